What follows belongs to an exercise in optimizing a design on an open flow for small area; a production flow would make more cautious choices. The RTL was checked by simulation tests, not by an equivalence proof against the original design. The runs stand in the order in which they began. Some may have run side by side, so a run need not build on the results above it, and the first need not be the original design. Some runs may be left out. An edit can pass the tests and still lose a function that they never use. In run 12 the design's own scripts or RTL, not TritonCTS, make the clock network. The clock input has no modelled driver; a real chip could not lean on it and would need a root buffer or a full tree.

<file path="design/flow/config.mk">
export PLATFORM = sky130hd
export DESIGN_NAME = EF_PSRAM_CTRL_AHBL
export DESIGN_NICKNAME = EF_PSRAM_CTRL_AHBL
export VERILOG_FILES = /design/flow/design.v
export SDC_FILE = /design/flow/constraint.sdc
export NUM_CORES = 4
export LEC_CHECK = 0
export CAP_MARGIN = 20
export CORE_MARGIN = 2
export CORE_UTILIZATION = 40
export SLEW_MARGIN = 20
</file>
<file path="design/flow/constraint.sdc">
create_clock -name core_clock -period 10.0 [get_ports {HCLK}]
set_input_delay 2.0000 -clock core_clock [delete_from_list [all_inputs] [get_ports {HCLK}]]
set_output_delay 2.0000 -clock core_clock [all_outputs]
set_load 0.01 [all_outputs]
</file>
<file path="design/flow/design.v">
`timescale              1ns/1ps
`default_nettype        none
module EF_PSRAM_CTRL (
    input   wire            clk,
    input   wire            rst_n,
    input   wire [23:0]     addr,
    input   wire [31: 0]    data_i,
    output  wire [31: 0]    data_o,
    input   wire [2:0]      size,
    input   wire            start,
    output  wire            done,
    input   wire  [3:0]     wait_states,
    input   wire  [7:0]     cmd,
    input   wire            rd_wr,
    input   wire            qspi,
    input   wire            qpi,
    input   wire            short_cmd,
    output  reg             sck,
    output  reg             ce_n,
    input   wire [3:0]      din,
    output  wire [3:0]      dout,
    output  wire [3:0]      douten
);
    localparam  IDLE = 1'b0, 
                BUSY = 1'b1;
    reg         state, nstate;
    reg [7:0]   counter;
    reg [23:0]  saddr;
    reg [7:0]   data [3:0]; 
    always @*
        case (state)
            IDLE: if(start) nstate = BUSY; else nstate = IDLE;
            BUSY: if(done) nstate = IDLE; else nstate = BUSY;
        endcase 
    always @ (posedge clk or negedge rst_n)
        if(!rst_n) state <= IDLE;
        else state <= nstate;
    always @ (posedge clk or negedge rst_n)
        if(!rst_n) 
            sck <= 1'b0;
        else if(done) 
            sck <= 1'b0;
        else if(~ce_n) 
            sck <= ~ sck;
    always @ (posedge clk or negedge rst_n)
        if(!rst_n) 
            ce_n <= 1'b1;
        else if(done)
            ce_n <= 1'b1;
        else if (state == BUSY) 
            ce_n <= 1'b0;
        else 
            ce_n <= 1'b1;
    wire [7:0]  wait_start  = (~qpi ? 8 : 2)                     
                            + ((qpi | qspi) ? 6 : 24);           
    wire [7:0]  data_start  = wait_start + (rd_wr ? wait_states : 0);
    wire [7:0]  data_count  = ((qpi | qspi) ? 2 : 8) * size;    
    wire [7:0]  final_count = short_cmd ? 8 : data_start + data_count;
    assign done     = (counter == final_count);
    always @ (posedge clk or negedge rst_n)
        if(!rst_n) 
            counter <= 8'b0;
        else if(sck & ~done) 
            counter <= counter + 1'b1;
        else if(state == IDLE) 
            counter <= 8'b0;
    wire [3:0]      dout_spi;
    wire [3:0]      dout_qspi;
    wire [3:0]      dout_qpi;
    wire [7:0]      spi_bit_index = (counter < 40)  ?   39 - (counter)  :
                                    (counter < 48)  ?   55 - (counter)  :
                                    (counter < 56)  ?   71 - (counter)  :
                                    (counter < 64)  ?   87 - (counter)  :
                                    0;
    assign dout_spi =   (counter < 8)   ?   cmd[7 - counter]            :
                        (counter < 32)  ?   addr[31 - counter]          : 
                        data_i[spi_bit_index];
    assign dout_qspi=   (counter < 8)   ?   cmd[7 - counter]            :
                        (counter == 8)  ?   addr[23:20]                 : 
                        (counter == 9)  ?   addr[19:16]                 :
                        (counter == 10) ?   addr[15:12]                 :
                        (counter == 11) ?   addr[11:8]                  :
                        (counter == 12) ?   addr[7:4]                   :
                        (counter == 13) ?   addr[3:0]                   :
                        (counter == 14) ?   data_i[7:4]                 :
                        (counter == 15) ?   data_i[3:0]                 :
                        (counter == 16) ?   data_i[15:12]               :
                        (counter == 17) ?   data_i[11:8]                :
                        (counter == 18) ?   data_i[23:20]               :
                        (counter == 19) ?   data_i[19:16]               :
                        (counter == 20) ?   data_i[31:28]               :                   
                        (counter == 21) ?   data_i[27:24]                 :
                        4'b0000;
    assign dout_qpi =   (counter == 0)  ?   cmd[7:4]                    :
                        (counter == 1)  ?   cmd[3:0]                    :
                        (counter == 2)  ?   addr[23:20]                 : 
                        (counter == 3)  ?   addr[19:16]                 :
                        (counter == 4)  ?   addr[15:12]                 :
                        (counter == 5)  ?   addr[11:8]                  :
                        (counter == 6)  ?   addr[7:4]                   :
                        (counter == 7)  ?   addr[3:0]                   :
                        (counter == 8)  ?   data_i[7:4]                 :
                        (counter == 9)  ?   data_i[3:0]                 :
                        (counter == 10) ?   data_i[15:12]               :
                        (counter == 11) ?   data_i[11:8]                :
                        (counter == 12) ?   data_i[23:20]               :
                        (counter == 13) ?   data_i[19:16]               :
                        (counter == 14) ?   data_i[31:28]               :                   
                        (counter == 15) ?   data_i[27:24]                 :
                        4'b0000;
    assign  dout    =   qpi     ?   dout_qpi    :
                        qspi    ?   dout_qspi   :
                        dout_spi;
    wire [7:0]  byte_index = (counter - data_start) >> ((qpi | qspi) ? 1 : 3);
    always @ (posedge clk)
        if(counter >= data_start && counter <= final_count)
            if(sck) 
                if(qpi | qspi) 
                    data[byte_index] <= {data[byte_index][3:0], din}; 
                else
                    data[byte_index] <= {data[byte_index][6:0], din[1]};  
    assign data_o = {data[3], data[2], data[1], data[0]};
    wire [3:0]  douten_qpi;
    wire [3:0]  douten_qspi;
    wire [3:0]  douten_spi;
    wire        has_wait_states = (wait_states != 0) & rd_wr;
    assign douten_spi   =   4'b0001;
    assign douten_qspi  =   (counter < 8)                               ?   4'b0001 :
                            (counter < 14)                              ?   4'b1111 :
                            ((counter < data_start) & has_wait_states)  ?   4'b0000 :
                            (rd_wr)                                     ?   4'b0000 :
                            4'b1111;
    assign douten_qpi   =   (counter < 2)                               ?   4'b1111 :
                            (counter < 8)                               ?   4'b1111 :
                            ((counter < data_start) & has_wait_states)  ?   4'b0000 :
                            (rd_wr)                                     ?   4'b0000 :
                            4'b1111;
    assign  douten      =   qpi     ?   douten_qpi    :
                            qspi    ?   douten_qspi   :
                            douten_spi;
endmodule
`timescale              1ns/1ps
`default_nettype        none
module EF_PSRAM_CTRL_AHBL #(parameter REGISTER_HWDATA = 1) 
(
    input   wire            HCLK,
    input   wire            HRESETn,
    input   wire            HSEL,
    input   wire [31:0]     HADDR,
    input   wire [31:0]     HWDATA,
    input   wire [1:0]      HTRANS,
    input   wire [2:0]      HSIZE,
    input   wire            HWRITE,
    input   wire            HREADY,
    output  reg             HREADYOUT,
    output  reg [31:0]      HRDATA,
    output  wire            sck,
    output  wire            ce_n,
    input   wire [3:0]      din,
    output  wire [3:0]      dout,
    output  wire [3:0]      douten     
);
    localparam  ST_IDLE = 1'b0,
                ST_WAIT = 1'b1;
    reg         state, nstate;
    reg         last_HSEL;
    reg [31:0]  last_HADDR;
    reg         last_HWRITE;
    reg [1:0]   last_HTRANS;
    reg [2:0]   last_HSIZE;
    wire [2:0]  size =  (last_HSIZE == 0) ? 1 :
                        (last_HSIZE == 1) ? 2 :
                        (last_HSIZE == 2) ? 4 : 4;
    reg data_cfg;
    wire        last_data_cfg   =   ~last_HADDR[23];
    wire        control         =   HADDR[22];
    wire        ahb_addr_phase  =   HTRANS[1] & HSEL & HREADY;
    wire        rd_wr;
    reg         rd_wr_reg;
    wire [3:0]  wait_states;
    wire [7:0]  cmd;
    wire        qspi;
    wire        qpi;
    wire        start;
    wire        done;
    reg [31:0]  data_i;
    reg [31:0]  data_i_sized;
    wire [31:0]  data_o;
    wire is_byte     = (last_HSIZE == 3'b000);
    wire is_half     = (last_HSIZE == 3'b001);
    wire is_word     = (last_HSIZE == 3'b010);
    wire byte_0      = is_byte & (last_HADDR[1:0] == 2'b00);
    wire byte_1      = is_byte & (last_HADDR[1:0] == 2'b01);
    wire byte_2      = is_byte & (last_HADDR[1:0] == 2'b10);
    wire byte_3      = is_byte & (last_HADDR[1:0] == 2'b11);
    wire half_0      = is_half & ~last_HADDR[1];
    wire half_2      = is_half & last_HADDR[1];
    always @(*) begin
        if (is_word) begin
            data_i_sized = data_i;   
        end
        else if (is_half) begin
            if (half_0) begin
                data_i_sized = data_i[15:0];   
            end
            else begin
                data_i_sized = data_i[31:16];   
            end
        end
        else begin
            if (byte_0) begin
                data_i_sized = data_i[7:0];   
            end
            else if (byte_1) begin
                data_i_sized = data_i[15:8];   
            end
            else if (byte_2) begin
                data_i_sized = data_i[23:16];   
            end
            else begin
                data_i_sized = data_i[31:24];   
            end
        end
    end
    always @(*) begin
        if (is_word) begin
            HRDATA = data_o;   
        end
        else if (is_half) begin
            if (half_0) begin
                HRDATA = data_o[15:0];   
            end
            else begin
                HRDATA = {data_o[15:0], 16'b0};   
            end
        end else begin
            if (byte_0) begin
                HRDATA = data_o[7:0];   
            end
            else if (byte_1) begin
                HRDATA = {data_o[7:0], 8'b0};   
            end
            else if (byte_2) begin
                HRDATA = {data_o[7:0], 16'b0};   
            end
            else begin
                HRDATA = {data_o[7:0], 24'b0};   
            end
        end
    end
    always@ (posedge HCLK or negedge HRESETn) begin
        if (!HRESETn) begin
            last_HSEL       <= 0;
            last_HADDR      <= 0;
            last_HWRITE     <= 0;
            last_HTRANS     <= 0;
        end
        else if(HREADY) begin
            last_HSEL       <= HSEL;
            last_HADDR      <= HADDR;
            last_HWRITE     <= HWRITE;
            last_HTRANS     <= HTRANS;
        end
    end
    always@(posedge HCLK or negedge HRESETn) begin 
        if(!HRESETn) 
            last_HSIZE <= 0;
        else if (HTRANS[1] & HREADYOUT)
                last_HSIZE<=HSIZE;
    end
    reg [7:0]   RD_CMD_REG;
    reg [7:0]   WR_CMD_REG;
    reg [7:0]   EQPI_CMD_REG;
    reg [7:0]   XQPI_CMD_REG;
    reg [3:0]   WAIT_STATES_REG;
    reg [1:0]   MODE_REG;
    reg         ENTER_QPI_REG;
    reg         EXIT_QPI_REG;
    always@(posedge HCLK or negedge HRESETn)
        if(!HRESETn) begin
            RD_CMD_REG      <= 8'h03;
            WR_CMD_REG      <= 8'h02;
            EQPI_CMD_REG    <= 8'h35;
            XQPI_CMD_REG    <= 8'hF5;
            WAIT_STATES_REG <= 8'd0;
            MODE_REG        <= 2'd0;
            ENTER_QPI_REG   <= 1'b0;
            EXIT_QPI_REG    <= 1'b0;
        end
        else if(~last_data_cfg & last_HWRITE & last_HSEL & last_HTRANS[1]) begin
            if(last_HADDR[8])   RD_CMD_REG      <= HWDATA;
            if(last_HADDR[9])   WR_CMD_REG      <= HWDATA;
            if(last_HADDR[10])  EQPI_CMD_REG    <= HWDATA;
            if(last_HADDR[11])  XQPI_CMD_REG    <= HWDATA;
            if(last_HADDR[12])  WAIT_STATES_REG <= HWDATA;
            if(last_HADDR[13])  MODE_REG        <= HWDATA;
            if(last_HADDR[14])  ENTER_QPI_REG   <= HWDATA;
            if(last_HADDR[15])  EXIT_QPI_REG    <= HWDATA;
        end
    assign  wait_states = WAIT_STATES_REG;
    assign  qspi        = MODE_REG[0];
    assign  qpi         = MODE_REG[1];
    always @ (posedge HCLK or negedge HRESETn)
        if(HRESETn == 0) 
            state <= ST_IDLE;
        else 
            state <= nstate;
    always @* begin
        case(state)
            ST_IDLE :   
                if(start) 
                    nstate = ST_WAIT;
                else
                    nstate = ST_IDLE;
            ST_WAIT :   
                if((done & last_data_cfg))
                    nstate = ST_IDLE;
                else
                    nstate = ST_WAIT; 
        endcase
    end
    reg         last_ahb_addr_phase;
    always @(posedge HCLK or negedge HRESETn)
        if(!HRESETn) 
            HREADYOUT <= 1'b1;
        else
            case (state)
                ST_IDLE :   
                    if((last_ahb_addr_phase|ahb_addr_phase)) 
                        HREADYOUT <= 1'b0;
                    else 
                        HREADYOUT <= 1'b1;
                ST_WAIT :   
                    if((done & last_data_cfg))  
                        HREADYOUT <= 1'b1;
                    else 
                        HREADYOUT <= 1'b0;
            endcase
    assign  rd_wr   =   ~last_HWRITE;
    always @(posedge HCLK or negedge HRESETn)
        if(!HRESETn)
            rd_wr_reg <= 1'b0;
        else if (last_HTRANS[1])
            rd_wr_reg <= rd_wr;
    assign  cmd     =   ENTER_QPI_REG   ?   EQPI_CMD_REG    :
                        EXIT_QPI_REG    ?   XQPI_CMD_REG    :
                        rd_wr_reg           ?   RD_CMD_REG      :
                        WR_CMD_REG; 
    wire    short_cmd   =   (ENTER_QPI_REG|EXIT_QPI_REG);
    wire [23:0] mctrl_addr = {1'b0,last_HADDR[22:0]};
            always @(posedge HCLK or negedge HRESETn) begin
                if(!HRESETn)
                    last_ahb_addr_phase <= 0;
                else
                    last_ahb_addr_phase <= ahb_addr_phase;
            end
            always @(posedge HCLK)
                if(last_ahb_addr_phase)
                    data_i <= HWDATA;
            assign  start   =   ( last_ahb_addr_phase & (state == ST_IDLE ) & data_cfg );
        always@(posedge HCLK or negedge HRESETn)
        if(!HRESETn)
            data_cfg <= 0;
        else if (ahb_addr_phase)
            data_cfg <= ~HADDR[23];
    EF_PSRAM_CTRL MCTRL(
        .clk(HCLK), 
        .rst_n(HRESETn), 
	    .addr(mctrl_addr), 
        .data_i(data_i_sized),
        .data_o(data_o),
        .size(size),
        .start(start),
        .done(done), 
        .wait_states(wait_states),
        .cmd(cmd),
        .rd_wr(rd_wr_reg),
        .qspi(qspi),
        .qpi(qpi),
        .sck(sck), 
        .ce_n(ce_n), 
        .din(din), 
        .dout(dout), 
        .douten(douten),
        .short_cmd(short_cmd)
    );
endmodule
</file>
<file path="design/flow/run.sh">
#!/bin/bash
# synth_recipe.tcl (not shown) runs the flow's synth.tcl, then flattens the netlist and writes it again
# the make line also repeats each setting of config.mk as NAME=value (left out here)
make -C /OpenROAD-flow-scripts/flow DESIGN_CONFIG=/design/flow/config.mk WORK_HOME=/design/flow/orfs CLKGATE_MAP_FILE= SYNTH_SCRIPT=/design/flow/synth_recipe.tcl finish
</file>
==> out/qor.txt, run 1 <==
status - no timing/DRC/antenna violations
final setup violation count - 0
Post-CTS Hold Buffers - 0
peak fanout along the critical path - 29
clock tree buffer depth - 2
wire length per cell - 23.53 um
die height - 164.9 um
Worst-path clk slew - 70 ps
Buffers on Ports - 111
Setup TNS Final - 0 ps
Ports - 121
initial antenna violation count - 0
CP max stage delay - 760 ps
RePlAce Congestion - 1.011
fin crit period - 6625 ps
Layout Nets - 1247
hold crit path type - reg -> reg
Initial Util - 0.4088
Distinct cells, synth - 92
Slew headroom - 0.3045
syn avg cell area - 9.841 um2
synth warn - 2
DRC Markers - 0
Worst Setup End Kind - primary output
layout cell share with drive strength beyond 1 - 0.1600
Post-Syn Area - 10350 um2
sequential-to-total area share from yosys stat - 0.3953
CP bufs+invs - 5
Routed Antenna Nets - 0
Final Hold Vio Count - 0
largest net degree at the start of global routing - 56
area delta synth->final - 18.69%
ANT cells - 0
critical path's most frequent cell - buf_4
WS Path Type - reg -> out
initial drt markers - 1334
die span in x - 164.9 um
vias in the first global route - 8711
# Post-CTS Setup Buffers - 0
remaining global-route overflow - 0
Max-cap violations - 0
family with the most delay on the worst path - buffers and inverters
row count - 58
Post-synth EDFFs - 64
Resize count post-CTS - 0
worst-margin pin slew - 1036 ps
Worst Path Required - 8000 ps
clock sink count - 150
Worst-Skew Late Latency - 440 ps
syn nets - 1168
gr usage total - 0.2596
Detailed Route WL - 34690 um
crit path DAT - 4620 ps
fraction of registers with async set/reset - 0.5733
vias - 9199
core area - 25330 um2
Slowest-stage cell, CP - nor2_1
Worst Skew - 13.44 ps
Die ar. - 27180 um2
max-slew violations - 0
vias per inst - 6.241
CTS tree - yes
Detailed Routing Iterations Pass 1 - 6
Main synth FF type - dfrtp_1
fin crit share - 0.6625
post-synthesis cell count - 1052
first-pass GRT wire length - 52750 um
Num CTS Buffers - 17
CP Cell Sequence - buf_4 -> inv_1 -> ha_1 -> buf_4 -> clkinv_1 -> nor2_1 -> a221oi_1 -> a22o_1 -> a31oi_1 -> o211ai_2 -> o221ai_2 -> clkdlybuf4s50_1
Root Buffer - clkbuf_16
type of origin of the critical path - register
H-tree depth - 4
RSZ-0062 raised after global routing - no
Top Registers - MCTRL.data x32, data_i x32, last_HADDR x24
Yosys reg bits - 150
Max Clock Freq - 151.0 MHz
HPWL Detailed - 25020 um
## final cells by class
class | count | area [um2]
Timing Repair Buffer | 131 | 1259
Tap cell | 330 | 412.9
Inverter | 36 | 135.1
Clock buffer | 18 | 429.2
Sequential cell | 150 | 4093
Clock inverter | 14 | 137.6
Fill cell | 2386 | 13040
Multi-Input combinational cell | 795 | 5821
## worst reg2reg max path, cell delays in order, from the launching register on
cell and delay (ps):
dfrtp_1 620, nor2_1 730, inv_1 310, fa_1 550, inv_1 50, fa_1 430
xnor2_1 150, xnor2_1 380, xnor2_1 140, ha_1 350, a21o_1 170, a21oi_1 160
xnor2_1 130, nand2_1 70, ha_1 310, nand4_1 120, nor2_1 270, nor2_1 90
o31ai_1 120, nand4_1 490, mux2_2 490
## Yosys cell counts (all sizes together), types with 6 or more instances
library cell,instances,area share
nand4,10,0.0060
a221oi,16,0.014
a22o,20,0.017
nand3,33,0.016
o2111ai,6,0.0051
mux2,81,0.088
nor3,22,0.012
o211ai,19,0.014
a31oi,16,0.0097
nand2,91,0.033
xnor2,11,0.0093
dfstp,15,0.038
ha,33,0.040
buf,32,0.016
and3,9,0.0054
mux4,12,0.026
o31ai,10,0.0073
a22oi,7,0.0051
edfxtp,64,0.19
o21ai,62,0.030
inv,35,0.013
nand2b,6,0.0036
and2,21,0.013
nor3b,6,0.0053
o221ai,10,0.0091
dfrtp,71,0.17
clkbuf,39,0.014
mux2i,18,0.017
o21a,6,0.0044
a21o,7,0.0051
nor2b,17,0.010
a211oi,17,0.014
a21oi,58,0.028
nor2,80,0.030
## layout by cell type, fill, tap and decap left out, types with 7 or more instances in the layout
master and n:
o31ai_1 10, inv_1 33, a22oi_1 7, a22o_1 20, mux2i_1 18, o221ai_1 9, nor2_1 78, xnor2_1 11
clkbuf_16 17, edfxtp_1 64, nand3_1 33, a221oi_1 16, mux4_2 12, buf_4 21, mux2_2 81, a31oi_1 16
nor3_1 20, ha_1 33, a21o_1 7, nand2_1 90, a211oi_1 16, a21oi_1 58, o21ai_0 56, and3_1 9
and2_1 21, o211ai_1 18, dfstp_2 15, clkdlybuf4s50_1 110, nand4_1 10, nor2b_1 17, dfrtp_1 71
## worst paths after layout
kind | start | endpoint | slack, ps | cells past startpoint
hold reg to reg | last_HWRITE | rd_wr_reg | 460 | 1
setup reg to reg | MODE_REG[1] | MCTRL.data[3][2] | 3590 | 20
max in group asynchronous | HRESETn | MCTRL.counter[1] | 7440 | 2
hold / removal | last_HWRITE | rd_wr_reg | 460 | 1
min in group asynchronous | HRESETn | WR_CMD_REG[5] | 1500 | 1
setup / recovery | MCTRL.counter[1] | dout[0] | 3380 | 12
## kinds of logic after synthesis
kind of cell,synth area share
AO/OA/AOI/OAI,0.2105
adder cells (fa/ha/maj),0.05052
XOR/XNOR,0.01015
flip-flops,0.3953
AND/OR/NAND/NOR,0.1584
other,0.0003622
buffers and inverters,0.04303
multiplexers,0.1316
## layer usage
layer / up-vias / GRT usage / share of wire
met4: 0 / 0.08538 / 0.031
met3: 70 / 0.03918 / 0.077
met5: - / 0 / 0
met1: 4494 / 0.3675 / 0.44
li1: 4166 / - / -
met2: 469 / 0.4083 / 0.45
## metrics by stage
stage                     instances  hold WS (ps)  area [um2]  utilization  setup WS, ps
after floorplan                1052         427.4       10350            -          4605
after global placement         1442         453.9       11720       0.4628          3669
after detailed placement       1442         463.9       11720       0.4628          3612
after CTS                      1474         470.4       12290       0.4851          3483
after global routing           1474         486.1       12290       0.4851          3058
final                          1474         465.0       12290       0.4851          3375
Power of run 1 is not shown: the default activity estimate is doubtful for this run.
==> run 2, diff against run 1 <==
==> design/flow/flow/run.sh (new file) <==
#!/bin/bash
# Standard ORFS layout, with small port buffers and a CTS without dummy loads.
set -euo pipefail
export BUFFER_PORTS_ARGS="-buffer_cell sky130_fd_sc_hd__buf_1"
export CTS_ARGS="-sink_clustering_enable -repair_clock_nets -dont_use_dummy_load -buf_list sky130_fd_sc_hd__clkbuf_8"
bash standard.sh > standard_flow.log 2>&1
==> design/flow/standard.sh (new file) <==
#!/bin/bash
# synth_recipe.tcl (not shown) runs the flow's synth.tcl, then flattens the netlist and writes it again
# the make line also repeats each setting of config.mk as NAME=value (left out here)
make -C /OpenROAD-flow-scripts/flow DESIGN_CONFIG=/design/flow/config.mk WORK_HOME=/design/flow/orfs CLKGATE_MAP_FILE= SYNTH_SCRIPT=/design/flow/synth_recipe.tcl "${@:-finish}"
removed: design/flow/run.sh
==> out/qor.txt, run 2 <==
die height - 164.9 um (unchanged)
# Post-CTS Setup Buffers - 0 (unchanged)
Distinct cells, synth - 92 (unchanged)
die span in x - 164.9 um (unchanged)
Synth area leader - edfxtp_1
RSZ-0062 raised after global routing - no
most frequent cells in the layout - buf_1, nand2_1, mux2_2
max-slew violations - 0 (unchanged)
Buffers on Ports - 111 (unchanged)
Resize count post-CTS - 0 (unchanged)
synth warn - 2 (unchanged)
post-synthesis cell count - 1052 (unchanged)
Filler cells - 2468 (+3.4%)
CTS tree - yes
syn avg cell area - 9.841 um2 (unchanged)
remaining global-route overflow - 0 (unchanged)
worst-margin pin slew - 1014 ps (-22.20 ps)
CP Cell Sequence - nor2_1 -> inv_1 -> fa_1 -> inv_1 -> fa_1 -> xnor2_1 -> xnor2_1 -> xnor2_1 -> ha_1 -> a21o_1 -> a21oi_1 -> xnor2_1 -> nand2_1 -> ha_1 -> nand4_1 -> nor2_1 -> nor2_1 -> o31ai_1 -> nand3_1 -> nor3b_1 -> buf_4
reg-to-reg critical path endpoint - MCTRL.data[2][4]
R2R cell count - 21 (+5.0%)
Worst-path clk slew - 90 ps (+20 ps)
Detailed Routing Iterations Pass 1 - 7 (+1)
Post-CTS Hold Buffers - 0 (unchanged)
critical path's most frequent cell - xnor2_1
HPWL Detailed - 24550 um (-1.9%)
fraction of registers with async set/reset - 0.5733 (unchanged)
Initial Util - 0.4088 (unchanged)
Max-cap violations - 0 (unchanged)
hold crit path type - reg -> reg
first-pass GRT wire length - 51920 um (-1.6%)
status - no timing/DRC/antenna violations
wire length per cell - 23.50 um (-0.15%)
Detailed Route WL - 34170 um (-1.5%)
ANT cells - 0 (unchanged)
Top Registers - MCTRL.data x32, data_i x32, last_HADDR x24
sequential-to-total area share from yosys stat - 0.3953 (unchanged)
Worst Path Required - 10140 ps (+2140 ps)
fin crit share - 0.6575 (-0.005011)
most common cell in the netlist - nand2_1
top cell type's share of synthesized area - 0.1856 (unchanged)
Worst Setup End Kind - register
crit path DAT - 6720 ps (+2100 ps)
layout cell share with drive strength beyond 1 - 0.1486 (-0.01139)
Hold Path Stages - 1 (unchanged)
Final WS setup - 3425 ps (+50.11 ps)
Worst-Skew Late Latency - 460 ps (+20 ps)
Slew headroom - 0.3194 (+0.01490)
vias - 9211 (+0.13%)
area of the multi-input gates - 5824 um2 (about the same)
gr usage total - 0.2538 (-0.005841)
initial antenna violation count - 0 (unchanged)
H-tree depth - 4 (unchanged)
Yosys reg bits - 150 (unchanged)
core area - 25330 um2 (unchanged)
peak fanout along the critical path - 14 (-52%)
FF+latch area - 4093 um2 (unchanged)
CP endpoint - MCTRL.data[2][4]
Layout Nets - 1242 (-0.40%)
row count - 58 (unchanged)
WS Path Type - reg -> reg
Crit Reg-Reg Startpoint - MODE_REG[1]
top cells by area in the synthesized netlist - edfxtp_1, dfrtp_1, mux2_2
clock tree buffer depth - 2 (unchanged)
critical path startpoint - MODE_REG[1]
worst slack at placement - 3427 ps (-185.6 ps)
Routed Antenna Nets - 0 (unchanged)
DRC Markers - 0 (unchanged)
Main synth FF type - dfrtp_1
initial drt markers - 1357 (+1.7%)
final setup violation count - 0 (unchanged)
Die ar. - 27180 um2 (unchanged)
vias per inst - 6.335 (+1.5%)
Num CTS Buffers - 17 (unchanged)
fin crit period - 6575 ps (-50.11 ps)
Final Hold Vio Count - 0 (unchanged)
Worst Skew - 37.32 ps (+23.88 ps)
vias in the first global route - 8544 (-1.9%)
Post-Syn Area - 10350 um2 (unchanged)
most common cell after layout, fill and taps aside - buf_1
CP max stage delay - 760 ps (about the same)
syn nets - 1168 (unchanged)
Post-synth EDFFs - 64 (unchanged)
r2r setup slk - 3430 ps (-160 ps)
Slowest-stage cell, CP - nor2_1
Root Buffer - clkbuf_8
area delta synth->final - 8.509%
type of origin of the critical path - register
largest net degree at the start of global routing - 58 (+3.6%)
Ports - 121 (unchanged)
Max Clock Freq - 152.1 MHz (+0.76%)
clock sink count - 150 (unchanged)
Synth top cells by count - nand2_1, mux2_2, nor2_1, dfrtp_1, edfxtp_1
Setup TNS Final - 0 ps (unchanged)
RePlAce Congestion - 0.9900 (-2.1%)
-- run 2: cell count changes in the layout (fill, tap and decap cells not counted), moves of 6 or more --
cell,before,now
buf_1,0,109
buf_4,21,15
clkbuf_16,17,0
clkbuf_8,0,17
clkdlybuf4s50_1,110,0
inv_6,6,0
-- run 2: worst min-delay path by stage --
stage | startpoint | to | slack, ps
floorplan | last_HWRITE | rd_wr_reg | 430
global placement | last_HWRITE | rd_wr_reg | 450
detailed placement | last_HWRITE | rd_wr_reg | 470
CTS | last_HWRITE | rd_wr_reg | 470
global route | last_HWRITE | rd_wr_reg | 500
finish | last_HWRITE | rd_wr_reg | 470
-- run 2: layer usage --
metal | global-route usage | share of wire | up-vias
met5 | 0 | 0 | -
li1 | - | - | 4133
met2 | 0.3918 | 0.45 | 519
met3 | 0.03867 | 0.085 | 76
met4 | 0.1016 | 0.037 | 0
met1 | 0.3575 | 0.43 | 4483
-- run 2: through the flow --
step | cells | hold slack (ps) | cell area (um2) | util
finish | 1454 | 472.5 | 11230 | 0.4435
global route | 1454 | 503.4 | 11230 | 0.4435
CTS | 1454 | 474.3 | 11230 | 0.4434
detailed placement | 1437 | 469.7 | 11000 | 0.4341
global placement | 1437 | 454.5 | 11000 | 0.4341
floorplan | 1052 | 427.4 | 10350 | -
-- run 2: worst max-delay path, delay by kind of cell, from the launching register on --
kind,cells,cell delay [ps]
buf+inv,3,650
xor+xnor,4,800
compound gates,3,470
simple gates,7,2060
fa+ha+maj,4,1670
flops,1,620
-- run 2: final cells by class --
class,count,area share
Sequential cell,150,0.3643
Inverter,36,0.01203
Timing Repair Buffer,126,0.04756
Tap cell,330,0.03676
Multi-Input combinational cell,795,0.5185
Clock buffer,17,0.02083
-- run 2: kinds of logic (layout without fill, tap and decap cells) --
group / Yosys count / after routing / share of synthesized area
AOI/OAI and AO/OA: 308 / 308 / 0.2105
xor gates and xnor gates: 12 / 12 / 0.01015
adders and majority gates: 39 / 39 / 0.05052
buffers and inverters: 107 / 179 / 0.04303
DFF: 150 / 150 / 0.3953
muxes: 111 / 111 / 0.1316
other: 1 / 1 / 0.0003622
and+or+nand+nor: 324 / 324 / 0.1584
Power of run 2 is not shown: the default activity estimate is doubtful for this run.
==> run 3, diff against run 2 <==
==> design/flow/design.v (replaced) <==
`timescale              1ns/1ps
`default_nettype        none
module EF_PSRAM_CTRL (
    input   wire            clk,
    input   wire            rst_n,
    input   wire            load,        
    input   wire            busy,        
    input   wire [31:0]     wdata,
    input   wire [22:0]     addr,
    input   wire [1:0]      size,        
    input   wire            rd_wr,
    input   wire            qspi,
    input   wire            qpi,
    input   wire            short_cmd,
    input   wire [3:0]      wait_states,
    input   wire [7:0]      cmd,
    output  wire            done,
    output  reg  [31:0]     sr,
    output  reg             sck,
    output  reg             ce_n,
    input   wire [3:0]      din,
    output  wire [3:0]      dout,
    output  wire [3:0]      douten
);
    reg  [6:0]  c;
    reg         d0;              
    wire        spi     = ~(qpi | qspi);
    wire        word    = size[1];
    wire        half    = size[0];
    wire [6:0]  dlen    = spi ? (word ? 7'd32 : half ? 7'd16 : 7'd8)
                              : (word ? 7'd8  : half ? 7'd4  : 7'd2);
    wire [6:0]  dend    = (spi ? 7'd56 : 7'd38) + dlen;
    wire [6:0]  nfinal  = short_cmd ? (qpi ? 7'd38 : 7'd32)
                                    : dend + (rd_wr ? {3'd0, wait_states} : 7'd0);
    assign done = (c == nfinal);
    wire        in_data = spi ? (c >= 7'd56) : (c >= 7'd38);
    wire        past    = (c >= dend);
    wire        bitmode = spi | (qspi & ~qpi & ~c[5]);
    always @(posedge clk)
        if (ce_n | done)
            c <= {2'b00, 2'b11, qpi, qpi, 1'b0};
        else
            c <= c + {6'd0, sck};
    always @(posedge clk or negedge rst_n)
        if (!rst_n)
            sck <= 1'b0;
        else
            sck <= ~(ce_n | done | sck);
    always @(posedge clk or negedge rst_n)
        if (!rst_n)
            ce_n <= 1'b1;
        else
            ce_n <= ~busy | done;
    wire [7:0]  lane_byte = (addr[1:0] == 2'd0) ? wdata[7:0]   :
                            (addr[1:0] == 2'd1) ? wdata[15:8]  :
                            (addr[1:0] == 2'd2) ? wdata[23:16] :
                                                  wdata[31:24];
    always @(posedge clk)
        if (load) begin
            sr  <= {lane_byte, (addr[1] ? wdata[31:24] : wdata[15:8]), wdata[23:16], wdata[31:24]};
            d0  <= spi & word & wdata[0];
        end
        else if (sck & in_data)
            sr  <= spi ? {sr[30:0], din[1]} : {sr[27:0], din};
    wire [2:0]  q = bitmode ? c[4:2] : c[2:0];
    reg  [3:0]  nib;
    always @*
        case (q)
            3'd6:   nib = cmd[7:4];
            3'd7:   nib = cmd[3:0];
            3'd0:   nib = {1'b0, addr[22:20]};
            3'd1:   nib = addr[19:16];
            3'd2:   nib = addr[15:12];
            3'd3:   nib = addr[11:8];
            3'd4:   nib = addr[7:4];
            default:nib = addr[3:0];
        endcase
    wire        head_bit = nib[~c[1:0]];
    assign dout[3:1] = in_data ? (past ? 3'b000 : sr[31:29]) : nib[3:1];
    assign dout[0]   = in_data ? (past ? d0 : (spi ? sr[31] : sr[28]))
                               : (bitmode ? head_bit : nib[0]);
    wire        oe_off  = in_data & rd_wr;
    assign douten[0]    = bitmode | ~oe_off;
    assign douten[3:1]  = {3{~bitmode & ~oe_off}};
endmodule
`timescale              1ns/1ps
`default_nettype        none
module EF_PSRAM_CTRL_AHBL #(parameter REGISTER_HWDATA = 1)
(
    input   wire            HCLK,
    input   wire            HRESETn,
    input   wire            HSEL,
    input   wire [31:0]     HADDR,
    input   wire [31:0]     HWDATA,
    input   wire [1:0]      HTRANS,
    input   wire [2:0]      HSIZE,
    input   wire            HWRITE,
    input   wire            HREADY,
    output  reg             HREADYOUT,
    output  reg [31:0]      HRDATA,
    output  wire            sck,
    output  wire            ce_n,
    input   wire [3:0]      din,
    output  wire [3:0]      dout,
    output  wire [3:0]      douten
);
    reg [22:0]  last_HADDR;
    reg         last_cfg;            
    reg         last_HWRITE;
    reg [1:0]   last_HSIZE;          
    reg         last_ahb_addr_phase;
    wire        ahb_addr_phase  = HTRANS[1] & HSEL & HREADY;
    always @(posedge HCLK)
        if (HREADY) begin
            last_HADDR  <= HADDR[22:0];
            last_cfg    <= HADDR[23];
            last_HWRITE <= HWRITE;
            last_HSIZE  <= HSIZE[1:0];
        end
    always @(posedge HCLK or negedge HRESETn)
        if (!HRESETn)
            last_ahb_addr_phase <= 1'b0;
        else
            last_ahb_addr_phase <= ahb_addr_phase;
    reg [7:0]   RD_CMD_REG;
    reg [7:0]   WR_CMD_REG;
    reg [7:0]   EQPI_CMD_REG;
    reg [7:0]   XQPI_CMD_REG;
    reg [3:0]   WAIT_STATES_REG;
    reg [1:0]   MODE_REG;
    reg         ENTER_QPI_REG;
    reg         EXIT_QPI_REG;
    wire        cfg_we = last_ahb_addr_phase & last_cfg & last_HWRITE;
    always @(posedge HCLK)
        if (!HRESETn) begin
            RD_CMD_REG      <= 8'h03;
            WR_CMD_REG      <= 8'h02;
            EQPI_CMD_REG    <= 8'h35;
            XQPI_CMD_REG    <= 8'hF5;
            WAIT_STATES_REG <= 4'd0;
            MODE_REG        <= 2'd0;
            ENTER_QPI_REG   <= 1'b0;
            EXIT_QPI_REG    <= 1'b0;
        end
        else if (cfg_we) begin
            if (last_HADDR[8])  RD_CMD_REG      <= HWDATA[7:0];
            if (last_HADDR[9])  WR_CMD_REG      <= HWDATA[7:0];
            if (last_HADDR[10]) EQPI_CMD_REG    <= HWDATA[7:0];
            if (last_HADDR[11]) XQPI_CMD_REG    <= HWDATA[7:0];
            if (last_HADDR[12]) WAIT_STATES_REG <= HWDATA[3:0];
            if (last_HADDR[13]) MODE_REG        <= HWDATA[1:0];
            if (last_HADDR[14]) ENTER_QPI_REG   <= HWDATA[0];
            if (last_HADDR[15]) EXIT_QPI_REG    <= HWDATA[0];
        end
    wire        done;
    wire        busy = ~HREADYOUT & ~last_ahb_addr_phase & ~last_cfg;
    always @(posedge HCLK or negedge HRESETn)
        if (!HRESETn)
            HREADYOUT <= 1'b1;
        else
            HREADYOUT <= ~ahb_addr_phase & ~last_ahb_addr_phase & (HREADYOUT | last_cfg | done);
    wire        rd_wr   = ~last_HWRITE;
    wire        short_cmd = ENTER_QPI_REG | EXIT_QPI_REG;
    wire [7:0]  cmd     = ENTER_QPI_REG ? EQPI_CMD_REG :
                          EXIT_QPI_REG  ? XQPI_CMD_REG :
                          rd_wr         ? RD_CMD_REG   :
                                          WR_CMD_REG;
    wire [31:0] sr;
    EF_PSRAM_CTRL MCTRL (
        .clk(HCLK),
        .rst_n(HRESETn),
        .load(last_ahb_addr_phase),
        .busy(busy),
        .wdata(HWDATA),
        .addr(last_HADDR),
        .size(last_HSIZE),
        .rd_wr(rd_wr),
        .qspi(MODE_REG[0]),
        .qpi(MODE_REG[1]),
        .short_cmd(short_cmd),
        .wait_states(WAIT_STATES_REG),
        .cmd(cmd),
        .done(done),
        .sr(sr),
        .sck(sck),
        .ce_n(ce_n),
        .din(din),
        .dout(dout),
        .douten(douten)
    );
    wire        is_word = last_HSIZE[1];
    wire        is_half = last_HSIZE[0];
    wire        is_byte = ~is_word & ~is_half;
    wire [1:0]  lane    = last_HADDR[1:0];
    always @* begin
        HRDATA[7:0]   = is_word ? sr[31:24] :
                        (is_half & ~lane[1]) ? sr[15:8] :
                        (is_byte & (lane == 2'd0)) ? sr[7:0] : 8'd0;
        HRDATA[15:8]  = is_word ? sr[23:16] :
                        (is_half & ~lane[1]) ? sr[7:0] :
                        (is_byte & (lane == 2'd1)) ? sr[7:0] : 8'd0;
        HRDATA[23:16] = is_word ? sr[15:8] :
                        (is_half & lane[1]) ? sr[15:8] :
                        (is_byte & (lane == 2'd2)) ? sr[7:0] : 8'd0;
        HRDATA[31:24] = (is_word | (is_half & lane[1]) | (is_byte & (lane == 2'd3))) ? sr[7:0] : 8'd0;
    end
endmodule
--- a/design/flow/config.mk
+++ b/design/flow/config.mk
@@ -5,6 +5,7 @@
 export SDC_FILE = /design/flow/constraint.sdc
 export NUM_CORES = 4
 export LEC_CHECK = 0
+export ABC_AREA = 1
 export CAP_MARGIN = 20
 export CORE_MARGIN = 2
 export CORE_UTILIZATION = 40
==> out/qor.txt, run 3 <==
hold path start - WR_CMD_REG[6]
area delta synth->final - 10.35%
Worst-Skew Late Latency - 390 ps (-70 ps)
Worst Path Required - 8000 ps (-2140 ps)
H-tree depth - 3 (-1)
Initial Util - 0.4056 (-0.003196)
gr usage total - 0.2377 (-0.01606)
clock sink count - 111 (-26%)
Post-Syn Area - 6372 um2 (-38%)
CP Cell Sequence - inv_2 -> nand2_4 -> inv_4 -> a21oi_1 -> ha_1 -> nor2_1 -> nor3_1 -> inv_1 -> ha_1 -> nand2_1 -> inv_1 -> o211ai_1 -> nand3_1 -> inv_1 -> o21ai_0 -> o211ai_1 -> nand2_1 -> buf_1
top cell type's share of synthesized area - 0.2827 (+0.09710)
hold crit path type - reg -> reg
vias per inst - 5.328 (-16%)
Layout Nets - 1022 (-18%)
sequential-to-total area share from yosys stat - 0.4465 (+0.05116)
most common cell in the netlist - nand2_1
first-pass GRT wire length - 30260 um (-42%)
CP bufs+invs - 6 (+3)
crit path DAT - 3730 ps (-2990 ps)
critical path startpoint - MODE_REG[1]
Detailed Route WL - 19970 um (-42%)
die height - 130.2 um (-21%)
Main synth FF type - edfxtp_1
largest net degree at the start of global routing - 52 (-10%)
Num CTS Buffers - 9 (-8)
synth warn - 2 (unchanged)
ANT cells - 0 (unchanged)
WS Path Type - reg -> out
Synth area leader - edfxtp_1
Worst Setup End Kind - primary output
Ports - 121 (unchanged)
layout cell share with drive strength beyond 1 - 0.04844 (-0.1001)
syn nets - 936 (-20%)
Buffers on Ports - 110 (-0.90%)
Root Buffer - clkbuf_8
Post-synth EDFFs - 60 (-6.3%)
initial antenna violation count - 0 (unchanged)
remaining global-route overflow - 0 (unchanged)
r2r setup slk - 6140 ps (+2710 ps)
family with the most delay on the worst path - simple AND/OR/NAND/NOR gates
vias in the first global route - 5503 (-36%)
core area - 15710 um2 (-38%)
status - no timing/DRC/antenna violations
Post-CTS Hold Buffers - 0 (unchanged)
row count - 46 (-21%)
R2R cell count - 19 (-9.5%)
Filler cells - 1646 (-33%)
vias - 6101 (-34%)
Worst-path clk slew - 90 ps (about the same)
Top Registers - MCTRL.sr x32, last_HADDR x23
Setup TNS Final - 0 ps (unchanged)
CTS tree - yes
Max Clock Freq - 174.4 MHz (+15%)
Resize count post-CTS - 0 (unchanged)
Crit Reg-Reg Startpoint - MODE_REG[1]
type of origin of the critical path - register
Routed Antenna Nets - 0 (unchanged)
syn avg cell area - 7.541 um2 (-23%)
CP max stage delay - 430 ps (-330 ps)
largest reg by FF count - MCTRL.sr
critical path's most frequent cell - inv_1
wire length per cell - 17.44 um (-26%)
initial drt markers - 709 (-48%)
Final Hold Vio Count - 0 (unchanged)
Hold Path End - WR_CMD_REG[6]
# Post-CTS Setup Buffers - 0 (unchanged)
peak fanout along the critical path - 51 (+37)
Slew headroom - 0.2984 (-0.02098)
max FFs per register - 32
post-synthesis cell count - 845 (-20%)
DRC Markers - 0 (unchanged)
fin crit period - 5734 ps (-840.2 ps)
HPWL Detailed - 14190 um (-42%)
clock tree buffer depth - 2 (unchanged)
top cells by area in the synthesized netlist - edfxtp_1, dfxtp_1, nand2_1
RSZ-0062 raised after global routing - no
final setup violation count - 0 (unchanged)
reg-to-reg critical path endpoint - MCTRL.c[2]
fraction of registers with async set/reset - 0.03604 (-0.5373)
die span in x - 130.2 um (-21%)
max-slew violations - 0 (unchanged)
Distinct cells, synth - 51 (-45%)
Worst Skew - 20.40 ps (-16.93 ps)
Die ar. - 16960 um2 (-38%)
Slowest-stage cell, CP - dfxtp_1
Synth top cells by count - nand2_1, nor2_1, a21oi_1, inv_1, o21ai_0
fin crit share - 0.5734 (-0.08402)
RePlAce Congestion - 0.9171 (-7.4%)
worst-margin pin slew - 1051 ps (+37.12 ps)
Hold Path Stages - 2 (+1)
Max-cap violations - 0 (unchanged)
most frequent cells in the layout - nand2_1, buf_1, nor2_1
most common cell after layout, fill and taps aside - nand2_1
Yosys reg bits - 111 (-26%)
Detailed Routing Iterations Pass 1 - 5 (-2)
[run 3: routing by layer]
metal	wire length, um	GRT usage	vias to the layer above
li1	-	-	3015
met1	9331	0.3580	2796
met2	8711	0.3449	259
met3	1493	0.04387	31
met5	0	0	-
met4	428	0.07337	0
[run 3: cell families (layout without fill, tap and decap cells)]
family / count (synthesis) / after routing / share of synthesized area
adders and majority gates: 13 / 13 / 0.02670
xor gates and xnor gates: 6 / 6 / 0.008247
buffers and inverters: 120 / 204 / 0.07658
DFF: 111 / 111 / 0.4465
AOI/OAI and AO/OA: 196 / 196 / 0.1801
and+or+nand+nor: 399 / 399 / 0.2619
[run 3: metrics by stage]
step | std cells | cell area (um2) | worst slack, ps | utilization | hold WS (ps)
after floorplan | 845 | 6372 | 5406 | - | 424.6
after global placement | 1136 | 6908 | 4732 | 0.4396 | 442.0
after detailed placement | 1136 | 6908 | 4742 | 0.4396 | 446.5
after CTS | 1145 | 7032 | 4312 | 0.4475 | 460.3
after global routing | 1145 | 7032 | 3993 | 0.4475 | 476.6
final | 1145 | 7032 | 4266 | 0.4475 | 453.9
[run 3: final cells by class]
| cell class | count | area [um2] | area share |
|---|---|---|---|
| Timing Repair Buffer | 114 | 444.2 | 0.06317 |
| Inverter | 81 | 306.5 | 0.04359 |
| Tap cell | 216 | 270.3 | 0.03843 |
| Sequential cell | 111 | 2845 | 0.4046 |
| Clock buffer | 9 | 123.9 | 0.01762 |
| Multi-Input combinational cell | 614 | 3042 | 0.4326 |
[run 3: worst min-delay path, stage by stage, from the launching register on]
cell and delay (ps):
dfxtp_1 310, inv_1 50, a21oi_1 50
[run 3: how the worst max path moves through the flow]
stage | end | slack [ps] | depth (start not counted)
2_1_floorplan | dout[0] | 5410 | 20
3_3_place_gp | dout[0] | 4730 | 18
3_5_place_dp | dout[0] | 4740 | 18
4_1_cts | dout[0] | 4310 | 18
5_1_grt | dout[0] | 3990 | 18
6_report | dout[0] | 4270 | 18
Power of run 3 is not shown: the default activity estimate is doubtful for this run.
==> run 4, diff against run 3 <==
--- a/design/flow/design.v
+++ b/design/flow/design.v
@@ -30,17 +30,23 @@
     wire [6:0]  dlen    = spi ? (word ? 7'd32 : half ? 7'd16 : 7'd8)
                               : (word ? 7'd8  : half ? 7'd4  : 7'd2);
     wire [6:0]  dend    = (spi ? 7'd56 : 7'd38) + dlen;
-    wire [6:0]  nfinal  = short_cmd ? (qpi ? 7'd38 : 7'd32)
-                                    : dend + (rd_wr ? {3'd0, wait_states} : 7'd0);
-    assign done = (c == nfinal);
-    wire        in_data = spi ? (c >= 7'd56) : (c >= 7'd38);
-    wire        past    = (c >= dend);
-    wire        bitmode = spi | (qspi & ~qpi & ~c[5]);
+    wire [3:0]  ws      = rd_wr ? wait_states : 4'd0;
+    reg         pf;
+    wire        at_end  = ~short_cmd & ~pf & (c == dend);
+    assign done = short_cmd ? (c == (qpi ? 7'd38 : 7'd32))
+                            : (pf ? (c[3:0] == 4'hF) : (at_end & (ws == 4'd0)));
+    wire        in_data = pf | (spi ? (c >= 7'd56) : (c >= 7'd38));
+    wire        past    = pf | at_end;
+    wire        bitmode = spi | (qspi & ~qpi & ~c[5] & ~pf);
     always @(posedge clk)
         if (ce_n | done)
             c <= {2'b00, 2'b11, qpi, qpi, 1'b0};
+        else if (at_end)
+            c <= {3'b000, ~ws};
         else
             c <= c + {6'd0, sck};
+    always @(posedge clk)
+        pf <= ~ce_n & ~done & (pf | at_end);
     always @(posedge clk or negedge rst_n)
         if (!rst_n)
             sck <= 1'b0;
@@ -51,17 +57,17 @@
             ce_n <= 1'b1;
         else
             ce_n <= ~busy | done;
-    wire [7:0]  lane_byte = (addr[1:0] == 2'd0) ? wdata[7:0]   :
-                            (addr[1:0] == 2'd1) ? wdata[15:8]  :
-                            (addr[1:0] == 2'd2) ? wdata[23:16] :
-                                                  wdata[31:24];
     always @(posedge clk)
         if (load) begin
-            sr  <= {lane_byte, (addr[1] ? wdata[31:24] : wdata[15:8]), wdata[23:16], wdata[31:24]};
+            sr  <= {wdata[7:0], wdata[15:8], wdata[23:16], wdata[31:24]};
             d0  <= spi & word & wdata[0];
         end
         else if (sck & in_data)
             sr  <= spi ? {sr[30:0], din[1]} : {sr[27:0], din};
+    wire [3:0]  sr_head = (addr[1:0] == 2'd0) ? sr[31:28] :
+                          (addr[1:0] == 2'd1) ? sr[23:20] :
+                          (addr[1:0] == 2'd2) ? sr[15:12] :
+                                                sr[7:4];
     wire [2:0]  q = bitmode ? c[4:2] : c[2:0];
     reg  [3:0]  nib;
     always @*
@@ -76,8 +82,8 @@
             default:nib = addr[3:0];
         endcase
     wire        head_bit = nib[~c[1:0]];
-    assign dout[3:1] = in_data ? (past ? 3'b000 : sr[31:29]) : nib[3:1];
-    assign dout[0]   = in_data ? (past ? d0 : (spi ? sr[31] : sr[28]))
+    assign dout[3:1] = in_data ? (past ? 3'b000 : sr_head[3:1]) : nib[3:1];
+    assign dout[0]   = in_data ? (past ? d0 : (spi ? sr_head[3] : sr_head[0]))
                                : (bitmode ? head_bit : nib[0]);
     wire        oe_off  = in_data & rd_wr;
     assign douten[0]    = bitmode | ~oe_off;
@@ -192,16 +198,16 @@
     wire        is_half = last_HSIZE[0];
     wire        is_byte = ~is_word & ~is_half;
     wire [1:0]  lane    = last_HADDR[1:0];
+    wire b0 = is_byte & (lane == 2'd0);
+    wire b1 = is_byte & (lane == 2'd1);
+    wire b2 = is_byte & (lane == 2'd2);
+    wire b3 = is_byte & (lane == 2'd3);
+    wire h0 = ~is_word & is_half & ~lane[1];
+    wire h2 = ~is_word & is_half & lane[1];
     always @* begin
-        HRDATA[7:0]   = is_word ? sr[31:24] :
-                        (is_half & ~lane[1]) ? sr[15:8] :
-                        (is_byte & (lane == 2'd0)) ? sr[7:0] : 8'd0;
-        HRDATA[15:8]  = is_word ? sr[23:16] :
-                        (is_half & ~lane[1]) ? sr[7:0] :
-                        (is_byte & (lane == 2'd1)) ? sr[7:0] : 8'd0;
-        HRDATA[23:16] = is_word ? sr[15:8] :
-                        (is_half & lane[1]) ? sr[15:8] :
-                        (is_byte & (lane == 2'd2)) ? sr[7:0] : 8'd0;
-        HRDATA[31:24] = (is_word | (is_half & lane[1]) | (is_byte & (lane == 2'd3))) ? sr[7:0] : 8'd0;
+        HRDATA[7:0]   = ({8{is_word}} & sr[31:24]) | ({8{h0}} & sr[15:8]) | ({8{b0}} & sr[7:0]);
+        HRDATA[15:8]  = ({8{is_word}} & sr[23:16]) | ({8{h0 | b1}} & sr[7:0]);
+        HRDATA[23:16] = ({8{is_word | h2}} & sr[15:8]) | ({8{b2}} & sr[7:0]);
+        HRDATA[31:24] = {8{is_word | h2 | b3}} & sr[7:0];
     end
 endmodule
==> out/qor.txt, run 4 <==
status - no timing/DRC/antenna violations
Root Buffer - clkbuf_8
H-tree depth - 3 (unchanged)
max FFs per register - 32 (unchanged)
CTS tree - yes
Num CTS Buffers - 9 (unchanged)
row count - 44 (-4.3%)
hold path start - WAIT_STATES_REG[2]
synth warn - 2 (unchanged)
Detailed Routing Iterations Pass 1 - 6 (+1)
Simple-Gate Fraction of Synth Area - 0.2635 (+0.001592)
area share of fa/ha/maj cells after synthesis - 0.006264 (-0.02044)
clock sink count - 112 (+0.90%)
RSZ-0062 raised after global routing - no
core area - 14590 um2 (-7.2%)
xor/xnor cell area share of the yosys netlist - 0.01169 (+0.003447)
Synth area leader - edfxtp_1
RePlAce Congestion - 0.8850 (-3.5%)
vias - 5638 (-7.6%)
Filler cells - 1517 (-7.8%)
Crit Reg-Reg Startpoint - MODE_REG[1]
Worst Path Required - 8000 ps (about the same)
Yosys reg bits - 112 (+0.90%)
Setup TNS Final - 0 ps (unchanged)
max-slew violations - 0 (unchanged)
Worst-path clk slew - 90 ps (about the same)
top cell type's share of synthesized area - 0.3007 (+0.01795)
Hold Path Stages - 2 (unchanged)
R2R cell count - 10 (-9)
Post-CTS Hold Buffers - 0 (unchanged)
fin crit period - 5618 ps (-116.1 ps)
DRC Markers - 0 (unchanged)
Main synth FF type - edfxtp_1
die span in x - 126.4 um (-2.9%)
Slew headroom - 0.4593 (+0.1609)
HPWL Detailed - 12800 um (-9.8%)
fraction of registers with async set/reset - 0.03571 (-0.0003218)
most common cell in the netlist - nand2_1
worst-margin pin slew - 811.0 ps (-240.2 ps)
Hold Path End - WAIT_STATES_REG[2]
Resize count post-CTS - 0 (unchanged)
Post-synth EDFFs - 60 (unchanged)
most common cell after layout, fill and taps aside - nand2_1
vias per inst - 5.385 (+1.1%)
Buffers on Ports - 110 (unchanged)
Max Clock Freq - 178.0 MHz (+2.1%)
layout cell share with drive strength beyond 1 - 0.05214 (+0.003705)
post-synthesis mux area share - 0.001879 (+0.001879)
largest net degree at the start of global routing - 45 (-13%)
post-synthesis compound-gate area fraction - 0.1706 (-0.009452)
Post-Syn Area - 5992 um2 (-6.0%)
final setup violation count - 0 (unchanged)
type of origin of the critical path - register
Die ar. - 15970 um2 (-5.8%)
gr usage total - 0.2250 (-0.01275)
Worst Skew - 51.58 ps (+31.19 ps)
crit path DAT - 3620 ps (-110 ps)
Final Hold Vio Count - 0 (unchanged)
largest reg by FF count - MCTRL.sr
FF+latch area - 2865 um2 (+0.70%)
post-synthesis cell count - 766 (-9.3%)
Distinct cells, synth - 44 (-14%)
# Post-CTS Setup Buffers - 0 (unchanged)
Layout Nets - 946 (-7.4%)
hold crit path type - reg -> reg
initial drt markers - 386 (-46%)
top cells by area in the synthesized netlist - edfxtp_1, dfxtp_1, nand2_1
ANT cells - 0 (unchanged)
r2r setup slk - 6510 ps (+370 ps)
Ports - 121 (unchanged)
Worst-Skew Late Latency - 410 ps (+20 ps)
Top Registers - MCTRL.sr x32, last_HADDR x23
Detailed Route WL - 17860 um (-11%)
vias in the first global route - 5151 (-6.4%)
clock tree buffer depth - 2 (unchanged)
Max-cap violations - 0 (unchanged)
syn nets - 847 (-9.5%)
wire length per cell - 17.06 um (-2.2%)
Worst Setup End Kind - primary output
Synth top cells by count - nand2_1, nor2_1, a21oi_1, inv_1, o21ai_0
die height - 126.4 um (-2.9%)
fin crit share - 0.5618 (-0.01161)
reg-to-reg critical path endpoint - MCTRL.sr[31]
syn avg cell area - 7.822 um2 (+3.7%)
area of the multi-input gates - 2720 um2 (-11%)
main combinational cell family by area after synthesis - simple AND/OR/NAND/NOR gates
remaining global-route overflow - 0 (unchanged)
Routed Antenna Nets - 0 (unchanged)
peak fanout along the critical path - 42 (-18%)
initial antenna violation count - 0 (unchanged)
first-pass GRT wire length - 28210 um (-6.8%)
Initial Util - 0.4107 (+0.005162)
sequential-to-total area share from yosys stat - 0.4782 (+0.03168)
most frequent cells in the layout - nand2_1, nor2_1, buf_1
WS Path Type - reg -> out
area delta synth->final - 10.98%
## run 4: layout make-up
type                            count  area share
Sequential cell                   112      0.4309
Timing Repair Buffer              116     0.06905
Tap cell                          184     0.03462
Inverter                           67     0.03782
Clock buffer                        9     0.01863
Multi-Input combinational cell    559      0.4090
## run 4: cells by family after synthesis
| kind of cell | Yosys count |
|---|---|
| AND/OR/NAND/NOR | 362 |
| AO/OA/AOI/OAI | 185 |
| flip-flops | 112 |
| buffers and inverters | 95 |
| XOR/XNOR | 8 |
| adder cells (fa/ha/maj) | 3 |
| multiplexers | 1 |
## run 4: how the worst max path moves through the flow
| stage | slack (ps) | startpoint | end | depth (start not counted) |
|---|---|---|---|---|
| 2_1_floorplan | 5640 | MODE_REG[1] | dout[0] | 14 |
| 3_3_place_gp | 4800 | MODE_REG[1] | dout[0] | 13 |
| 3_5_place_dp | 4800 | MODE_REG[1] | dout[0] | 13 |
| 4_1_cts | 4360 | MODE_REG[1] | dout[0] | 13 |
| 5_1_grt | 4020 | MODE_REG[1] | dout[0] | 17 |
| 6_report | 4380 | MODE_REG[1] | dout[0] | 13 |
## run 4: metrics by stage
step / hold slack, ps / utilization / setup slack (ps) / area, um2 / cells
after floorplan: 423.6 / - / 5642 / 5992 / 766
after global placement: 432.5 / 0.4473 / 4798 / 6526 / 1038
after detailed placement: 437.3 / 0.4473 / 4796 / 6526 / 1038
after CTS: 463.3 / 0.4558 / 4358 / 6650 / 1047
after global routing: 482.9 / 0.4558 / 4016 / 6650 / 1047
final: 461.0 / 0.4558 / 4382 / 6650 / 1047
## run 4: per-layer routing
metal,track usage,share of wire,up-vias
li1,-,-,2787
met1,0.3196,0.46,2621
met2,0.3542,0.46,210
met3,0.04386,0.067,20
met4,0.05624,0.014,0
met5,0,0,-
## run 4: critical path: stages, from the launching register on
cell	delay (ps)
dfxtp_1	500
nor2_4	60
buf_4	280
inv_2	570
nand2_4	240
o21ai_2	520
nor3b_1	120
nor3_1	310
nand4_1	150
nand2_1	100
nand2_1	50
nand2_1	60
nand2_1	70
buf_1	140
Power of run 4 is not shown: the default activity estimate is doubtful for this run.
==> run 5, diff against run 4 <==
==> design/flow/flow/run.sh (replaced) <==
#!/bin/bash
# Standard ORFS layout, with small port buffers and a CTS without dummy loads.
set -euo pipefail
export BUFFER_PORTS_ARGS="-buffer_cell sky130_fd_sc_hd__buf_1"
export CTS_ARGS="-sink_clustering_enable -repair_clock_nets -dont_use_dummy_load -sink_clustering_size 60 -sink_clustering_max_diameter 200 -buf_list sky130_fd_sc_hd__clkbuf_16"
bash standard.sh > standard_flow.log 2>&1
==> out/qor.txt, run 5 <==
synth warn - 2 (unchanged)
Worst Path Required - 8000 ps (about the same)
fin crit period - 5578 ps (-39.89 ps)
Layout Nets - 946 (unchanged)
gr usage total - 0.2252 (about the same)
die span in x - 126.4 um (unchanged)
most common cell after layout, fill and taps aside - nand2_1
initial antenna violation count - 0 (unchanged)
Post-Syn Area - 5992 um2 (unchanged)
Crit Reg-Reg Startpoint - MODE_REG[1]
Slew headroom - 0.4607 (+0.001383)
max-slew violations - 0 (unchanged)
Resize count post-CTS - 0 (unchanged)
Buffers on Ports - 110 (unchanged)
reg-to-reg critical path endpoint - MCTRL.sr[31]
syn avg cell area - 7.822 um2 (unchanged)
largest net degree at the start of global routing - 45 (unchanged)
Detailed Routing Iterations Pass 1 - 6 (unchanged)
r2r setup slk - 6520 ps (about the same)
Final WS setup - 4422 ps (+39.89 ps)
Setup TNS Final - 0 ps (unchanged)
hold crit path type - reg -> reg
first-pass GRT wire length - 28230 um (about the same)
worst-margin pin slew - 808.9 ps (-2.074 ps)
WS Path Type - reg -> out
Max Clock Freq - 179.3 MHz (+0.72%)
fraction of registers with async set/reset - 0.03571 (unchanged)
Root Buffer - clkbuf_16
Synth top cells by count - nand2_1, nor2_1, a21oi_1, inv_1, o21ai_0
final setup violation count - 0 (unchanged)
Main synth FF type - edfxtp_1
type of origin of the critical path - register
# Post-CTS Setup Buffers - 0 (unchanged)
peak fanout along the critical path - 42 (unchanged)
Worst-Skew Late Latency - 370 ps (-40 ps)
largest reg by FF count - MCTRL.sr
status - no timing/DRC/antenna violations
final core utilization - 0.4628 (+0.006947)
post-synthesis cell count - 766 (unchanged)
CP endpoint - dout[0]
ANT cells - 0 (unchanged)
Final Hold Vio Count - 0 (unchanged)
Worst Skew - 28.26 ps (-23.32 ps)
Max-cap violations - 0 (unchanged)
most common cell in the netlist - nand2_1
Num CTS Buffers - 9 (unchanged)
top cell type's share of synthesized area - 0.3007 (unchanged)
fin crit share - 0.5578 (-0.003989)
Worst Setup End Kind - primary output
Detailed Route WL - 17860 um (about the same)
die height - 126.4 um (unchanged)
crit path DAT - 3580 ps (-40 ps)
worst slack at placement - 4796 ps (unchanged)
H-tree depth - 3 (unchanged)
Post-synth EDFFs - 60 (unchanged)
vias in the first global route - 5150 (-0.019%)
remaining global-route overflow - 0 (unchanged)
critical path startpoint - MODE_REG[1]
Die ar. - 15970 um2 (unchanged)
layout cell share with drive strength beyond 1 - 0.05214 (unchanged)
top cells by area in the synthesized netlist - edfxtp_1, dfxtp_1, nand2_1
core area - 14590 um2 (unchanged)
vias per inst - 5.426 (+0.76%)
vias - 5681 (+0.76%)
Synth area leader - edfxtp_1
most frequent cells in the layout - nand2_1, nor2_1, buf_1
Initial Util - 0.4107 (unchanged)
Hold Path Stages - 2 (unchanged)
Distinct cells, synth - 44 (unchanged)
Post-CTS Hold Buffers - 0 (unchanged)
DRC Markers - 0 (unchanged)
Worst-path clk slew - 70 ps (-20 ps)
Routed Antenna Nets - 0 (unchanged)
clock sink count - 112 (unchanged)
wire length per cell - 17.06 um (about the same)
Yosys reg bits - 112 (unchanged)
syn nets - 847 (unchanged)
initial drt markers - 439 (+14%)
CTS tree - yes
sequential-to-total area share from yosys stat - 0.4782 (unchanged)
Ports - 121 (unchanged)
Top Registers - MCTRL.sr x32, last_HADDR x23
area delta synth->final - 12.67%
row count - 44 (unchanged)
clock tree buffer depth - 2 (unchanged)
max FFs per register - 32 (unchanged)
R2R cell count - 10 (unchanged)
RSZ-0062 raised after global routing - no
HPWL Detailed - 12800 um (unchanged)
RePlAce Congestion - 0.8850 (unchanged)
[run 5: cell count changes in the layout (fill, tap and decap cells not counted)]
cell and delta:
clkbuf_16 +9, clkbuf_8 -9
[run 5: kinds of logic after synthesis]
family,count (synthesis),synth area share
AOI/OAI and AO/OA,185,0.1706
xor gates and xnor gates,8,0.01169
muxes,1,0.001879
buffers and inverters,95,0.06786
adders and majority gates,3,0.006265
DFF,112,0.4782
and+or+nand+nor,362,0.2635
[run 5: worst min-delay path by stage]
stage / startpoint / end
finish: WR_CMD_REG[1] / WR_CMD_REG[1]
global route: WR_CMD_REG[3] / WR_CMD_REG[3]
CTS: RD_CMD_REG[1] / RD_CMD_REG[1]
detailed placement: RD_CMD_REG[1] / RD_CMD_REG[1]
global placement: RD_CMD_REG[1] / RD_CMD_REG[1]
floorplan: RD_CMD_REG[1] / RD_CMD_REG[1]
[run 5: final cells by class]
class | count | area, um2
Inverter | 67 | 251.5
Timing Repair Buffer | 116 | 459.2
Tap cell | 184 | 230.2
Multi-Input combinational cell | 559 | 2720
Fill cell | 1506 | 7838
Sequential cell | 112 | 2865
Clock buffer | 9 | 225.2
[run 5: through the flow]
step | std cells | area (um2) | hold WS (ps)
floorplan | 766 | 5992 | 423.6
global placement | 1038 | 6526 | 432.5
detailed placement | 1038 | 6526 | 437.3
CTS | 1047 | 6751 | 458.6
global route | 1047 | 6751 | 479.6
finish | 1047 | 6751 | 456.6
[run 5: worst max-delay path: stages (launching register included)]
cell,delay (ps)
dfxtp_1,490
nor2_4,60
buf_4,270
inv_2,570
nand2_4,240
o21ai_2,520
nor3b_1,120
nor3_1,310
nand4_1,150
nand2_1,100
nand2_1,50
nand2_1,60
nand2_1,70
buf_1,140
[run 5: per-layer routing]
layer  up-vias  track usage  routed length [um]
met2       225       0.3536                8207
met5         -            0                   0
li1       2788            -                   -
met4         0      0.07046                 350
met1      2642       0.3202                8159
met3        26      0.03543                1144
Power of run 5 is not shown: the default activity estimate is doubtful for this run.
==> run 6, diff against run 5 <==
==> design/flow/flow/run.sh (replaced) <==
#!/bin/bash
# Layout flow: the standard synthesis, then the combinational logic is
# re-mapped by ABC for area (flip-flops untouched, proven equivalent), then
# the standard ORFS layout with buf_1 port buffers and a CTS without dummy loads.
set -euo pipefail
HERE=$(pwd)
FL=$HERE/flow
LIB=$FLOW_HOME/platforms/sky130hd/lib/sky130_fd_sc_hd__tt_025C_1v80.lib
YOSYS=$FLOW_HOME/../tools/install/yosys/bin/yosys
[ -x "$YOSYS" ] || YOSYS=yosys
RES=$HERE/orfs/results/sky130hd/EF_PSRAM_CTRL_AHBL/base

export BUFFER_PORTS_ARGS="-buffer_cell sky130_fd_sc_hd__buf_1"
export CTS_ARGS="${CTS_ARGS_OVERRIDE:--sink_clustering_enable -repair_clock_nets -dont_use_dummy_load -buf_list sky130_fd_sc_hd__clkbuf_8}"

# 1. standard synthesis
bash standard.sh synth > synth_standard.log 2>&1
cp $RES/1_2_yosys.v $HERE/synth_standard.v

# 2. re-map the combinational logic
cat > $HERE/remap.ys <<EOF
read_liberty -ignore_miss_func $LIB
read_verilog $HERE/synth_standard.v
hierarchy -top $FLOW_TOP
blackbox sky130_fd_sc_hd__df* sky130_fd_sc_hd__edf*
flatten
opt -purge
abc -script $FL/remap.abc -liberty $LIB -dont_use *probe* -dont_use *lpflow*
opt_clean -purge
hilomap -singleton -hicell sky130_fd_sc_hd__conb_1 HI -locell sky130_fd_sc_hd__conb_1 LO
insbuf -buf sky130_fd_sc_hd__buf_4 A X
splitnets
opt_clean -purge
tee -o $HERE/remap_stat.txt stat -liberty $LIB
write_verilog -noattr -nohex -nodec $HERE/synth_remap.v
EOF
$YOSYS -s $HERE/remap.ys > remap_yosys.log 2>&1

# 3. prove the re-mapped logic equal to the standard synthesis (flip-flops cut)
python3 $FL/cut_flops.py $HERE/synth_standard.v $HERE/eq_std.v
python3 $FL/cut_flops.py $HERE/synth_remap.v $HERE/eq_remap.v
cat > $HERE/equiv.ys <<EOF
read_liberty -ignore_miss_func $LIB
read_verilog $HERE/eq_std.v
rename $FLOW_TOP gold
read_verilog $HERE/eq_remap.v
rename $FLOW_TOP gate
miter -equiv -flatten -make_outputs gold gate miter
hierarchy -top miter
sat -verify -prove trigger 0 miter
EOF
$YOSYS -s $HERE/equiv.ys > equiv_yosys.log 2>&1
grep -q "SUCCESS" equiv_yosys.log

# 4. layout from the re-mapped netlist
cp $HERE/synth_remap.v $RES/1_2_yosys.v
touch $RES/1_2_yosys.v
bash standard.sh > layout_standard.log 2>&1
==> design/flow/flow/cut_flops.py (new file) <==
import re,sys
# cut flops out of a yosys-written netlist: flop outputs become inputs, flop inputs become outputs
src=open(sys.argv[1]).read()
m=re.search(r'module\s+(\S+)\s*\((.*?)\);',src,re.S)
inst_re=re.compile(r'(sky130_fd_sc_hd__(?:df|edf)\w+)\s+(\\?\S+)\s*\((.*?)\);',re.S)
newports=[];decls=[];assigns=[]
def pname(inst,pin): 
    return 'ff_'+re.sub(r'[^A-Za-z0-9_]','_',inst)+'_'+pin
def repl(mo):
    cell,inst,conns=mo.groups()
    for pin,net in re.findall(r'\.(\w+)\((.*?)\)\s*(?:,|$)',conns.strip(),re.S):
        net=net.strip()
        if net.startswith('\\'): net=net+' '
        p=pname(inst,pin)
        newports.append(p)
        if pin in ('Q','Q_N'):
            decls.append('  input %s;'%p); assigns.append('  assign %s = %s;'%(net,p))
        else:
            decls.append('  output %s;'%p); assigns.append('  assign %s = %s;'%(p,net))
    return ''
body=inst_re.sub(repl,src)
body=body.replace(m.group(0),'module %s(%s, %s);'%(m.group(1),m.group(2),', '.join(newports)),1)
body=body.replace('endmodule','\n'.join(decls)+'\n'+'\n'.join(assigns)+'\nendmodule')
open(sys.argv[2],'w').write(body)
==> design/flow/flow/remap.abc (new file) <==
strash
dch
amap
mfs2
strash
dch
amap
mfs2
strash
dch
amap
==> out/qor.txt, run 6 <==
Slew headroom - 0.3491 (-0.1116)
first-pass GRT wire length - 25250 um (-11%)
Detailed Routing Iterations Pass 1 - 5 (-1)
Worst-Skew Late Latency - 390 ps (+20 ps)
clock tree buffer depth - 2 (unchanged)
most common cell after layout, fill and taps aside - buf_1
hold path start - RD_CMD_REG[2]
Final WS setup - 3164 ps (-1257 ps)
Crit Reg-Reg Startpoint - MODE_REG[1]
vias per inst - 5.841 (+7.6%)
largest net degree at the start of global routing - 38 (-16%)
final core utilization - 0.4786 (+0.01578)
Hold Path End - RD_CMD_REG[2]
largest reg by FF count - MCTRL.sr
RePlAce Congestion - 0.8740 (-1.2%)
row count - 41 (-6.8%)
Worst Skew - 32.51 ps (+4.246 ps)
post-synthesis cell count - 570 (-26%)
Worst Path Required - 8000 ps (about the same)
Post-CTS Hold Buffers - 0 (unchanged)
vias - 5058 (-11%)
Worst Hold Slack - 463.6 ps (+6.921 ps)
core area - 12720 um2 (-13%)
final setup violation count - 0 (unchanged)
worst slack at placement - 3743 ps (-1053 ps)
layout cell share with drive strength beyond 1 - 0.02882 (-0.02333)
CP max stage delay - 560 ps (about the same)
worst-margin pin slew - 976.3 ps (+167.4 ps)
Top Registers - MCTRL.sr x32, last_HADDR x23
gr usage total - 0.2304 (+0.005250)
most frequent cells in the layout - buf_1, clkinv_1, nor2_1
synth warn - 2 (unchanged)
Worst-path clk slew - 100 ps (+30 ps)
DRC Markers - 0 (unchanged)
Post-Syn Area - 5275 um2 (-12%)
hold crit path type - reg -> reg
family with the most delay on the worst path - compound AO/OA/AOI/OAI gates
WS Path Type - reg -> out
Num CTS Buffers - 9 (unchanged)
clock sink count - 112 (unchanged)
syn nets - 648 (-23%)
ANT cells - 0 (unchanged)
CP bufs+invs - 6 (+3)
status - no timing/DRC/antenna violations
die span in x - 118.8 um (-6.0%)
area delta synth->final - 15.42%
crit path DAT - 4840 ps (+1260 ps)
syn avg cell area - 9.254 um2 (+18%)
Max-cap violations - 0 (unchanged)
fin crit period - 6836 ps (+1257 ps)
peak fanout along the critical path - 37 (-12%)
Initial Util - 0.4146 (+0.003914)
fin crit share - 0.6836 (+0.1257)
wire length per cell - 18.58 um (+8.9%)
critical path's most frequent cell - clkinv_1
Buffers on Ports - 110 (unchanged)
initial antenna violation count - 0 (unchanged)
Hold Path Stages - 2 (unchanged)
Detailed Route WL - 16090 um (-9.9%)
R2R cell count - 17 (+7)
initial drt markers - 527 (+20%)
Resize count post-CTS - 0 (unchanged)
Filler cells - 1281 (-15%)
Layout Nets - 774 (-18%)
CTS tree - yes
die height - 118.8 um (-6.0%)
Final Hold Vio Count - 0 (unchanged)
Setup TNS Final - 0 ps (unchanged)
H-tree depth - 3 (unchanged)
type of origin of the critical path - register
RSZ-0062 raised after global routing - no
Root Buffer - clkbuf_8
CP Cell Sequence - nor2_2 -> buf_4 -> clkinv_1 -> buf_4 -> o31ai_1 -> clkinv_1 -> o22ai_1 -> clkinv_1 -> nand3_1 -> o21ai_0 -> a2111oi_0 -> o211ai_1 -> o21ai_0 -> nor2b_1 -> o32ai_1 -> a22o_1 -> o32ai_1 -> buf_1
Slowest-stage cell, CP - o22ai_1
r2r setup slk - 6270 ps (-250 ps)
reg-to-reg critical path endpoint - MCTRL.c[0]
max FFs per register - 32 (unchanged)
vias in the first global route - 4667 (-9.4%)
Worst Setup End Kind - primary output
Ports - 121 (unchanged)
# Post-CTS Setup Buffers - 0 (unchanged)
Max Clock Freq - 146.3 MHz (-18%)
remaining global-route overflow - 0 (unchanged)
HPWL Detailed - 11660 um (-8.9%)
max-slew violations - 0 (unchanged)
Die ar. - 14120 um2 (-12%)
Routed Antenna Nets - 0 (unchanged)
[run 6: final cells by class]
type / instances / area, um2 / area share
sequential: 112 / 2865 / 0.4706
clock buffer: 9 / 123.9 / 0.02035
multi-input combinational: 375 / 2093 / 0.3438
timing repair buffer: 117 / 486.7 / 0.07994
inverter: 81 / 304.0 / 0.04994
tap: 172 / 215.2 / 0.03535
[run 6: worst max path at each step]
| stage | from | to | slack [ps] | cells past startpoint |
|---|---|---|---|---|
| final | MODE_REG[1] | dout[0] | 3160 | 18 |
| after global routing | MODE_REG[1] | dout[0] | 2770 | 18 |
| after CTS | MODE_REG[1] | dout[0] | 3300 | 18 |
| after detailed placement | MODE_REG[1] | dout[0] | 3740 | 18 |
| after global placement | MODE_REG[1] | dout[0] | 3810 | 17 |
| after floorplan | MODE_REG[1] | dout[0] | 2780 | 15 |
[run 6: through the flow]
step	area, um2	instances
after global placement	5937	856
after CTS	6088	866
final	6088	866
after global routing	6088	866
after floorplan	5275	570
after detailed placement	5964	857
[run 6: worst reg2reg max path, cell delays in order (launching register included)]
cell and delay (ps):
dfxtp_1 370, nor2_2 90, buf_4 370, clkinv_1 120, buf_4 280, nor2_1 190
o22ai_1 100, nor4_1 200, o2111ai_1 140, a2111oi_0 400, buf_4 230, clkinv_1 120
a21oi_1 160, o21ai_0 130, a31oi_1 280, nor2_1 170, nand2_1 150, o32ai_1 100
[run 6: layer usage]
layer | vias to the layer above | share of wire | track usage
met2 | 231 | 0.46 | 0.3509
met1 | 2400 | 0.46 | 0.3356
li1 | 2409 | - | -
met4 | 0 | 0.013 | 0.05729
met5 | - | 0 | 0
met3 | 18 | 0.065 | 0.04741
Power of run 6 is not shown: the default activity estimate is doubtful for this run.
==> run 7, diff against run 6 <==
--- a/design/flow/config.mk
+++ b/design/flow/config.mk
@@ -8,5 +8,5 @@
 export ABC_AREA = 1
 export CAP_MARGIN = 20
 export CORE_MARGIN = 2
-export CORE_UTILIZATION = 40
+export CORE_UTILIZATION = 60
 export SLEW_MARGIN = 20
==> out/qor.txt, run 7 <==
vias - 5098 (+0.79%)
Detailed Routing Iterations Pass 1 - 5 (unchanged)
worst slack at placement - 2839 ps (-903.7 ps)
Final Hold Vio Count - 0 (unchanged)
ANT cells - 0 (unchanged)
FF+latch area - 2867 um2 (about the same)
syn nets - 648 (unchanged)
core area - 8636 um2 (-32%)
Worst Setup End Kind - primary output
type of origin of the critical path - register
dpl cells - 790 (-7.8%)
hold crit path type - reg -> reg
DRC Markers - 0 (unchanged)
peak fanout along the critical path - 37 (unchanged)
met1 Use GR - 0.4502 (+0.1146)
post-synthesis cell count - 570 (unchanged)
# Post-CTS Setup Buffers - 0 (unchanged)
vias per inst - 6.373 (+9.1%)
Routed Antenna Nets - 0 (unchanged)
H-tree depth - 3 (unchanged)
Ports - 121 (unchanged)
max FFs per register - 32 (unchanged)
Top Registers - MCTRL.sr x32, last_HADDR x23
worst-margin pin slew - 1097 ps (+120.7 ps)
max-slew violations - 0 (unchanged)
remaining global-route overflow - 0 (unchanged)
Root Buffer - clkbuf_8
Worst-path clk slew - 100 ps (about the same)
fin crit share - 0.7336 (+0.05008)
Finished Layout Cells - 800 (-7.6%)
Worst Skew - 26.73 ps (-5.781 ps)
M3 GR Usage - 0.04581 (-0.001601)
most frequent cells in the layout - buf_1, clkinv_1, nor2_1
initial antenna violation count - 0 (unchanged)
Resize count post-CTS - 0 (unchanged)
WS Path Type - reg -> out
most common cell after layout, fill and taps aside - buf_1
Max Clock Freq - 136.3 MHz (-6.8%)
largest reg by FF count - MCTRL.sr
clock tree buffer depth - 2 (unchanged)
GR Layer Usage met2 - 0.5464 (+0.1955)
final setup violation count - 0 (unchanged)
Worst Path Required - 8000 ps (about the same)
RePlAce Congestion - 0.9264 (+6.0%)
first-pass GRT wire length - 24790 um (-1.8%)
vias in the first global route - 4755 (+1.9%)
Initial Util - 0.6108 (+0.1962)
Slew headroom - 0.2686 (-0.08049)
CTS tree - yes
Final WS setup - 2664 ps (-500.8 ps)
gr usage total - 0.3257 (+0.09524)
Num CTS Buffers - 9 (unchanged)
row count - 34 (-17%)
largest net degree at the start of global routing - 39 (+2.6%)
syn avg cell area - 9.254 um2 (unchanged)
Filler cells - 750 (-41%)
Die ar. - 9558 um2 (-32%)
synth warn - 2 (unchanged)
layout cell share with drive strength beyond 1 - 0.02746 (-0.001362)
Post-CTS Hold Buffers - 0 (unchanged)
area delta synth->final - 13.61%
Max-cap violations - 0 (unchanged)
initial drt markers - 524 (-0.57%)
R2R cell count - 17 (unchanged)
Hold Path Stages - 2 (unchanged)
crit path DAT - 5340 ps (+500 ps)
clock sink count - 112 (unchanged)
die height - 97.77 um (-18%)
RSZ-0062 raised after global routing - no
Setup TNS Final - 0 ps (unchanged)
Layout Nets - 772 (-0.26%)
Worst-Skew Late Latency - 370 ps (-20 ps)
Buffers on Ports - 110 (unchanged)
Detailed Route WL - 15510 um (-3.6%)
status - no timing/DRC/antenna violations
HPWL Detailed - 11060 um (-5.1%)
wire length per cell - 19.39 um (+4.4%)
Post-Syn Area - 5275 um2 (unchanged)
fin crit period - 7336 ps (+500.8 ps)
die span in x - 97.77 um (-18%)
most utilized layer in the global route result - met2
area of the multi-input gates - 2093 um2 (unchanged)
[run 7: area by class of cell]
type,count,area share
Timing Repair Buffer,115,0.07850
Clock buffer,9,0.02067
Inverter,81,0.05073
Multi-Input combinational cell,375,0.3493
Sequential cell,112,0.4783
Tap cell,108,0.02255
[run 7: path summary, 6_finish.rpt]
| check | slack, ps | startpoint | to |
|---|---|---|---|
| worst min-delay path | 470 | WR_CMD_REG[0] | WR_CMD_REG[0] |
| max in group asynchronous | 7460 | HRESETn | last_ahb_addr_phase |
| worst max register to register | 5870 | MODE_REG[1] | MCTRL.c[0] |
| min in group asynchronous | 1810 | HRESETn | MCTRL.sck |
| worst max-delay path | 2660 | MODE_REG[1] | dout[0] |
| worst min register to register | 470 | WR_CMD_REG[0] | WR_CMD_REG[0] |
[run 7: per-layer routing]
| layer | routed length, um | up-vias |
|---|---|---|
| met5 | 0 | - |
| met4 | 280 | 0 |
| met3 | 1505 | 27 |
| met2 | 7569 | 326 |
| met1 | 6157 | 2350 |
| li1 | - | 2395 |
[run 7: critical path, cell delays in order, from the launching register on]
cell and delay [ps]:
dfxtp_1 380, nor2_2 100, buf_4 360, clkinv_1 560
buf_16 350, o31ai_1 210, clkinv_1 280, o22ai_1 600
clkinv_1 210, nand3_1 220, o21ai_0 120, a2111oi_0 400
o211ai_1 160, o21ai_0 220, nor2b_1 100, o32ai_1 270
a22o_1 180, o32ai_1 90, buf_1 170
[run 7: stage by stage]
stage          hold WS, ps  utilization  instance area (um2)
2_1_floorplan        437.6            -                 5275
3_3_place_gp         444.9       0.6763                 5841
3_5_place_dp         454.6       0.6763                 5841
4_1_cts              465.8       0.6907                 5964
5_1_grt              477.1       0.6940                 5993
6_report             466.5       0.6940                 5993
Power of run 7 is not shown: the default activity estimate is doubtful for this run.
==> run 8, diff against run 7 <==
--- a/design/flow/design.v
+++ b/design/flow/design.v
@@ -31,7 +31,7 @@
                               : (word ? 7'd8  : half ? 7'd4  : 7'd2);
     wire [6:0]  dend    = (spi ? 7'd56 : 7'd38) + dlen;
     wire [3:0]  ws      = rd_wr ? wait_states : 4'd0;
-    reg         pf;
+    wire        pf      = (c[6:4] == 3'd0);    
     wire        at_end  = ~short_cmd & ~pf & (c == dend);
     assign done = short_cmd ? (c == (qpi ? 7'd38 : 7'd32))
                             : (pf ? (c[3:0] == 4'hF) : (at_end & (ws == 4'd0)));
@@ -45,8 +45,6 @@
             c <= {3'b000, ~ws};
         else
             c <= c + {6'd0, sck};
-    always @(posedge clk)
-        pf <= ~ce_n & ~done & (pf | at_end);
     always @(posedge clk or negedge rst_n)
         if (!rst_n)
             sck <= 1'b0;
@@ -57,13 +55,15 @@
             ce_n <= 1'b1;
         else
             ce_n <= ~busy | done;
-    always @(posedge clk)
-        if (load) begin
-            sr  <= {wdata[7:0], wdata[15:8], wdata[23:16], wdata[31:24]};
+    wire        shift = sck & in_data;
+    wire [31:0] sr_ld = {wdata[7:0], wdata[15:8], wdata[23:16], wdata[31:24]};
+    wire [31:0] sr_sh = spi ? {sr[30:0], din[1]} : {sr[27:0], din};
+    wire        hold  = ~load & ~shift;
+    always @(posedge clk) begin
+        sr  <= ({32{hold}} & sr) | ({32{load}} & sr_ld) | ({32{~load & shift}} & sr_sh);
+        if (load)
             d0  <= spi & word & wdata[0];
-        end
-        else if (sck & in_data)
-            sr  <= spi ? {sr[30:0], din[1]} : {sr[27:0], din};
+    end
     wire [3:0]  sr_head = (addr[1:0] == 2'd0) ? sr[31:28] :
                           (addr[1:0] == 2'd1) ? sr[23:20] :
                           (addr[1:0] == 2'd2) ? sr[15:12] :
--- a/design/flow/config.mk
+++ b/design/flow/config.mk
@@ -8,5 +8,5 @@
 export ABC_AREA = 1
 export CAP_MARGIN = 20
 export CORE_MARGIN = 2
-export CORE_UTILIZATION = 60
+export CORE_UTILIZATION = 40
 export SLEW_MARGIN = 20
==> out/qor.txt, run 8 <==
fin crit share - 0.6961 (-0.03758)
area of the multi-input gates - 2241 um2 (+7.1%)
Worst Setup End Kind - primary output
Post-CTS Hold Buffers - 0 (unchanged)
Initial Util - 0.4056 (-0.2052)
area delta synth->final - 15.66%
worst slack at placement - 3660 ps (+820.4 ps)
RePlAce Congestion - 0.9123 (-1.5%)
Setup TNS Final - 0 ps (unchanged)
CP bufs+invs - 4 (-2)
Max Clock Freq - 143.7 MHz (+5.4%)
Detailed Route WL - 16400 um (+5.7%)
Crit Reg-Reg Startpoint - last_HSIZE[1]
final setup violation count - 0 (unchanged)
hold crit path type - reg -> reg
wire length per cell - 18.70 um (-3.6%)
core area - 12470 um2 (+44%)
worst-margin pin slew - 1026 ps (-71.49 ps)
first-pass GRT wire length - 25080 um (+1.2%)
initial antenna violation count - 0 (unchanged)
HPWL Detailed - 11870 um (+7.4%)
Buffers on Ports - 110 (unchanged)
reg-to-reg critical path endpoint - MCTRL.c[2]
Slew headroom - 0.2986 (+0.02998)
largest reg by FF count - MCTRL.sr
vias - 5281 (+3.6%)
r2r setup slk - 6200 ps (+330 ps)
die span in x - 116.4 um (+19%)
Final WS setup - 3039 ps (+375.8 ps)
most common cell after layout, fill and taps aside - buf_1
family with the most delay on the worst path - compound AO/OA/AOI/OAI gates
largest net degree at the start of global routing - 40 (+2.6%)
vias per inst - 6.022 (-5.5%)
initial drt markers - 648 (+24%)
max-slew violations - 0 (unchanged)
RSZ-0062 raised after global routing - no
Final Hold Vio Count - 0 (unchanged)
Filler cells - 1262 (+68%)
max FFs per register - 32 (unchanged)
DRC Markers - 0 (unchanged)
critical path startpoint - MODE_REG[1]
fin crit period - 6961 ps (-375.8 ps)
Worst Path Required - 8000 ps (about the same)
WS Path Type - reg -> out
Routed Antenna Nets - 0 (unchanged)
Ports - 121 (unchanged)
synth warn - 2 (unchanged)
H-tree depth - 3 (unchanged)
Post-Syn Area - 5056 um2 (-4.2%)
Worst Skew - 13.56 ps (-13.17 ps)
Die ar. - 13560 um2 (+42%)
type of origin of the critical path - register
row count - 41 (+21%)
Slowest-stage cell, CP - a2111oi_0
hold path start - RD_CMD_REG[0]
CP max stage delay - 870 ps (+270 ps)
status - no timing/DRC/antenna violations
Layout Nets - 785 (+1.7%)
CTS tree - yes
Hold Path Stages - 2 (unchanged)
syn nets - 659 (+1.7%)
clock tree buffer depth - 2 (unchanged)
die height - 116.4 um (+19%)
layout cell share with drive strength beyond 1 - 0.02695 (-0.0005063)
syn avg cell area - 8.702 um2 (-6.0%)
most frequent cells in the layout - buf_1, dfxtp_1, clkinv_1
FF+latch area - 2525 um2 (-12%)
remaining global-route overflow - 0 (unchanged)
clock sink count - 111 (-0.89%)
Max-cap violations - 0 (unchanged)
R2R cell count - 17 (unchanged)
post-synthesis cell count - 581 (+1.9%)
ANT cells - 0 (unchanged)
CP Cell Sequence - nor2_2 -> buf_4 -> a31oi_1 -> clkinv_1 -> o22ai_1 -> clkinv_1 -> nand2_1 -> nor2_1 -> a311o_1 -> a2111oi_0 -> nor3_1 -> nor3_1 -> a31oi_1 -> o21ai_0 -> o32ai_1 -> buf_1
Detailed Routing Iterations Pass 1 - 5 (unchanged)
Worst-Skew Late Latency - 380 ps (about the same)
vias in the first global route - 4697 (-1.2%)
Num CTS Buffers - 9 (unchanged)
Hold Path End - RD_CMD_REG[0]
gr usage total - 0.2437 (-0.08198)
Top Registers - MCTRL.sr x32, last_HADDR x23
crit path DAT - 4960 ps (-380 ps)
Worst-path clk slew - 90 ps (about the same)
Root Buffer - clkbuf_8
Resize count post-CTS - 0 (unchanged)
peak fanout along the critical path - 39 (+5.4%)
# Post-CTS Setup Buffers - 0 (unchanged)
-- run 8: layout make-up --
type | instances | area share
flip-flops and latches | 111 | 0.4317
inverters | 74 | 0.04750
well taps | 172 | 0.03680
repair buffers | 117 | 0.07959
multi-input cells | 394 | 0.3832
clock buffers | 9 | 0.02118
-- run 8: tightest hold or removal path: stages, from the launching register on --
cell and delay (ps):
dfxtp_1 330, a21oi_1 50, o21ai_0 60
-- run 8: stage by stage --
step             util  hold slack, ps  cell area (um2)  std cells
3_3_place_gp   0.4592           451.9             5724        868
6_report       0.4691           475.8             5848        877
2_1_floorplan       -           438.8             5056        581
3_5_place_dp   0.4592           461.4             5724        868
4_1_cts        0.4691           484.6             5848        877
5_1_grt        0.4691           521.2             5848        877
-- run 8: worst max-delay path by stage --
stage | cells past startpoint | end | slack (ps)
2_1_floorplan | 13 | dout[0] | 4060
3_3_place_gp | 16 | dout[0] | 3770
3_5_place_dp | 16 | dout[0] | 3660
4_1_cts | 16 | dout[0] | 3260
5_1_grt | 16 | dout[0] | 2610
6_report | 16 | dout[0] | 3040
-- run 8: metal layers --
| layer | vias to the layer above | GRT usage | routed length [um] | part of all wire |
|---|---|---|---|---|
| met1 | 2456 | 0.3471 | 7228 | 0.44 |
| met2 | 323 | 0.3721 | 7256 | 0.44 |
| met3 | 31 | 0.04255 | 1547 | 0.094 |
| met5 | - | 0 | 0 | 0 |
| met4 | 0 | 0.08968 | 364 | 0.022 |
| li1 | 2471 | - | - | - |
Power of run 8 is not shown: the default activity estimate is doubtful for this run.
==> run 9, diff against run 8 <==
--- a/design/flow/config.mk
+++ b/design/flow/config.mk
@@ -6,7 +6,8 @@
 export NUM_CORES = 4
 export LEC_CHECK = 0
 export ABC_AREA = 1
-export CAP_MARGIN = 20
+export CAP_MARGIN = 0
 export CORE_MARGIN = 2
 export CORE_UTILIZATION = 40
-export SLEW_MARGIN = 20
+export GPL_TIMING_DRIVEN = 0
+export SLEW_MARGIN = 0
==> out/qor.txt, run 9 <==
status - no timing/DRC/antenna violations
post-synthesis cell count - 581 (unchanged)
vias in the first global route - 4674 (-0.49%)
clock tree buffer depth - 2 (unchanged)
vias per inst - 5.883 (-2.3%)
Buffers on Ports - 110 (unchanged)
area delta synth->final - 15.44%
max FFs per register - 32 (unchanged)
most frequent cells in the layout - buf_1, dfxtp_1, clkinv_1
Post-CTS Hold Buffers - 0 (unchanged)
max-slew violations - 0 (unchanged)
Root Buffer - clkbuf_8
r2r setup slk - 5430 ps (-770 ps)
die height - 116.4 um (unchanged)
HPWL Detailed - 11820 um (-0.43%)
largest net degree at the start of global routing - 40 (unchanged)
initial antenna violation count - 0 (unchanged)
RePlAce Congestion - 0.9017 (-1.2%)
initial drt markers - 531 (-18%)
clock sink count - 111 (unchanged)
Die ar. - 13560 um2 (unchanged)
Resize count post-CTS - 0 (unchanged)
Filler cells - 1247 (-1.2%)
H-tree depth - 3 (unchanged)
family with the most delay on the worst path - compound AO/OA/AOI/OAI gates
most common cell after layout, fill and taps aside - buf_1
hold crit path type - reg -> reg
wire length per cell - 18.67 um (-0.14%)
Worst-Skew Late Latency - 390 ps (about the same)
# Post-CTS Setup Buffers - 0 (unchanged)
remaining global-route overflow - 0 (unchanged)
worst-margin pin slew - 1277 ps (+251.8 ps)
die span in x - 116.4 um (unchanged)
Top Registers - MCTRL.sr x32, last_HADDR x23
Max Clock Freq - 142.7 MHz (-0.68%)
WS Path Type - reg -> out
Worst-path clk slew - 100 ps (about the same)
Max-cap violations - 0 (unchanged)
Layout Nets - 782 (-0.38%)
layout cell share with drive strength beyond 1 - 0.02279 (-0.004158)
fin crit period - 7008 ps (+47.33 ps)
Worst Skew - 18.07 ps (+4.506 ps)
RSZ-0062 raised after global routing - no
DRC Markers - 0 (unchanged)
Initial Util - 0.4056 (unchanged)
gr usage total - 0.2439 (about the same)
CP Cell Sequence - nor2_4 -> a31oi_1 -> clkinv_1 -> o22ai_1 -> clkinv_1 -> nand2_1 -> nor2_1 -> a311o_1 -> a2111oi_0 -> nor3_1 -> nor3_1 -> a31oi_1 -> o21ai_0 -> o32ai_1 -> buf_1
synth warn - 2 (unchanged)
Worst Path Required - 8000 ps (about the same)
Slew headroom - 0.1460 (-0.1526)
CP bufs+invs - 3 (-1)
row count - 41 (unchanged)
peak fanout along the critical path - 39 (unchanged)
type of origin of the critical path - register
vias - 5142 (-2.6%)
ANT cells - 0 (unchanged)
Setup TNS Final - 0 ps (unchanged)
largest reg by FF count - MCTRL.sr
syn nets - 659 (unchanged)
Detailed Route WL - 16320 um (-0.48%)
first-pass GRT wire length - 25080 um (unchanged)
final setup violation count - 0 (unchanged)
fin crit share - 0.7008 (+0.004733)
Routed Antenna Nets - 0 (unchanged)
syn avg cell area - 8.702 um2 (unchanged)
Detailed Routing Iterations Pass 1 - 8 (+3)
CP max stage delay - 860 ps (about the same)
Worst Hold Slack - 478.6 ps (+2.746 ps)
Worst Setup End Kind - primary output
Num CTS Buffers - 9 (unchanged)
Final Hold Vio Count - 0 (unchanged)
Post-Syn Area - 5056 um2 (unchanged)
dpl cells - 865 (-0.35%)
Ports - 121 (unchanged)
core area - 12470 um2 (unchanged)
Slowest-stage cell, CP - a2111oi_0
placed instance area - 5713 um2 (-0.20%)
final instance area - 5837 um2 (-0.19%)
CTS tree - yes
Finished Layout Cells - 874 (-0.34%)
crit path DAT - 5010 ps (+50 ps)
==> run 9: changes by cell type in the layout (fill, tap and decap cells not counted), sizes merged <==
cell / before / now
buf: 117 / 114
==> run 9: metal layers <==
layer	vias up	global-route usage	share of wire
li1	2463	-	-
met1	2394	0.3428	0.45
met2	261	0.3667	0.44
met3	24	0.05086	0.085
met4	0	0.1000	0.024
met5	-	0	0
==> run 9: worst paths after layout <==
kind                            startpoint             endpoint  cells after the start
max                            MODE_REG[1]              dout[0]                     15
min                        EQPI_CMD_REG[0]      EQPI_CMD_REG[0]                      2
max reg2reg                    MODE_REG[1]           MCTRL.c[2]                     15
min reg2reg                EQPI_CMD_REG[0]      EQPI_CMD_REG[0]                      2
max in group asynchronous          HRESETn  last_ahb_addr_phase                      1
min in group asynchronous          HRESETn            MCTRL.sck                      1
==> run 9: area by class of cell <==
cell class,instances,area (um2),area share
timing repair buffer,112,432.9,0.07417
sequential,111,2525,0.4326
clock buffer,9,123.9,0.02122
multi-input combinational,394,2247,0.3850
buffer,2,15.01,0.002572
inverter,74,277.8,0.04759
tap,172,215.2,0.03687
==> run 9: worst reg2reg max path, cell delays in order (launching register included) <==
cell,delay (ps)
dfxtp_1,390
nor2_4,750
clkinv_1,1160
a21oi_1,400
or3_1,140
a2111oi_1,80
o21a_1,140
a41oi_1,160
o32ai_1,140
nor2_1,280
clkinv_1,170
nor2_1,200
clkinv_1,200
nor2_1,150
a21oi_1,40
o21ai_0,80
==> run 9: metrics by stage <==
step | worst slack (ps) | utilization
2_1_floorplan | 4060 | -
6_report | 2992 | 0.4682
4_1_cts | 3123 | 0.4682
3_5_place_dp | 3576 | 0.4583
5_1_grt | 2626 | 0.4682
3_3_place_gp | 2219 | 0.4560
Power of run 9 is not shown: the default activity estimate is doubtful for this run.
==> run 10, diff against run 9 <==
--- a/design/flow/design.v
+++ b/design/flow/design.v
@@ -27,24 +27,23 @@
     wire        spi     = ~(qpi | qspi);
     wire        word    = size[1];
     wire        half    = size[0];
-    wire [6:0]  dlen    = spi ? (word ? 7'd32 : half ? 7'd16 : 7'd8)
-                              : (word ? 7'd8  : half ? 7'd4  : 7'd2);
-    wire [6:0]  dend    = (spi ? 7'd56 : 7'd38) + dlen;
+    wire [6:0]  dend    = word ? 7'd88 : half ? 7'd72 : 7'd64;
     wire [3:0]  ws      = rd_wr ? wait_states : 4'd0;
-    wire        pf      = (c[6:4] == 3'd0);    
+    wire        pf      = &c[6:4];
     wire        at_end  = ~short_cmd & ~pf & (c == dend);
-    assign done = short_cmd ? (c == (qpi ? 7'd38 : 7'd32))
+    assign done = short_cmd ? (c == (qpi ? 7'd56 : 7'd32))
                             : (pf ? (c[3:0] == 4'hF) : (at_end & (ws == 4'd0)));
-    wire        in_data = pf | (spi ? (c >= 7'd56) : (c >= 7'd38));
+    wire        in_data = c >= 7'd56;
     wire        past    = pf | at_end;
-    wire        bitmode = spi | (qspi & ~qpi & ~c[5] & ~pf);
+    wire        bitmode = spi | (qspi & ~qpi & ~c[6] & ~c[5]);
+    wire        by4     = ~bitmode & ~pf;
     always @(posedge clk)
         if (ce_n | done)
-            c <= {2'b00, 2'b11, qpi, qpi, 1'b0};
+            c <= 7'd24;
         else if (at_end)
-            c <= {3'b000, ~ws};
-        else
-            c <= c + {6'd0, sck};
+            c <= {3'b111, ~ws};
+        else
+            c <= c + {4'd0, sck & by4, 1'b0, sck & ~by4};
     always @(posedge clk or negedge rst_n)
         if (!rst_n)
             sck <= 1'b0;
@@ -68,7 +67,7 @@
                           (addr[1:0] == 2'd1) ? sr[23:20] :
                           (addr[1:0] == 2'd2) ? sr[15:12] :
                                                 sr[7:4];
-    wire [2:0]  q = bitmode ? c[4:2] : c[2:0];
+    wire [2:0]  q = c[4:2];
     reg  [3:0]  nib;
     always @*
         case (q)
==> design/flow/flow/remap.abc (replaced) <==
strash
&get -n
&deepsyn -T 240
&put
dch
amap
mfs2
strash
dch
amap
mfs2
strash
dch
amap
==> out/qor.txt, run 10 <==
status - no timing/DRC/antenna violations
final core utilization - 0.4674 (-0.0007950)
CTS tree - yes
WS Path Type - reg -> out
row count - 40 (-2.4%)
DRC Markers - 0 (unchanged)
Layout Nets - 729 (-6.8%)
metal2 WL - 7195 um (+0.88%)
hold crit path type - reg -> reg
ANT cells - 0 (unchanged)
Setup TNS Final - 0 ps (unchanged)
Initial Util - 0.4066 (+0.001017)
worst-margin pin slew - 1404 ps (+126.9 ps)
vias in the first global route - 4543 (-2.8%)
wire length per cell - 19.07 um (+2.2%)
H-tree depth - 3 (unchanged)
vias per inst - 6.034 (+2.6%)
Max-cap violations - 0 (unchanged)
Root Buffer - clkbuf_8
vias - 4803 (-6.6%)
core area - 11910 um2 (-4.4%)
syn avg cell area - 9.138 um2 (+5.0%)
Slew headroom - 0.06384 (-0.08219)
Post-Syn Area - 4843 um2 (-4.2%)
clock tree buffer depth - 2 (unchanged)
largest net degree at the start of global routing - 39 (-2.5%)
remaining global-route overflow - 0 (unchanged)
initial antenna violation count - 0 (unchanged)
layout cell share with drive strength beyond 1 - 0.02311 (+0.0003205)
max-slew violations - 0 (unchanged)
initial drt markers - 508 (-4.3%)
final setup violation count - 0 (unchanged)
largest reg by FF count - MCTRL.sr
clock sink count - 111 (unchanged)
worst slack at placement - 5029 ps (+1453 ps)
Top Registers - MCTRL.sr x32, last_HADDR x23
die height - 114.0 um (-2.1%)
Routed Antenna Nets - 0 (unchanged)
type of origin of the critical path - register
Worst Setup End Kind - primary output
Final WS setup - 4566 ps (+1573 ps)
Final Hold Vio Count - 0 (unchanged)
Worst Path Required - 8000 ps (about the same)
Max Clock Freq - 184.0 MHz (+29%)
die span in x - 114.0 um (-2.1%)
# Post-CTS Setup Buffers - 0 (unchanged)
most frequent cells in the layout - buf_1, clkinv_1, dfxtp_1
met3 wire len - 1236 um (-11%)
peak fanout along the critical path - 5 (-87%)
area delta synth->final - 14.96%
Detailed Route WL - 15180 um (-6.9%)
HPWL Detailed - 11220 um (-5.1%)
Num CTS Buffers - 9 (unchanged)
fin crit period - 5434 ps (-1573 ps)
Worst Skew - 27.37 ps (+9.304 ps)
synth warn - 2 (unchanged)
crit path DAT - 3430 ps (-1580 ps)
Ports - 121 (unchanged)
gr usage total - 0.2370 (-0.006927)
Detailed Routing Iterations Pass 1 - 5 (-3)
RSZ-0062 raised after global routing - no
M1 wire length - 6445 um (-13%)
syn nets - 608 (-7.7%)
top sig layer - met4
fin crit share - 0.5434 (-0.1573)
max FFs per register - 32 (unchanged)
Die ar. - 13010 um2 (-4.1%)
Buffers on Ports - 110 (unchanged)
Post-CTS Hold Buffers - 0 (unchanged)
Resize count post-CTS - 0 (unchanged)
Worst-Skew Late Latency - 390 ps (about the same)
Worst-path clk slew - 90 ps (about the same)
post-synthesis cell count - 530 (-8.8%)
RePlAce Congestion - 0.9271 (+2.8%)
most common cell after layout, fill and taps aside - buf_1
first-pass GRT wire length - 23760 um (-5.3%)
## run 10: final cells by class
| cell class | instances | area, um2 |
|---|---|---|
| fillers | 1200 | 6344 |
| flip-flops and latches | 111 | 2525 |
| multi-input cells | 330 | 1979 |
| repair buffers | 110 | 414.1 |
| inverters | 87 | 326.6 |
| well taps | 147 | 183.9 |
| clock buffers | 9 | 123.9 |
| plain buffers | 2 | 15.01 |
## run 10: final timing paths
check / start / to / slack (ps) / cells past startpoint
hold / removal: MCTRL.sck / MCTRL.sck / 480 / 1
hold reg to reg: MCTRL.sck / MCTRL.sck / 480 / 1
setup / recovery: MCTRL.c[3] / dout[0] / 4570 / 13
max in group asynchronous: HRESETn / last_ahb_addr_phase / 7470 / 1
min in group asynchronous: HRESETn / MCTRL.sck / 1830 / 1
setup reg to reg: MCTRL.c[4] / MCTRL.sr[4] / 6020 / 9
## run 10: routing by layer
metal / GRT usage / vias to the layer above
met2: 0.3833 / 255
li1: - / 2265
met5: 0 / -
met1: 0.3147 / 2262
met3: 0.05632 / 21
met4: 0.07561 / 0
## run 10: worst max-delay path, cell delays in order, from the launching register on
cell and delay, ps:
dfxtp_1 360, clkinv_1 130, nor2_1 360, clkinv_1 290, a31oi_1 220, o21ai_0 110, a211oi_1 500, nor2_1 140
nand2_1 180, a211oi_1 70, o21ai_0 130, o22ai_1 100, a311o_1 310, buf_1 140
## run 10: per-stage QoR
step                      std cells  hold slack, ps  area (um2)
final                           796           476.7        5568
after global placement          787           453.2        5440
after CTS                       796           477.7        5567
after detailed placement        787           463.5        5443
after global routing            796           493.3        5568
after floorplan                 530           431.0        4843
Power of run 10 is not shown: the default activity estimate is doubtful for this run.
==> run 11, diff against run 10 <==
==> design/flow/flow/run.sh (replaced) <==
#!/bin/bash
# Layout flow: the standard synthesis; then the combinational logic is
# re-synthesised by ABC for area (flip-flops untouched; several ABC seeds are
# tried and the smallest netlist is kept, after a SAT proof that it equals the
# standard synthesis); then the standard ORFS layout, with buf_1 port buffers
# and a CTS without dummy loads.
set -euo pipefail
HERE=$(pwd)
FL=$HERE/flow
LIB=$FLOW_HOME/platforms/sky130hd/lib/sky130_fd_sc_hd__tt_025C_1v80.lib
YOSYS=$FLOW_HOME/../tools/install/yosys/bin/yosys
[ -x "$YOSYS" ] || YOSYS=yosys
RES=$HERE/orfs/results/sky130hd/EF_PSRAM_CTRL_AHBL/base
SEEDS="${REMAP_SEEDS:-1 2 3 4}"
DSTIME="${REMAP_TIME:-200}"

export BUFFER_PORTS_ARGS="-buffer_cell sky130_fd_sc_hd__buf_1"
export CTS_ARGS="-sink_clustering_enable -repair_clock_nets -dont_use_dummy_load -buf_list sky130_fd_sc_hd__clkbuf_8"

# 1. standard synthesis
bash standard.sh synth > synth_standard.log 2>&1
cp $RES/1_2_yosys.v $HERE/synth_standard.v

# 2. re-synthesise the combinational logic, one ABC run per seed
for s in $SEEDS; do
  printf '%s\n' strash '&get -n' "&deepsyn -S $s -T $DSTIME" '&put' strash amap > $HERE/remap_$s.abc
  cat > $HERE/remap_$s.ys <<EOF
read_liberty -ignore_miss_func $LIB
read_verilog $HERE/synth_standard.v
hierarchy -top $FLOW_TOP
blackbox sky130_fd_sc_hd__df* sky130_fd_sc_hd__edf*
flatten
opt -purge
abc -script $HERE/remap_$s.abc -liberty $LIB -dont_use *probe* -dont_use *lpflow*
opt_clean -purge
hilomap -singleton -hicell sky130_fd_sc_hd__conb_1 HI -locell sky130_fd_sc_hd__conb_1 LO
insbuf -buf sky130_fd_sc_hd__buf_4 A X
splitnets
opt_clean -purge
tee -o $HERE/remap_stat_$s.txt stat -liberty $LIB
write_verilog -noattr -nohex -nodec $HERE/synth_remap_$s.v
EOF
  $YOSYS -s $HERE/remap_$s.ys > remap_yosys_$s.log 2>&1 &
done
wait
best=""; barea=""
for s in $SEEDS; do
  a=$(grep "Chip area for module" $HERE/remap_stat_$s.txt | awk '{print $NF}' || true)
  [ -n "$a" ] || continue
  if [ -z "$barea" ] || awk "BEGIN{exit !($a < $barea)}"; then best=$s; barea=$a; fi
done
echo "remap: seed $best, area $barea" | tee remap_choice.log
cp $HERE/synth_remap_$best.v $HERE/synth_remap.v

# 3. prove the re-synthesised logic equal to the standard synthesis (flip-flops cut)
python3 $FL/cut_flops.py $HERE/synth_standard.v $HERE/eq_std.v
python3 $FL/cut_flops.py $HERE/synth_remap.v $HERE/eq_remap.v
cat > $HERE/equiv.ys <<EOF
read_liberty -ignore_miss_func $LIB
read_verilog $HERE/eq_std.v
rename $FLOW_TOP gold
read_verilog $HERE/eq_remap.v
rename $FLOW_TOP gate
miter -equiv -flatten -make_outputs gold gate miter
hierarchy -top miter
sat -verify -prove trigger 0 miter
EOF
$YOSYS -s $HERE/equiv.ys > equiv_yosys.log 2>&1
grep -q "SUCCESS" equiv_yosys.log

# 4. layout from the re-synthesised netlist
cp $HERE/synth_remap.v $RES/1_2_yosys.v
touch $RES/1_2_yosys.v
bash standard.sh > layout_standard.log 2>&1
removed: design/flow/flow/remap.abc
==> out/qor.txt, run 11 <==
syn avg cell area - 9.047 um2 (-1.0%)
area delta synth->final - 15.46%
CP endpoint - dout[0]
vias per inst - 5.976 (-0.96%)
peak fanout along the critical path - 6 (+1)
HPWL Detailed - 11810 um (+5.3%)
Ports - 121 (unchanged)
Worst-path clk slew - 90 ps (about the same)
syn nets - 611 (+0.49%)
final setup violation count - 0 (unchanged)
most common cell after layout, fill and taps aside - buf_1
remaining global-route overflow - 0 (unchanged)
worst-margin pin slew - 1257 ps (-147.5 ps)
crit path DAT - 3270 ps (-160 ps)
DRC Markers - 0 (unchanged)
Slew headroom - 0.1591 (+0.09523)
Worst-Skew Late Latency - 390 ps (about the same)
Die ar. - 12950 um2 (-0.43%)
Max-cap violations - 0 (unchanged)
reg-to-reg critical path endpoint - MCTRL.sr[7]
hold crit path type - reg -> reg
Initial Util - 0.4048 (-0.001786)
RSZ-0062 raised after global routing - no
Resize count post-CTS - 0 (unchanged)
Filler cells - 1202 (+0.17%)
clock sink count - 111 (unchanged)
WS Path Type - reg -> out
post-synthesis cell count - 533 (+0.57%)
Crit Reg-Reg Startpoint - MCTRL.c[4]
wire length per cell - 19.88 um (+4.2%)
ANT cells - 0 (unchanged)
CTS tree - yes
Final Hold Vio Count - 0 (unchanged)
Detailed Route WL - 15910 um (+4.8%)
Max Clock Freq - 189.8 MHz (+3.1%)
die height - 113.8 um (-0.21%)
Buffers on Ports - 110 (unchanged)
Root Buffer - clkbuf_8
Num CTS Buffers - 9 (unchanged)
H-tree depth - 3 (unchanged)
Post-CTS Hold Buffers - 0 (unchanged)
fin crit period - 5269 ps (-165.5 ps)
status - no timing/DRC/antenna violations
final core utilization - 0.4674 (unchanged)
die span in x - 113.8 um (-0.21%)
initial antenna violation count - 0 (unchanged)
critical path startpoint - MCTRL.c[4]
Top Registers - MCTRL.sr x32, last_HADDR x23
core area - 11910 um2 (unchanged)
Setup TNS Final - 0 ps (unchanged)
Detailed Routing Iterations Pass 1 - 6 (+1)
RePlAce Congestion - 0.9531 (+2.8%)
R2R cell count - 10 (+1)
r2r setup slk - 5700 ps (-320 ps)
layout cell share with drive strength beyond 1 - 0.02910 (+0.005984)
max FFs per register - 32 (unchanged)
largest net degree at the start of global routing - 41 (+5.1%)
synth warn - 2 (unchanged)
type of origin of the critical path - register
Post-Syn Area - 4822 um2 (-0.44%)
most frequent cells in the layout - buf_1, clkinv_1, dfxtp_1
Layout Nets - 733 (+0.55%)
first-pass GRT wire length - 24860 um (+4.6%)
Worst Skew - 23.95 ps (-3.419 ps)
vias in the first global route - 4501 (-0.92%)
largest reg by FF count - MCTRL.sr
# Post-CTS Setup Buffers - 0 (unchanged)
row count - 40 (unchanged)
Worst Setup End Kind - primary output
max-slew violations - 0 (unchanged)
initial drt markers - 643 (+27%)
gr usage total - 0.2512 (+0.01422)
Routed Antenna Nets - 0 (unchanged)
vias - 4781 (-0.46%)
fin crit share - 0.5269 (-0.01655)
Worst Path Required - 8000 ps (about the same)
clock tree buffer depth - 2 (unchanged)
## run 11: cell types whose count changed in the layout (fill, tap and decap cells not counted), moves of 3 or more
cell       delta
a222oi_1     +20
o21ai_0      +14
a22oi_1      -13
o22ai_1      -13
a221o_1      -11
nor2_1        +7
nand2_1       +4
a31o_1        -3
o2111ai_1     +3
o22a_1        -3
or2_0         -3
## run 11: worst min path at each step
stage | start | end | slack (ps) | cells past startpoint
6_report | WR_CMD_REG[4] | WR_CMD_REG[4] | 470 | 2
3_3_place_gp | WR_CMD_REG[5] | WR_CMD_REG[5] | 450 | 2
4_1_cts | RD_CMD_REG[7] | RD_CMD_REG[7] | 470 | 2
5_1_grt | RD_CMD_REG[3] | RD_CMD_REG[3] | 480 | 2
2_1_floorplan | WR_CMD_REG[5] | WR_CMD_REG[5] | 430 | 2
3_5_place_dp | WR_CMD_REG[7] | WR_CMD_REG[7] | 460 | 2
## run 11: final cells by class
type	instances	area, um2	share of cell area
multi-input combinational	331	1954	0.3510
timing repair buffer	111	430.4	0.07730
inverter	89	334.1	0.06000
sequential	111	2526	0.4537
clock buffer	9	123.9	0.02225
buffer	2	15.01	0.002697
tap	147	183.9	0.03303
## run 11: critical path, stage by stage, from the launching register on
cell       delay, ps
dfxtp_1          380
clkinv_1         120
nor2_1           470
clkinv_1         390
a21oi_1          240
o2111ai_1        210
clkinv_1         180
nor2_1           100
nand2_1          160
clkinv_1          80
o2111ai_1         80
o221a_1          230
o21ai_0          110
buf_1            140
## run 11: per-layer routing
layer / GRT usage / vias up / share of wire
li1: - / 2265 / -
met1: 0.3613 / 2297 / 0.46
met2: 0.3681 / 190 / 0.45
met3: 0.06536 / 29 / 0.066
met4: 0.08618 / 0 / 0.020
met5: 0 / - / 0
## run 11: stage by stage
step,setup WS [ps],cell area [um2],hold WS [ps],std cells
6_report,4731,5568,471.0,800
5_1_grt,4523,5568,482.3,800
4_1_cts,4796,5564,471.0,800
3_5_place_dp,5139,5440,457.8,791
3_3_place_gp,5193,5419,447.4,790
2_1_floorplan,5970,4822,434.1,533
Power of run 11 is not shown: the default activity estimate is doubtful for this run.
==> run 12, diff against run 11 <==
--- a/design/flow/flow/run.sh
+++ b/design/flow/flow/run.sh
@@ -11,11 +11,16 @@
 YOSYS=$FLOW_HOME/../tools/install/yosys/bin/yosys
 [ -x "$YOSYS" ] || YOSYS=yosys
 RES=$HERE/orfs/results/sky130hd/EF_PSRAM_CTRL_AHBL/base
-SEEDS="${REMAP_SEEDS:-1 2 3 4}"
-DSTIME="${REMAP_TIME:-200}"
+SEEDS="1"
+DSTIME="20"
 
 export BUFFER_PORTS_ARGS="-buffer_cell sky130_fd_sc_hd__buf_1"
 export CTS_ARGS="-sink_clustering_enable -repair_clock_nets -dont_use_dummy_load -buf_list sky130_fd_sc_hd__clkbuf_8"
+# clock tree: four clkbuf_16, each driving the flip-flops of one k-means cluster
+export PRE_CTS_TCL=$FL/manual_cts.tcl
+export FLOW_CLOCK_PORT=HCLK
+export MANUAL_CTS_BUF=sky130_fd_sc_hd__clkbuf_16
+export MANUAL_CTS_K=4
 
 # 1. standard synthesis
 bash standard.sh synth > synth_standard.log 2>&1
==> design/flow/flow/manual_cts.tcl (new file) <==
# Manual clock tree: K clock buffers, each driving the flip-flops nearest to it
# (k-means on the placed flip-flop positions). The clock port drives only the
# K buffer inputs.
proc manual_cts {bufcell k {rootcell ""}} {
  set block [ord::get_db_block]
  set db [ord::get_db]
  set master [$db findMaster $bufcell]
  set clknet [[$block findBTerm $::env(FLOW_CLOCK_PORT)] getNet]
  set sinks [$clknet getITerms]
  set pts {}
  foreach it $sinks {
    set inst [$it getInst]
    set bb [$inst getBBox]
    lappend pts [list [expr {([$bb xMin]+[$bb xMax])/2.0}] [expr {([$bb yMin]+[$bb yMax])/2.0}] $it]
  }
  # initial centres: spread along x then y
  set n [llength $pts]
  set sorted [lsort -real -index 0 $pts]
  set cs {}
  for {set i 0} {$i < $k} {incr i} {
    set p [lindex $sorted [expr {int(($i + 0.5) * $n / $k)}]]
    lappend cs [list [lindex $p 0] [lindex $p 1]]
  }
  # balanced-ish k-means
  for {set iter 0} {$iter < 50} {incr iter} {
    set groups {}
    for {set i 0} {$i < $k} {incr i} { lappend groups {} }
    foreach p $pts {
      set best 0; set bd 1e30
      for {set i 0} {$i < $k} {incr i} {
        set c [lindex $cs $i]
        set d [expr {abs([lindex $p 0]-[lindex $c 0]) + abs([lindex $p 1]-[lindex $c 1])}]
        if {$d < $bd} { set bd $d; set best $i }
      }
      lset groups $best [concat [lindex $groups $best] [list $p]]
    }
    set ncs {}
    for {set i 0} {$i < $k} {incr i} {
      set g [lindex $groups $i]
      if {[llength $g] == 0} { lappend ncs [lindex $cs $i]; continue }
      set sx 0; set sy 0
      foreach p $g { set sx [expr {$sx + [lindex $p 0]}]; set sy [expr {$sy + [lindex $p 1]}] }
      lappend ncs [list [expr {$sx / [llength $g]}] [expr {$sy / [llength $g]}]]
    }
    set cs $ncs
  }
  set drv $clknet
  if {$rootcell != ""} {
    set rinst [odb::dbInst_create $block [$db findMaster $rootcell] "clkbuf_manual_root"]
    set rnet [odb::dbNet_create $block "clknet_manual_root"]
    $rnet setSigType CLOCK
    set sx 0; set sy 0
    foreach c $cs { set sx [expr {$sx + [lindex $c 0]}]; set sy [expr {$sy + [lindex $c 1]}] }
    $rinst setLocation [expr {int($sx / $k)}] [expr {int($sy / $k)}]
    $rinst setPlacementStatus PLACED
    [$rinst findITerm A] connect $clknet
    [$rinst findITerm X] connect $rnet
    set drv $rnet
  }
  for {set i 0} {$i < $k} {incr i} {
    set g [lindex $groups $i]
    if {[llength $g] == 0} continue
    set inst [odb::dbInst_create $block $master "clkbuf_manual_$i"]
    set net [odb::dbNet_create $block "clknet_manual_$i"]
    $net setSigType CLOCK
    set c [lindex $cs $i]
    $inst setLocation [expr {int([lindex $c 0])}] [expr {int([lindex $c 1])}]
    $inst setPlacementStatus PLACED
    foreach p $g { set it [lindex $p 2]; $it disconnect; $it connect $net }
    [$inst findITerm A] connect $drv
    [$inst findITerm X] connect $net
    puts "manual_cts: buffer $i drives [llength $g] sinks"
  }
}

proc clock_tree_synthesis {args} {
  manual_cts $::env(MANUAL_CTS_BUF) $::env(MANUAL_CTS_K)
  set_propagated_clock [all_clocks]
}
==> out/qor.txt, run 12 <==
status - no timing/DRC/antenna violations
hold path start - WR_CMD_REG[5]
Worst-path clk slew - 110 ps (+20 ps)
largest reg by FF count - MCTRL.sr
reg-to-reg critical path endpoint - MCTRL.sr[2]
synth warn - 2 (unchanged)
Slew headroom - 0.1592 (about the same)
Post-Syn Area - 4841 um2 (+0.39%)
DRC Markers - 0 (unchanged)
Max-cap violations - 0 (unchanged)
Post-CTS Hold Buffers - 0 (unchanged)
Die ar. - 13000 um2 (+0.38%)
Ports - 121 (unchanged)
vias per inst - 6.057 (+1.3%)
post-synthesis cell count - 531 (-0.38%)
initial drt markers - 759 (+18%)
max-slew violations - 0 (unchanged)
Worst Skew - 21.11 ps (-2.846 ps)
fin crit share - 0.5299 (+0.003030)
die height - 114.0 um (+0.19%)
ANT cells - 0 (unchanged)
wire length per cell - 19.37 um (-2.6%)
CP Cell Sequence - clkinv_1 -> o2111ai_1 -> clkinv_1 -> nor2_1 -> nand2_1 -> or3_1 -> o221ai_1 -> a31o_1 -> buf_1
critical path's most frequent cell - clkinv_1
Crit Reg-Reg Startpoint - MCTRL.c[4]
Final Hold Vio Count - 0 (unchanged)
row count - 40 (unchanged)
initial antenna violation count - 0 (unchanged)
most frequent cells in the layout - buf_1, clkinv_1, dfxtp_1
Resize count post-CTS - 0 (unchanged)
max FFs per register - 32 (unchanged)
Worst Setup End Kind - primary output
die span in x - 114.0 um (+0.19%)
Filler cells - 1178 (-2.0%)
syn nets - 609 (-0.33%)
Initial Util - 0.4064 (+0.001576)
core area - 11910 um2 (unchanged)
Routed Antenna Nets - 0 (unchanged)
WS Path Type - reg -> out
Hold Path Stages - 2 (unchanged)
R2R cell count - 8 (-2)
Slowest-stage cell, CP - edfxtp_1
crit path DAT - 3300 ps (+30 ps)
first-pass GRT wire length - 23800 um (-4.3%)
worst-margin pin slew - 1257 ps (-0.1990 ps)
Hold Path End - WR_CMD_REG[5]
Detailed Routing Iterations Pass 1 - 7 (+1)
type of origin of the critical path - register
final setup violation count - 0 (unchanged)
layout cell share with drive strength beyond 1 - 0.02012 (-0.008973)
vias in the first global route - 4431 (-1.6%)
Final WS setup - 4701 ps (-30.30 ps)
# Post-CTS Setup Buffers - 0 (unchanged)
RePlAce Congestion - 0.8834 (-7.3%)
RSZ-0062 raised after global routing - no
gr usage total - 0.2286 (-0.02262)
Worst-Skew Late Latency - 170 ps (-220 ps)
r2r setup slk - 5400 ps (-300 ps)
fin crit period - 5299 ps (+30.30 ps)
Buffers on Ports - 110 (unchanged)
CP max stage delay - 650 ps (+180 ps)
largest net degree at the start of global routing - 41 (unchanged)
Worst Path Required - 8000 ps (about the same)
remaining global-route overflow - 0 (unchanged)
Setup TNS Final - 0 ps (unchanged)
HPWL Detailed - 11480 um (-2.8%)
hold crit path type - reg -> reg
worst slack at placement - 4935 ps (-204.6 ps)
area delta synth->final - 14.89%
peak fanout along the critical path - 12 (+6)
Top Registers - MCTRL.sr x32, last_HADDR x23
Max Clock Freq - 188.7 MHz (-0.57%)
vias - 4803 (+0.46%)
most common cell after layout, fill and taps aside - buf_1
Detailed Route WL - 15360 um (-3.5%)
Layout Nets - 726 (-0.95%)
syn avg cell area - 9.117 um2 (+0.77%)
==> run 12: final cells by class <==
class | instances | area, um2 | share of cell area
tap | 147 | 183.9 | 0.03307
buffer | 6 | 115.1 | 0.02070
inverter | 107 | 401.6 | 0.07222
sequential | 111 | 2526 | 0.4542
multi-input combinational | 311 | 1906 | 0.3426
timing repair buffer | 111 | 429.2 | 0.07717
==> run 12: how the worst max path moves through the flow <==
stage	startpoint	end	slack, ps	depth (start not counted)
after global placement	last_HSIZE[1]	dout[0]	4900	9
after CTS	last_HSIZE[1]	dout[0]	4710	9
final	last_HSIZE[1]	dout[0]	4700	9
after detailed placement	last_HSIZE[1]	dout[0]	4930	9
after global routing	last_HSIZE[1]	dout[0]	4390	9
after floorplan	last_HSIZE[1]	dout[0]	5720	10
==> run 12: per-layer routing <==
layer,global-route usage,vias to the layer above,share of wire
li1,-,2245,-
met1,0.3387,2316,0.44
met2,0.3722,221,0.47
met3,0.01647,21,0.077
met4,0.04146,0,0.018
met5,0,-,0
==> run 12: per-stage QoR <==
| step | cells | util | hold WS [ps] | cell area [um2] |
|---|---|---|---|---|
| after floorplan | 531 | - | 433.2 | 4841 |
| after global placement | 788 | 0.4565 | 447.1 | 5438 |
| after detailed placement | 789 | 0.4581 | 453.0 | 5456 |
| after CTS | 793 | 0.4665 | 471.0 | 5557 |
| after global routing | 793 | 0.4669 | 486.8 | 5562 |
| final | 793 | 0.4669 | 467.4 | 5562 |
==> run 12: critical path: cells and delay by family, from the launching register on <==
family                 cells  cell delay (ps)
AOI/OAI and AO/OA          3              880
buffers and inverters      3              850
and+or+nand+nor            3              740
DFF                        1              650
Power of run 12 is not shown: the default activity estimate is doubtful for this run.
==> run 13, diff against run 12 <==
--- a/design/flow/flow/run.sh
+++ b/design/flow/flow/run.sh
@@ -16,11 +16,6 @@
 
 export BUFFER_PORTS_ARGS="-buffer_cell sky130_fd_sc_hd__buf_1"
 export CTS_ARGS="-sink_clustering_enable -repair_clock_nets -dont_use_dummy_load -buf_list sky130_fd_sc_hd__clkbuf_8"
-# clock tree: four clkbuf_16, each driving the flip-flops of one k-means cluster
-export PRE_CTS_TCL=$FL/manual_cts.tcl
-export FLOW_CLOCK_PORT=HCLK
-export MANUAL_CTS_BUF=sky130_fd_sc_hd__clkbuf_16
-export MANUAL_CTS_K=4
 
 # 1. standard synthesis
 bash standard.sh synth > synth_standard.log 2>&1
removed: design/flow/flow/manual_cts.tcl
==> out/qor.txt, run 13 <==
status - no timing/DRC/antenna violations
core area - 11910 um2 (unchanged)
most utilized layer in the global route result - met2
largest net degree at the start of global routing - 41 (unchanged)
Post-Syn Area - 4841 um2 (unchanged)
hold crit path type - reg -> reg
vias in the first global route - 4538 (+2.4%)
hold path start - WR_CMD_REG[5]
ANT cells - 0 (unchanged)
Final Hold Vio Count - 0 (unchanged)
Top Registers - MCTRL.sr x32, last_HADDR x23
# Post-CTS Setup Buffers - 0 (unchanged)
largest reg by FF count - MCTRL.sr
clock sink count - 111
Num CTS Buffers - 9
WS Path Type - reg -> out
Crit Reg-Reg Startpoint - MCTRL.c[4]
initial antenna violation count - 0 (unchanged)
clock tree buffer depth - 2
layout cell share with drive strength beyond 1 - 0.02765 (+0.007526)
Layout Nets - 731 (+0.69%)
gr usage total - 0.2428 (+0.01425)
vias per inst - 6.085 (+0.47%)
type of origin of the critical path - register
max FFs per register - 32 (unchanged)
Resize count post-CTS - 0 (unchanged)
Initial Util - 0.4064 (unchanged)
Ports - 121 (unchanged)
area delta synth->final - 15.38%
Die ar. - 13000 um2 (unchanged)
Worst-Skew Late Latency - 390 ps (+220 ps)
peak fanout along the critical path - 12 (unchanged)
GR Layer Usage met2 - 0.3786 (+0.006349)
die height - 114.0 um (unchanged)
syn avg cell area - 9.117 um2 (unchanged)
RSZ-0062 raised after global routing - no
synth warn - 2 (unchanged)
Post-CTS Hold Buffers - 0 (unchanged)
H-tree depth - 3
M3 GR Usage - 0.05313 (+0.03666)
Routed Antenna Nets - 0 (unchanged)
final setup violation count - 0 (unchanged)
post-synthesis cell count - 531 (unchanged)
syn nets - 609 (unchanged)
vias - 4856 (+1.1%)
worst slack at placement - 4935 ps (unchanged)
fin crit share - 0.5541 (+0.02418)
worst-margin pin slew - 1286 ps (+29.30 ps)
Worst Path Required - 8000 ps (about the same)
met1 Use GR - 0.3347 (-0.004061)
Detailed Routing Iterations Pass 1 - 10 (+3)
DRC Markers - 0 (unchanged)
HPWL Detailed - 11480 um (unchanged)
row count - 40 (unchanged)
Worst Skew - 19.05 ps (-2.052 ps)
Max-cap violations - 0 (unchanged)
initial drt markers - 738 (-2.8%)
most frequent cells in the layout - buf_1, clkinv_1, dfxtp_1
Worst-path clk slew - 100 ps (about the same)
most common cell after layout, fill and taps aside - buf_1
first-pass GRT wire length - 24110 um (+1.3%)
die span in x - 114.0 um (unchanged)
Slew headroom - 0.1396 (-0.01961)
Worst Setup End Kind - primary output
Setup TNS Final - 0 ps (unchanged)
Root Buffer - clkbuf_8
crit path DAT - 3540 ps (+240 ps)
RePlAce Congestion - 0.8834 (unchanged)
Buffers on Ports - 110 (unchanged)
max-slew violations - 0 (unchanged)
fin crit period - 5541 ps (+241.8 ps)
remaining global-route overflow - 0 (unchanged)
Detailed Route WL - 15580 um (+1.4%)
Final WS setup - 4459 ps (-241.8 ps)
critical path startpoint - last_HSIZE[1]
CTS tree - yes
Max Clock Freq - 180.5 MHz (-4.4%)
wire length per cell - 19.52 um (+0.80%)
[run 13: final timing paths]
path	end	slack (ps)	depth (start not counted)
worst min register to register	WR_CMD_REG[5]	460	2
worst max register to register	MCTRL.sr[0]	5370	8
worst max-delay path	dout[0]	4460	9
worst min-delay path	WR_CMD_REG[5]	460	2
max in group asynchronous	last_ahb_addr_phase	7590	1
min in group asynchronous	MCTRL.sck	1750	1
[run 13: layer usage]
layer,routed length (um),share of wire
met5,0,0
met4,323,0.021
met3,1336,0.086
met2,7254,0.47
met1,6662,0.43
[run 13: final cells by class]
cell class | count | area (um2)
Inverter | 107 | 401.6
Fill cell | 1185 | 6326
Buffer | 2 | 15.01
Sequential cell | 111 | 2526
Timing Repair Buffer | 111 | 429.2
Multi-Input combinational cell | 311 | 1906
Clock buffer | 9 | 123.9
Tap cell | 147 | 183.9
[run 13: worst max-delay path, stage by stage (launching register included)]
cell and delay (ps):
edfxtp_1 660, clkinv_1 440, o2111ai_1 540, clkinv_1 250, nor2_1 230, nand2_1 130, or3_1 390, o221ai_1 190
a31o_1 160, buf_1 160
[run 13: stage by stage]
stage               std cells    util  hold slack, ps  cell area, um2
finish                    798  0.4689           463.7            5585
global route              798  0.4689           482.0            5585
CTS                       798  0.4685           465.5            5580
detailed placement        789  0.4581           453.0            5456
global placement          788  0.4565           447.1            5438
floorplan                 531       -           433.2            4841
Power of run 13 is not shown: the default activity estimate is doubtful for this run.
==> run 14, diff against run 13 <==
--- a/design/flow/flow/run.sh
+++ b/design/flow/flow/run.sh
@@ -11,8 +11,8 @@
 YOSYS=$FLOW_HOME/../tools/install/yosys/bin/yosys
 [ -x "$YOSYS" ] || YOSYS=yosys
 RES=$HERE/orfs/results/sky130hd/EF_PSRAM_CTRL_AHBL/base
-SEEDS="1"
-DSTIME="20"
+SEEDS="${REMAP_SEEDS:-1 2 3 4 5 6 7 8}"
+DSTIME="${REMAP_TIME:-200}"
 
 export BUFFER_PORTS_ARGS="-buffer_cell sky130_fd_sc_hd__buf_1"
 export CTS_ARGS="-sink_clustering_enable -repair_clock_nets -dont_use_dummy_load -buf_list sky130_fd_sc_hd__clkbuf_8"
@@ -41,6 +41,8 @@
 write_verilog -noattr -nohex -nodec $HERE/synth_remap_$s.v
 EOF
   $YOSYS -s $HERE/remap_$s.ys > remap_yosys_$s.log 2>&1 &
+  # at most NUM_CORES runs at a time
+  while [ "$(jobs -rp | wc -l)" -ge "${NUM_CORES:-4}" ]; do sleep 1; done
 done
 wait
 best=""; barea=""
==> out/qor.txt, run 14 <==
dpl cells - 791 (+0.25%)
Resize count post-CTS - 0 (unchanged)
Worst-Skew Late Latency - 390 ps (about the same)
most common cell after layout, fill and taps aside - buf_1
Root Buffer - clkbuf_8
post-synthesis cell count - 533 (+0.38%)
Die ar. - 12950 um2 (-0.38%)
first-pass GRT wire length - 24860 um (+3.1%)
H-tree depth - 3 (unchanged)
Worst Setup End Kind - primary output
vias in the first global route - 4501 (-0.82%)
clock tree buffer depth - 2 (unchanged)
largest reg by FF count - MCTRL.sr
vias per inst - 5.976 (-1.8%)
syn nets - 611 (+0.33%)
Num CTS Buffers - 9 (unchanged)
layout cell share with drive strength beyond 1 - 0.02910 (+0.001447)
final setup violation count - 0 (unchanged)
hold crit path type - reg -> reg
Initial Util - 0.4048 (-0.001576)
Worst Hold Slack - 471.0 ps (+7.240 ps)
Post-CTS Hold Buffers - 0 (unchanged)
syn avg cell area - 9.047 um2 (-0.76%)
RSZ-0062 raised after global routing - no
CTS tree - yes
largest net degree at the start of global routing - 41 (unchanged)
gr usage total - 0.2512 (+0.008373)
RePlAce Congestion - 0.9531 (+7.9%)
die span in x - 113.8 um (-0.19%)
max-slew violations - 0 (unchanged)
clock sink count - 111 (unchanged)
row count - 40 (unchanged)
type of origin of the critical path - register
DRC Markers - 0 (unchanged)
WS Path Type - reg -> out
initial drt markers - 643 (-13%)
Worst Path Required - 8000 ps (about the same)
Setup TNS Final - 0 ps (unchanged)
wire length per cell - 19.88 um (+1.9%)
Finished Layout Cells - 800 (+0.25%)
die height - 113.8 um (-0.19%)
Detailed Routing Iterations Pass 1 - 6 (-4)
Slew headroom - 0.1591 (+0.01947)
fin crit share - 0.5269 (-0.02721)
Buffers on Ports - 110 (unchanged)
Detailed Route WL - 15910 um (+2.1%)
initial antenna violation count - 0 (unchanged)
fin crit period - 5269 ps (-272.1 ps)
ANT cells - 0 (unchanged)
crit path DAT - 3270 ps (-270 ps)
core area - 11910 um2 (unchanged)
Max Clock Freq - 189.8 MHz (+5.2%)
worst-margin pin slew - 1257 ps (-29.11 ps)
Worst-path clk slew - 90 ps (about the same)
Layout Nets - 733 (+0.27%)
area delta synth->final - 15.46% (about the same)
Worst Skew - 23.95 ps (+4.898 ps)
Max-cap violations - 0 (unchanged)
Routed Antenna Nets - 0 (unchanged)
most frequent cells in the layout - buf_1, clkinv_1, dfxtp_1
synth warn - 2 (unchanged)
Final Hold Vio Count - 0 (unchanged)
HPWL Detailed - 11810 um (+2.9%)
peak fanout along the critical path - 6 (-6)
# Post-CTS Setup Buffers - 0 (unchanged)
vias - 4781 (-1.5%)
status - no timing/DRC/antenna violations
Filler cells - 1202 (+1.4%)
remaining global-route overflow - 0 (unchanged)
Post-Syn Area - 4822 um2 (-0.39%)
Ports - 121 (unchanged)
Top Registers - MCTRL.sr x32, last_HADDR x23
max FFs per register - 32 (unchanged)
[run 14: layout make-up]
type                    instances  area (um2)  area share
repair buffers                111       430.4     0.07730
clock buffers                   9       123.9     0.02225
multi-input cells             331        1954      0.3510
well taps                     147       183.9     0.03303
inverters                      89       334.1     0.06000
plain buffers                   2       15.01    0.002697
flip-flops and latches        111        2526      0.4537
[run 14: worst paths after layout]
path / start / endpoint / slack [ps] / cells after the start
worst max-delay path: MCTRL.c[4] / dout[0] / 4730 / 13
worst min-delay path: WR_CMD_REG[4] / WR_CMD_REG[4] / 470 / 2
worst max register to register: MCTRL.c[4] / MCTRL.sr[7] / 5700 / 10
worst min register to register: WR_CMD_REG[4] / WR_CMD_REG[4] / 470 / 2
max in group asynchronous: HRESETn / last_ahb_addr_phase / 7920 / 1
min in group asynchronous: HRESETn / MCTRL.sck / 1640 / 1
[run 14: worst max-delay path, stage by stage, from the launching register on]
cell and delay, ps:
dfxtp_1 380, clkinv_1 120, nor2_1 470, clkinv_1 390, a21oi_1 240, o2111ai_1 210, clkinv_1 180, nor2_1 100
nand2_1 160, clkinv_1 80, o2111ai_1 80, o221a_1 230, o21ai_0 110, buf_1 140
[run 14: stage by stage]
| stage | cell area, um2 | worst slack [ps] | util |
|---|---|---|---|
| after floorplan | 4822 | 5970 | - |
| after global placement | 5419 | 5193 | 0.4549 |
| after detailed placement | 5440 | 5139 | 0.4567 |
| after CTS | 5564 | 4796 | 0.4671 |
| after global routing | 5568 | 4523 | 0.4674 |
| final | 5568 | 4731 | 0.4674 |
[run 14: metal layers]
metal / routed length [um] / track usage / up-vias
met5: 0 / 0 / -
met4: 316 / 0.08618 / 0
met3: 1056 / 0.06536 / 29
met2: 7151 / 0.3681 / 190
met1: 7381 / 0.3613 / 2297
li1: - / - / 2265
Power of run 14 is not shown: the default activity estimate is doubtful for this run.
==> run 15, diff against run 14 <==
--- a/design/flow/flow/run.sh
+++ b/design/flow/flow/run.sh
@@ -11,7 +11,7 @@
 YOSYS=$FLOW_HOME/../tools/install/yosys/bin/yosys
 [ -x "$YOSYS" ] || YOSYS=yosys
 RES=$HERE/orfs/results/sky130hd/EF_PSRAM_CTRL_AHBL/base
-SEEDS="${REMAP_SEEDS:-1 2 3 4 5 6 7 8}"
+SEEDS="${REMAP_SEEDS:-1 2 3 4}"
 DSTIME="${REMAP_TIME:-200}"
 
 export BUFFER_PORTS_ARGS="-buffer_cell sky130_fd_sc_hd__buf_1"
@@ -34,15 +34,13 @@
 abc -script $HERE/remap_$s.abc -liberty $LIB -dont_use *probe* -dont_use *lpflow*
 opt_clean -purge
 hilomap -singleton -hicell sky130_fd_sc_hd__conb_1 HI -locell sky130_fd_sc_hd__conb_1 LO
-insbuf -buf sky130_fd_sc_hd__buf_4 A X
+insbuf -buf sky130_fd_sc_hd__buf_1 A X
 splitnets
 opt_clean -purge
 tee -o $HERE/remap_stat_$s.txt stat -liberty $LIB
 write_verilog -noattr -nohex -nodec $HERE/synth_remap_$s.v
 EOF
   $YOSYS -s $HERE/remap_$s.ys > remap_yosys_$s.log 2>&1 &
-  # at most NUM_CORES runs at a time
-  while [ "$(jobs -rp | wc -l)" -ge "${NUM_CORES:-4}" ]; do sleep 1; done
 done
 wait
 best=""; barea=""
==> out/qor.txt, run 15 <==
status - no timing/DRC/antenna violations
Detailed Routing Iterations Pass 1 - 7 (+1)
most common cell after layout, fill and taps aside - buf_1
clock sink count - 111 (unchanged)
vias per inst - 5.980 (about the same)
largest net degree at the start of global routing - 41 (unchanged)
FF+latch area - 2525 um2 (about the same)
row count - 40 (unchanged)
syn nets - 611 (unchanged)
Crit Reg-Reg Startpoint - MCTRL.c[4]
Max Clock Freq - 191.1 MHz (+0.71%)
Post-CTS Hold Buffers - 0 (unchanged)
family with the most delay on the worst path - buffers and inverters
Hold Path Stages - 2 (unchanged)
reg-to-reg critical path endpoint - MCTRL.sr[8]
peak fanout along the critical path - 6 (unchanged)
initial antenna violation count - 0 (unchanged)
critical path's most frequent cell - clkinv_1
vias in the first global route - 4302 (-4.4%)
synth warn - 2 (unchanged)
Worst Skew - 16.50 ps (-7.453 ps)
hold crit path type - reg -> reg
Worst Setup End Kind - primary output
Detailed Route WL - 15560 um (-2.2%)
Top Registers - MCTRL.sr x32, last_HADDR x23
CTS tree - yes
Final WS setup - 4768 ps (+37.00 ps)
wire length per cell - 19.45 um (-2.2%)
critical path startpoint - MCTRL.c[4]
CP max stage delay - 460 ps (about the same)
layout cell share with drive strength beyond 1 - 0.02297 (-0.006126)
WS Path Type - reg -> out
post-synthesis cell count - 533 (unchanged)
Die ar. - 12930 um2 (-0.15%)
area of the multi-input gates - 1954 um2 (unchanged)
syn avg cell area - 9.033 um2 (-0.16%)
DRC Markers - 0 (unchanged)
Resize count post-CTS - 0 (unchanged)
Worst Path Required - 8000 ps (about the same)
CP bufs+invs - 5 (unchanged)
Setup TNS Final - 0 ps (unchanged)
Filler cells - 1209 (+0.58%)
final setup violation count - 0 (unchanged)
largest reg by FF count - MCTRL.sr
most frequent cells in the layout - buf_1, clkinv_1, dfxtp_1
CP Cell Sequence - clkinv_1 -> nor2_1 -> clkinv_1 -> a21oi_1 -> o2111ai_1 -> clkinv_1 -> nor2_1 -> nand2_1 -> clkinv_1 -> o2111ai_1 -> o221a_1 -> o21ai_0 -> buf_1
Layout Nets - 733 (unchanged)
Ports - 121 (unchanged)
Final Hold Vio Count - 0 (unchanged)
die span in x - 113.7 um (about the same)
worst-margin pin slew - 1391 ps (+134.5 ps)
fin crit share - 0.5232 (-0.003700)
HPWL Detailed - 11720 um (-0.77%)
Slew headroom - 0.07248 (-0.08659)
first-pass GRT wire length - 23820 um (-4.2%)
Root Buffer - clkbuf_8
crit path DAT - 3230 ps (-40 ps)
# Post-CTS Setup Buffers - 0 (unchanged)
Initial Util - 0.4059 (+0.001075)
Max-cap violations - 0 (unchanged)
hold path start - WR_CMD_REG[5]
initial drt markers - 690 (+7.3%)
Worst-path clk slew - 90 ps (about the same)
max FFs per register - 32 (unchanged)
Routed Antenna Nets - 0 (unchanged)
remaining global-route overflow - 0 (unchanged)
Num CTS Buffers - 9 (unchanged)
Hold Path End - WR_CMD_REG[5]
worst slack at placement - 5154 ps (+14.65 ps)
Worst-Skew Late Latency - 390 ps (about the same)
clock tree buffer depth - 2 (unchanged)
fin crit period - 5232 ps (-37.00 ps)
RSZ-0062 raised after global routing - no
area delta synth->final - 15.70%
gr usage total - 0.2420 (-0.009206)
Post-Syn Area - 4815 um2 (-0.16%)
R2R cell count - 10 (unchanged)
vias - 4784 (+0.063%)
RePlAce Congestion - 0.9235 (-3.1%)
Buffers on Ports - 110 (unchanged)
Slowest-stage cell, CP - nor2_1
type of origin of the critical path - register
r2r setup slk - 5910 ps (+210 ps)
die height - 113.7 um (about the same)
ANT cells - 0 (unchanged)
H-tree depth - 3 (unchanged)
max-slew violations - 0 (unchanged)
core area - 11860 um2 (-0.42%)
==> run 15: metrics by stage <==
stage / util / std cells / area, um2 / hold WS, ps
floorplan: - / 533 / 4815 / 434.1
global placement: 0.4562 / 790 / 5411 / 442.4
detailed placement: 0.4591 / 791 / 5445 / 452.6
CTS: 0.4695 / 800 / 5569 / 464.5
global route: 0.4696 / 800 / 5570 / 485.3
finish: 0.4696 / 800 / 5570 / 466.0
==> run 15: worst max-delay path by stage <==
stage                            endpoint  cells past startpoint
after global placement            dout[0]                     10
after floorplan                   dout[0]                      9
after CTS                         dout[0]                     10
after detailed placement  XQPI_CMD_REG[5]                      7
after global routing              dout[0]                     10
final                             dout[0]                     13
==> run 15: worst reg2reg max path: cells and delay by family (launching register included) <==
kind | cells | cell delay [ps]
AND/OR/NAND/NOR | 5 | 1760
buffers and inverters | 4 | 1470
AO/OA/AOI/OAI | 1 | 390
flip-flops | 1 | 380
==> run 15: layer usage <==
metal,GRT usage,routed length (um)
met4,0.05610,191
met1,0.3533,7043
met3,0.05898,1177
met2,0.3641,7148
met5,0,0
==> run 15: layout make-up <==
class	count	area share
Sequential cell	111	0.4533
Clock buffer	9	0.02224
Timing Repair Buffer	111	0.07929
Multi-Input combinational cell	331	0.3509
Tap cell	147	0.03302
Inverter	89	0.05997
Buffer	2	0.001348
Power of run 15 is not shown: the default activity estimate is doubtful for this run.

## afterwards: timing with drivers on the ports
The results above use ideal ports. As a check the final layouts listed here were re-extracted and re-timed, cells and wires unchanged.
Step 1 assumes that a clkbuf_16 drives the clock port and a buf_2 every other input.
Step 2 moves the port delays by t, midway between the first and last clock arrival at a register: inputs arrive t later, outputs are due t later. That takes back most of the time a late clock gives input paths.
Slacks: no drivers / after step 1 / after step 2; pairs: no drivers / after step 1.
| run | t, ns | slack for setup (ns) | worst hold slack (ns) | pins driven straight from the clock port |
|---|---|---|---|---|
| run 1 | 0.476 | 3.375 / 3.330 / 3.585 | 0.465 / 0.465 / 0.465 | 1 |
| run 2 | 0.489 | 3.425 / 3.425 / 3.425 | 0.472 / 0.472 / 0.472 | 1 |
| run 3 | 0.421 | 4.266 / 4.226 / 4.647 | 0.454 / 0.454 / 0.454 | 1 |
| run 4 | 0.427 | 4.382 / 4.343 / 4.770 | 0.461 / 0.461 / 0.461 | 1 |
| run 5 | 0.397 | 4.422 / 4.379 / 4.776 | 0.457 / 0.457 / 0.457 | 1 |
| run 6 | 0.414 | 3.164 / 3.127 / 3.542 | 0.464 / 0.464 / 0.464 | 1 |
| run 7 | 0.393 | 2.664 / 2.629 / 3.022 | 0.466 / 0.466 / 0.466 | 1 |
| run 8 | 0.411 | 3.039 / 3.002 / 3.414 | 0.476 / 0.476 / 0.476 | 1 |
| run 9 | 0.420 | 2.992 / 2.956 / 3.377 | 0.479 / 0.479 / 0.479 | 1 |
| run 10 | 0.413 | 4.566 / 4.531 / 4.944 | 0.477 / 0.477 / 0.477 | 1 |
| run 11 | 0.416 | 4.731 / 4.693 / 5.109 | 0.471 / 0.471 / 0.471 | 1 |
| run 12 | 0.251 | 4.701 / 4.615 / 4.865 | 0.467 / 0.467 / 0.467 | 4 |
| run 13 | 0.415 | 4.459 / 4.423 / 4.839 | 0.464 / 0.464 / 0.464 | 1 |
| run 14 | 0.416 | 4.731 / 4.693 / 5.109 | 0.471 / 0.471 / 0.471 | 1 |
| run 15 | 0.413 | 4.768 / 4.733 / 5.075 | 0.466 / 0.466 / 0.466 | 1 |
After both steps setup and hold are still met in every run listed.
